This is an optimization exercise on Yosys and OpenROAD, whose aim is small area and a short achievable clock period, not a production implementation.
The RTL was checked by simulation tests, not by an equivalence proof against the original design.
Runs are listed by start time; runs that overlapped did not see each other's results, and the first one shown may already differ from the original design.
The series may have gaps, and a smaller design here may also do less where the tests do not look.
Power figures rest on the tool's default switching activity, not on a simulated workload.

$ cat run.sh
#!/bin/bash
# synth_recipe.tcl (not shown) runs the flow's synth.tcl, then flattens the netlist and writes it again
# the make line also repeats each setting of config.mk as NAME=value (left out here)
make -C /OpenROAD-flow-scripts/flow DESIGN_CONFIG=/design/flow/config.mk WORK_HOME=/design/flow/orfs CLKGATE_MAP_FILE= SYNTH_SCRIPT=/design/flow/synth_recipe.tcl finish
$ cat config.mk
export PLATFORM = sky130hd
export DESIGN_NAME = CPU
export DESIGN_NICKNAME = CPU
export VERILOG_FILES = /design/flow/design.v
export SDC_FILE = /design/flow/constraint.sdc
export NUM_CORES = 4
export LEC_CHECK = 0
export CAP_MARGIN = 20
export CORE_MARGIN = 2
export CORE_UTILIZATION = 40
export PLACE_DENSITY = 0.6
export SETUP_SLACK_MARGIN = 0.5
export SLEW_MARGIN = 20
$ cat constraint.sdc
create_clock -name core_clock -period 12.0 [get_ports {sysclk}]
set_input_delay 2.4000 -clock core_clock [delete_from_list [all_inputs] [get_ports {sysclk}]]
set_output_delay 2.4000 -clock core_clock [all_outputs]
set_load 0.01 [all_outputs]
$ cat design.v
module CPU(
	input sysclk,
	input cpu_resetn,
	output [31:0] imem_addr,
	input  [31:0] imem_rdata,
	output [31:0] dmem_addr,
	output [31:0] dmem_wdata,
	output [3:0]  dmem_wen_n,
	input  [31:0] dmem_rdata,
	output uart_tx
);
	wire [31:0] pc, ins, rreg1, rreg2, imm, ex_result, rmem, nextpc, hc_data;
	wire [6:0] opcode;
	wire [2:0] funct3;
	wire [4:0] srcregnum1, srcregnum2, dstregnum;
	wire rd_enablen, uart_write_enablen;
	wire [3:0] mem_enablen;
	wire [7:0] uart_data;
	assign imem_addr = pc;
	assign ins = imem_rdata;
	decode decode0(
		.ins(ins),
		.opcode(opcode),
		.funct3(funct3),
		.rs1(srcregnum1),
		.rs2(srcregnum2),
		.rd(dstregnum),
		.imm(imm)
	);
	reg_file reg_file0(
		.clk(sysclk),
		.resetn(cpu_resetn),
		.rs1(srcregnum1),
		.rs2(srcregnum2),
		.rd(dstregnum),
		.rd_enablen(rd_enablen),
		.wdata(
			(opcode != 7'b0000011)? ex_result : 
			(funct3 == 3'b000)? {{24{rmem[7]}}, rmem[7:0]} : 
			(funct3 == 3'b001)? {{16{rmem[15]}}, rmem[15:0]} : 
			(funct3 == 3'b010)? rmem : 
			(funct3 == 3'b100)? {24'b0, rmem[7:0]} : 
			(funct3 == 3'b101)? {16'b0, rmem[15:0]} : 
			ex_result
		),
		.rreg1(rreg1),
		.rreg2(rreg2)
	);
	execute execute0(
		.opcode(opcode),
		.funct3(funct3),
		.rs1(rreg1),
		.rs2(rreg2),
		.imm(imm),
		.pc(pc),
		.rd_enablen(rd_enablen),
		.mem_enablen(mem_enablen),
		.result(ex_result),
		.nextpc(nextpc)
	);
	assign dmem_addr = ex_result;
	assign dmem_wdata = rreg2;
	assign dmem_wen_n = mem_enablen;
	assign rmem = (ex_result == 32'hffffff00)? hc_data : dmem_rdata;
	assign uart_data = rreg2[7:0];
	assign uart_write_enablen = (ex_result == 32'hf6fff070)? mem_enablen[0] : 1'b1;
	program_counter program_counter0(
		.clk(sysclk),
		.resetn(cpu_resetn),
		.nextpc(nextpc),
		.pc(pc)
	);
	hardware_counter hardware_counter0(
		.clk(sysclk),
		.resetn(cpu_resetn),
		.counter(hc_data)
	);
	uart uart0(
		.clk(sysclk),
		.resetn(cpu_resetn),
		.uart_enablen(uart_write_enablen),
		.data(uart_data),
		.uart_busy(),
		.uart_tx(uart_tx)
	);
endmodule
module decode(
	input [31:0] ins,
	output [6:0] opcode,
	output [2:0] funct3,
	output [4:0] rs1, rs2, rd,
	output [31:0] imm
);
	wire [31:0] imm_i, imm_s, imm_b, imm_u, imm_j, funct7;
	assign opcode = ins[6:0];
	assign funct3 = ins[14:12];
	assign rs1 = ins[19:15];
	assign rs2 = ins[24:20];
	assign rd = ins[11:7];
	assign imm = select_imm(imm_i, imm_s, imm_b, imm_u, imm_j, funct7);
	assign imm_i = {{20{ins[31]}}, ins[31:20]};
    assign imm_s = {{20{ins[31]}}, ins[31:25], ins[11:7]};
    assign imm_b = {{20{ins[31]}}, ins[7], ins[30:25], ins[11:8], 1'b0};
    assign imm_u = {ins[31:12], 12'b0};
    assign imm_j = {{12{ins[31]}}, ins[19:12], ins[20], ins[30:21], 1'b0};
	assign funct7 = {{25{ins[31]}}, ins[31:25]};
	function [31:0] select_imm;
		input [31:0] imm_i, imm_s, imm_b, imm_u, imm_j, funct7;
		case (ins[6:0])
			7'b0110111:
				select_imm = imm_u;
			7'b0010111:
				select_imm = imm_u;
			7'b1101111:
				select_imm = imm_j;
			7'b1100111:
				select_imm = imm_j;
			7'b1100011:
				select_imm = imm_b;
			7'b0000011:
				select_imm = imm_i;
			7'b0100011:
				select_imm = imm_s;
			7'b0010011:
				select_imm = imm_i;
			7'b0110011:
				select_imm = funct7;
			default:
				select_imm = 32'b0;
		endcase
	endfunction
endmodule
module reg_file (
	input clk,
	input resetn,
	input [4:0] rs1, rs2, rd,
	input rd_enablen,
	input [31:0] wdata,
	output [31:0] rreg1, rreg2
);
	reg [31:0] regfile[1:31];
	reg [31:0] reg0;
	assign rreg1 = (rs1 == 5'd0)? reg0 : regfile[rs1];
	assign rreg2 = (rs2 == 5'd0)? reg0 : regfile[rs2];
	always @(negedge resetn or posedge clk) begin
		if(resetn == 0) reg0 <= 32'h00000000;
	end
	always @(posedge clk) begin
		if(|rd & ~rd_enablen) regfile[rd] <= wdata;
	end
endmodule
module execute (
	input [6:0] opcode,
	input [2:0] funct3,
	input [31:0] rs1, rs2,
	input [31:0] imm,
	input [31:0] pc,
	output rd_enablen,
	output [3:0] mem_enablen,
	output [31:0] result, nextpc
);
	wire [31:0] alu_result;
	wire branch_flag;
	assign result = calc_result(opcode, alu_result, pc + 32'd4);
	assign rd_enablen = calc_rd_enablen(opcode);
	assign mem_enablen = calc_mem_enablen(opcode, funct3);
	assign branch_flag = calc_branch_flag(opcode, |alu_result);
	assign nextpc = (branch_flag)? alu_result : pc + 32'd4;
	function [31:0] calc_result;
		input [6:0] opcode;
		input [31:0] alu_result, pc4;
		case (opcode)
			7'b1101111: calc_result = pc4;
			7'b1100111: calc_result = pc4;
			default: calc_result = alu_result;
		endcase
	endfunction
	function calc_rd_enablen;
		input [6:0] opcode;
		case (opcode)
			7'b1100011: calc_rd_enablen = 1'b1;
			7'b0100011: calc_rd_enablen = 1'b1;
			default: calc_rd_enablen = 1'b0;
		endcase
	endfunction
	function [3:0] calc_mem_enablen;
		input [6:0] opcode;
		input [2:0] funct3;
		if(opcode == 7'b0100011) begin
			case (funct3)
				3'b000: calc_mem_enablen = 4'b1110;
				3'b001: calc_mem_enablen = 4'b1100;
				3'b010: calc_mem_enablen = 4'b0000;
				default: calc_mem_enablen = 4'b1111;
			endcase
		end else begin
			calc_mem_enablen = 4'b1111;
		end
	endfunction
	function calc_branch_flag;
		input [6:0] opcode;
		input alu_result_or;
		case (opcode)
			7'b1101111: calc_branch_flag = 1'b1;
			7'b1100111: calc_branch_flag = 1'b1;
			7'b1100011: calc_branch_flag = alu_result_or;
			default: calc_branch_flag = 1'b0;
		endcase
	endfunction
	alu alu0(
		.opcode(opcode),
		.funct3(funct3),
		.rs1(rs1),
		.rs2(rs2),
		.imm(imm),
		.pc(pc),
		.alu_result(alu_result)
	);
endmodule
module alu (
	input [6:0] opcode,
	input [2:0] funct3,
	input [31:0] rs1,
	input [31:0] rs2,
	input [31:0] imm, 
	input [31:0] pc,
	output [31:0] alu_result
);
	assign alu_result = alu_calc(opcode, funct3, rs1, rs2, imm, pc);
	function [31:0] alu_calc;
		input [6:0] opcode;
		input [2:0] funct3;
		input [31:0] rs1, rs2, imm, pc;
		case (opcode)
			7'b0110111:
				alu_calc = imm;
			7'b0010111:
				alu_calc = pc + imm;
			7'b1101111:
				alu_calc = pc + imm;
			7'b1100111:
				alu_calc = rs1 + imm;
			7'b1100011:
				case (funct3)
					3'b000:	alu_calc = (rs1 == rs2)? pc + imm : 32'b0;
					3'b001:	alu_calc = (rs1 != rs2)? pc + imm : 32'b0;
					3'b100:	alu_calc = ($signed(rs1) < $signed(rs2))? pc + imm : 32'b0;
					3'b101:	alu_calc = ($signed(rs1) >= $signed(rs2))? pc + imm : 32'b0;
					3'b110:	alu_calc = (rs1 < rs2)? pc + imm : 32'b0;
					3'b111:	alu_calc = (rs1 >= rs2)? pc + imm : 32'b0;
					default: alu_calc = 32'b0;
				endcase
			7'b0000011:
				alu_calc = rs1 + imm;
			7'b0100011:
				alu_calc = rs1 + imm;
			7'b0010011:
				case (funct3)
					3'b000:	 
						alu_calc = rs1 + imm;
					3'b010:	 
						alu_calc = $signed(rs1) < $signed(imm);
					3'b011:	 
						alu_calc = rs1 < imm;
					3'b100:	 
						alu_calc = rs1 ^ imm;
					3'b110:	 
						alu_calc = rs1 | imm;
					3'b111:	 
						alu_calc = rs1 & imm;
					3'b001:	 
						alu_calc = rs1 << imm[4:0];
					3'b101:	 
						alu_calc = (imm[10])? $signed(rs1) >>> imm[4:0] : $signed(rs1) >> imm[4:0];
				endcase
			7'b0110011:
				case (funct3)
					3'b000:	 
						alu_calc = (imm[5])? $signed(rs1) - $signed(rs2) : rs1 + rs2;
					3'b010:	 
						alu_calc = $signed(rs1) < $signed(rs2);
					3'b011:	 
						alu_calc = rs1 < rs2;
					3'b100:	 
						alu_calc = rs1 ^ rs2;
					3'b110:	 
						alu_calc = rs1 | rs2;
					3'b111:	 
						alu_calc = rs1 & rs2;
					3'b001:	 
						alu_calc = rs1 << rs2[4:0];
					3'b101:	 
						alu_calc = (imm[5])? $signed(rs1) >>> rs2[4:0] : $signed(rs1) >> rs2[4:0];
				endcase
			default:
				alu_calc = 32'b0;
		endcase
	endfunction
endmodule
module program_counter (
	input clk, resetn,
	input [31:0] nextpc,
	output reg [31:0] pc
);
	always @(negedge resetn or posedge clk) begin
		if (resetn == 0) pc <= 32'h00008000;
		else pc <= nextpc;
	end
endmodule
module hardware_counter (
	input clk, resetn,
	output reg [31:0] counter
);
	always @(posedge clk or negedge resetn) begin
		if(resetn == 0) begin
			counter <= 32'd0;
		end else begin
			counter <= counter + 1;
		end
	end
endmodule
module uart (
	input clk,
	input resetn,
	input uart_enablen,
	input [7:0] data,
	output uart_busy,
	output reg uart_tx
);
	reg [3:0] bitcount;
	reg [8:0] shifter;
	wire sending = |bitcount;
	assign uart_busy = |bitcount[3:1];
	reg [28:0] d;
	wire [28:0] dInc = d[28] ? (115200) : (115200 - 30000000);
	wire [28:0] dNxt = d + dInc;
	always @(posedge clk or negedge resetn) begin
		if(!resetn) begin
			d <= 29'b0;
		end else begin
			d <= dNxt;
		end
	end
	wire ser_clk = ~d[28];
	always @(posedge clk or negedge resetn) begin
		if(!resetn) begin
			uart_tx <= 1;
			bitcount <= 0;
			shifter <= 0;
		end else begin
			if(~uart_enablen & ~uart_busy) begin
				shifter <= {data[7:0], 1'h0};
				bitcount <= (1 + 8 + 2);
			end
			if(sending & ser_clk) begin
				{shifter, uart_tx} <= {1'h1, shifter};
				bitcount <= bitcount - 1;
			end
		end
	end
endmodule
==> out/results.ini, run 1 <==
[setup_path]
crit_path_top_delay_cell=sky130_fd_sc_hd__a31oi_1
path_common_cell=sky130_fd_sc_hd__buf_4
timing.critical_path.to_type=primary output
critPathLaunchType=input pin
timing.critical_path.slowest_cell_delay_ns=1.12
required_ns=9.60
arrival_worst_endpoint_ns=9.18
critPathMaxFanout=13
cp_num_buf_inv=11
timing.critical_path.cells=buf_16 > buf_16 > buf_12 > or3b_4 > buf_4 > buf_4 > o22ai_1 > a2111oi_1 > buf_4 > nor3_4 > buf_4 > buf_4 > inv_2 > o21ai_0 > a21oi_1 > mux2i_1 > o211ai_1 > a31oi_1 > a31oi_2 > buf_4 > mux2i_1 > clkdlybuf4s50_1
critPathTopFamily=buffers and inverters
worst-setup-path-type=input pin to primary output

[routing]
first_pass_iters=6
antenna_left=0
remaining_drc_errors=0
drt_iter0_drc=10100
via_per_inst=6.95
route.detailed.wl_per_inst_microns=42.7
vias_after_detailed_routing=70400
wl_microns=433000

[clock_tree]
max-clock-path-buffers=3
cts_root_buffer=sky130_fd_sc_hd__clkbuf_16
cts_inserted_buffers=112
clock_latency_reported_for_the_late_side_of_the_worst_skew_pair_ns=0.84
tritoncts=done
clk_pin_slew_ns=0.10
cts_max_level=3
cts_num_sinks=1092
hold_buffers=0

[global_routing]
grtUsageMet2_pct=66.5
wire_length_of_the_first_global_routing_pass_microns=573000
gr-total-overflow=0
grt_antenna_before_repair=30
peak_usage_layer_in_the_global_routing_report=met2
track_usage_pct=43.5
gr-usage-met1_pct=54.9
first_global_vias=66500
maximum_number_of_pins_on_one_net_before_global_route_repair=106
grt.met3_usage_pct=9.82

[power]
p_int_mw=7.51
p_leak_nw=33.7
switching_power_of_the_nets_mw=4.21
combinational_group_share_of_total_power_pct=32.9
power.switching_fraction_pct=35.9
share_seq_of_total_power_pct=37.0
vdd.ir_drop.worst_v=0.000180
p_clk_share_pct=30.1
p_per_area_nw_per_um2=129

[yosys]
cell_type_with_the_highest_aggregate_area_in_the_netlist=sky130_fd_sc_hd__edfxtp_1
synth.distinct_cells=111
yosysTopAreaCellShare_pct=39.7
synth_cells=6855
postSynth.asyncResetShare_pct=9.16
synth.ff_latch_count=1092
postSynth.topFlopCell=sky130_fd_sc_hd__edfxtp_1
seq_area_frac_synth_pct=43.1
post_syn_area_per_cell_sq_um=10.9
synth_edf_count=992
synth_warnings=7
synth_common_cells=sky130_fd_sc_hd__edfxtp_1 (992), sky130_fd_sc_hd__a21oi_1 (507), sky130_fd_sc_hd__mux2i_1 (504), sky130_fd_sc_hd__nand2_1 (479), sky130_fd_sc_hd__nor2_1 (466)
mappedNetlistArea_sq_um=75000
synth_most_common_cell=sky130_fd_sc_hd__edfxtp_1
post_synth_main_area_contributors=sky130_fd_sc_hd__edfxtp_1 (40%), sky130_fd_sc_hd__mux4_2 (8.4%), sky130_fd_sc_hd__mux2i_1 (6.7%)

[die]
die-area_sq_um=191000
initial_utilization_pct=40.4
pin_count=167
design.core.area_sq_um=186000
placement_rows=158
die-height_microns=437
die_w_microns=437

[placed_design]
gpl.final_weighted_congestion=1.10
place_area_sq_um=85500
place.detailed.instances=9847
buffer_ports.inserted=166
detailedPlacementHpwl_microns=318000

[timing]
minimum_hold_slack_ns=0.480
fin_skew_ns=0.128
post-route-period-util_pct=96.5
timing.max_slew.rel_slack_pct=12.3
max_slew.worst_pin.slew_ns=1.31
setup_viol=0
final_hold_viol_count=0
clock_period_minus_worst_slack_ns=11.58
max_clock_freq_mhz=86.3
rsz_0062_raised_after_global_routing=true
timing_max_transition_violations_final=0

[worst_hold_path]
hold_path.class=register to register

[layout]
nFillCells=16800
final_cell_area_sq_um=90900
multi_input_area_sq_um=40700
area_growth_syn_to_layout_pct=21.3
register_area_sq_um=32300
post-route-util_pct=48.9
finalNetCount=7854
drive_gt1_share_pct=23.5
finalNonFillerCells=10100

[job]
cap_violations=0

[outcome]
result_of_the_run=finished clean

layer usage:
| layer | up-vias | part of all wire, % |
|---|---|---|
| met5 | - | 0.026 |
| met1 | 35800 | 38 |
| li1 | 28500 | - |
| met4 | 18 | 8.4 |
| met2 | 4935 | 44 |
| met3 | 1183 | 10 |
cells by family after synthesis:
group	share of synthesized area, %
AOI/OAI and AO/OA	18.8
xor gates and xnor gates	1.93
adders and majority gates	4.14
buffers and inverters	4.37
DFF	43.1
muxes	17.5
and+or+nand+nor	10.2
power groups by stage:
stage / sequential (mW) / clock, mW / combinational (mW)
after detailed placement: 4.42 / 0 / 3.59
after global routing: 4.34 / 3.71 / 3.91
after global placement: 4.42 / 0 / 3.61
after floorplan: 4.37 / 0 / 1.71
after CTS: 4.34 / 3.56 / 3.63
final: 4.34 / 3.53 / 3.86
cell type report:
class,count,share of cell area (%)
clock inverters,64,0.828
flip-flops and latches,1092,35.5
multi-input cells,5040,44.7
inverters,188,0.783
repair buffers,1109,11.5
clock buffers,141,3.20
diodes,18,0.0495
well taps,2480,3.41
metrics by stage:
step                total power [mW]  setup WS (ns)  TNS [ns]
detailed placement              8.01         -0.517   -205.01
CTS                             11.5          0.432         0
finish                          11.7          0.415         0
floorplan                       6.08         -0.130    -16.07
global placement                8.03          -1.22   -366.34
global route                    12.0          0.403         0
state kept, by name, indices dropped and copies added (netlist names):
name / count
reg_file0.regfile: 992
hardware_counter0.counter: 32
program_counter0.pc: 32
uart0.d: 22
uart0.shifter: 9
uart0.bitcount: 4
uart0.uart_tx: 1
final timing paths:
| path | start | endpoint | slack [ns] | cells past startpoint |
|---|---|---|---|---|
| hold / removal | uart0.shifter[5]$_DFFE_PN0P_ | uart0.shifter[4]$_DFFE_PN0P_ | 0.48 | 2 |
| setup reg to reg | reg_file0.regfile[31][9]$_DFFE_PP_ | reg_file0.regfile[27][26]$_DFFE_PP_ | 3.04 | 32 |
| max in group asynchronous | cpu_resetn | hardware_counter0.counter[4]$_DFF_PN0_ | 9.02 | 2 |
| min in group asynchronous | cpu_resetn | uart0.shifter[4]$_DFFE_PN0P_ | 1.52 | 1 |
| setup / recovery | imem_rdata[15] | dmem_addr[27] | 0.42 | 22 |
| hold reg to reg | uart0.shifter[5]$_DFFE_PN0P_ | uart0.shifter[4]$_DFFE_PN0P_ | 0.48 | 2 |
repair_timing:
| item | in CTS | in global routing |
|---|---|---|
| gates resized for setup | 68 | 102 |
| cloned | 1 | 12 |
| buffers inserted | 5 | 43 |
| endpoints found under the setup margin | 277 | 25 |
| pin swaps | 5 | 27 |
worst reg2reg max path: cells and delay by family (launching register included):
kind | cells | cell delay [ns]
AO/OA/AOI/OAI | 11 | 3.11
AND/OR/NAND/NOR | 9 | 2.26
buffers and inverters | 9 | 1.61
multiplexers | 2 | 0.88
adder cells (fa/ha/maj) | 1 | 0.40
flip-flops | 1 | 0.39
layout by cell type, fill, tap and decap left out, types with 142 or more instances in the layout:
cell type / count
sky130_fd_sc_hd__nor2_1: 426
sky130_fd_sc_hd__mux2i_1: 503
sky130_fd_sc_hd__nand3_1: 142
sky130_fd_sc_hd__o22ai_1: 150
sky130_fd_sc_hd__buf_4: 817
sky130_fd_sc_hd__inv_1: 169
sky130_fd_sc_hd__nand2_1: 474
sky130_fd_sc_hd__clkdlybuf4s50_1: 150
sky130_fd_sc_hd__mux2_2: 142
sky130_fd_sc_hd__ha_1: 235
sky130_fd_sc_hd__o21ai_0: 360
sky130_fd_sc_hd__edfxtp_1: 992
sky130_fd_sc_hd__mux4_2: 279
sky130_fd_sc_hd__a21oi_1: 500
==> run 2, diff against run 1 <==
==> design.v (replaced) <==
module CPU(
	input sysclk,
	input cpu_resetn,
	output [31:0] imem_addr,
	input  [31:0] imem_rdata,
	output [31:0] dmem_addr,
	output [31:0] dmem_wdata,
	output [3:0]  dmem_wen_n,
	input  [31:0] dmem_rdata,
	output uart_tx
);
	wire [31:0] ins = imem_rdata;
	wire [6:0] op = ins[6:0];
	wire [2:0] f3 = ins[14:12];
	wire [4:0] ra = ins[19:15];
	wire [4:0] rb = ins[24:20];
	wire [4:0] rd = ins[11:7];
	wire alt = ins[30];
	wire is_lui    = (op == 7'b0110111);
	wire is_auipc  = (op == 7'b0010111);
	wire is_jal    = (op == 7'b1101111);
	wire is_jalr   = (op == 7'b1100111);
	wire is_branch = (op == 7'b1100011);
	wire is_load   = (op == 7'b0000011);
	wire is_store  = (op == 7'b0100011);
	wire is_opimm  = (op == 7'b0010011);
	wire is_op     = (op == 7'b0110011);
	wire [31:0] imm_i = {{20{ins[31]}}, ins[31:20]};
	wire [31:0] imm_s = {{20{ins[31]}}, ins[31:25], ins[11:7]};
	wire [31:0] imm_b = {{20{ins[31]}}, ins[7], ins[30:25], ins[11:8], 1'b0};
	wire [31:0] imm_u = {ins[31:12], 12'b0};
	wire [31:0] imm_j = {{12{ins[31]}}, ins[19:12], ins[20], ins[30:21], 1'b0};
	reg  [31:0] pc;
	wire [31:0] a, b, wd;
	wire we = ~(is_branch | is_store);
	reg_file reg_file0(
		.clk(sysclk),
		.ra(ra), .rb(rb), .rd(rd),
		.we(we), .wd(wd),
		.a(a), .b(b)
	);
	wire [31:0] addr = a + (is_store ? imm_s : imm_i);
	assign dmem_addr = addr;
	assign dmem_wdata = b;
	assign dmem_wen_n = ~({4{is_store}} & ((f3 == 3'b000) ? 4'b0001 :
	                                       (f3 == 3'b001) ? 4'b0011 :
	                                       (f3 == 3'b010) ? 4'b1111 : 4'b0000));
	wire use_b = is_op | is_branch;
	wire [31:0] bsel = use_b ? b : (is_jalr ? imm_j : imm_i);
	wire slt_op = (f3 == 3'b010) | (f3 == 3'b011);
	wire sub = is_branch | ((is_op | is_opimm) & slt_op) | (is_op & (f3 == 3'b000) & alt);
	wire [32:0] sum = {1'b0, a} + {1'b0, bsel ^ {32{sub}}} + {32'b0, sub};
	wire ltu = ~sum[32];
	wire lt = (a[31] ^ bsel[31]) ? a[31] : ltu;
	wire eq = (a == bsel);
	wire shl = ~f3[2];
	wire [4:0] shamt = is_op ? b[4:0] : rb;
	reg  [31:0] a_rev, sr_rev;
	integer k;
	always @(*) for (k = 0; k < 32; k = k + 1) a_rev[k] = a[31-k];
	wire [31:0] sin = shl ? a_rev : a;
	wire fill = ~shl & alt & a[31];
	wire [63:0] sr64 = {{32{fill}}, sin} >> shamt;
	wire [31:0] sr = sr64[31:0];
	always @(*) for (k = 0; k < 32; k = k + 1) sr_rev[k] = sr[31-k];
	wire [31:0] shres = shl ? sr_rev : sr;
	reg [31:0] alu;
	always @(*) begin
		case (f3)
			3'b000: alu = sum[31:0];
			3'b010: alu = {31'b0, lt};
			3'b011: alu = {31'b0, ltu};
			3'b100: alu = a ^ bsel;
			3'b110: alu = a | bsel;
			3'b111: alu = a & bsel;
			default: alu = shres;
		endcase
	end
	reg [31:0] hc;
	wire [31:0] rmem = (addr == 32'hffffff00) ? hc : dmem_rdata;
	wire ld_mem = (f3 == 3'b000) | (f3 == 3'b001) | (f3 == 3'b010) | (f3 == 3'b100) | (f3 == 3'b101);
	wire [31:0] ldv = (f3[1:0] == 2'b00) ? {{24{rmem[7] & ~f3[2]}}, rmem[7:0]} :
	                  (f3[1:0] == 2'b01) ? {{16{rmem[15] & ~f3[2]}}, rmem[15:0]} : rmem;
	wire [31:0] pc4 = pc + 32'd4;
	wire [31:0] pcimm = pc + (is_branch ? imm_b : is_jal ? imm_j : imm_u);
	assign wd = (is_lui) ? imm_u :
	            (is_auipc) ? pcimm :
	            (is_jal | is_jalr) ? pc4 :
	            (is_load) ? (ld_mem ? ldv : addr) :
	            (is_op | is_opimm) ? alu : 32'b0;
	reg cond;
	always @(*) begin
		case (f3)
			3'b000: cond = eq;
			3'b001: cond = ~eq;
			3'b100: cond = lt;
			3'b101: cond = ~lt;
			3'b110: cond = ltu;
			3'b111: cond = ~ltu;
			default: cond = 1'b0;
		endcase
	end
	wire taken = is_branch & cond & (pcimm != 32'b0);
	wire [31:0] nextpc = (is_jal | taken) ? pcimm : is_jalr ? sum[31:0] : pc4;
	always @(posedge sysclk or negedge cpu_resetn) begin
		if (!cpu_resetn) pc <= 32'h00008000;
		else pc <= nextpc;
	end
	assign imem_addr = pc;
	always @(posedge sysclk or negedge cpu_resetn) begin
		if (!cpu_resetn) hc <= 32'd0;
		else hc <= hc + 32'd1;
	end
	wire uart_we = is_store & (f3 == 3'b000 | f3 == 3'b001 | f3 == 3'b010) & (addr == 32'hf6fff070);
	uart uart0(
		.clk(sysclk),
		.resetn(cpu_resetn),
		.we(uart_we),
		.data(b[7:0]),
		.uart_tx(uart_tx)
	);
endmodule
module reg_file (
	input clk,
	input [4:0] ra, rb, rd,
	input we,
	input [31:0] wd,
	output reg [31:0] a, b
);
	reg [31:0] regs [1:31];
	integer i;
	always @(*) begin
		a = 32'b0;
		b = 32'b0;
		for (i = 1; i < 32; i = i + 1) begin
			a = a | ({32{ra == i}} & regs[i]);
			b = b | ({32{rb == i}} & regs[i]);
		end
	end
	genvar g;
	generate for (g = 1; g < 32; g = g + 1) begin : w
		always @(posedge clk)
			if (we & (rd == g)) regs[g] <= wd;
	end endgenerate
endmodule
module uart (
	input clk,
	input resetn,
	input we,
	input [7:0] data,
	output reg uart_tx
);
	reg [3:0] bitcount;
	reg [8:0] shifter;
	wire sending = |bitcount;
	wire busy = |bitcount[3:1];
	reg [12:0] d;
	wire ser_clk = ~d[12];
	always @(posedge clk or negedge resetn) begin
		if (!resetn) d <= 13'd0;
		else d <= d + (ser_clk ? -13'd3113 : 13'd12);
	end
	always @(posedge clk or negedge resetn) begin
		if (!resetn) begin
			uart_tx <= 1'b1;
			bitcount <= 4'd0;
		end else begin
			if (sending & ser_clk) begin
				uart_tx <= shifter[0];
				bitcount <= bitcount - 4'd1;
			end else if (we & ~busy) begin
				bitcount <= 4'd11;
			end
		end
	end
	always @(posedge clk) begin
		if (sending & ser_clk) shifter <= {1'b1, shifter[8:1]};
		else if (we & ~busy) shifter <= {data, 1'b0};
	end
endmodule
==> out/results.ini, run 2 <==
[outcome]
result_of_the_run=finished clean  ; unchanged

[yosys]
cell_type_with_the_highest_aggregate_area_in_the_netlist=sky130_fd_sc_hd__edfxtp_1  ; unchanged
post_synth_main_area_contributors=sky130_fd_sc_hd__edfxtp_1 (48%), sky130_fd_sc_hd__a22oi_1 (5.0%), sky130_fd_sc_hd__and3_1 (3.5%)  ; was sky130_fd_sc_hd__edfxtp_1 (40%), sky130_fd_sc_hd__mux4_2 (8.4%), sky130_fd_sc_hd__mux2i_1 (6.7%)
synth_common_cells=sky130_fd_sc_hd__edfxtp_1 (1,000), sky130_fd_sc_hd__a22oi_1 (420), sky130_fd_sc_hd__and3_1 (354), sky130_fd_sc_hd__nand2_1 (331), sky130_fd_sc_hd__nor2_1 (326)  ; was sky130_fd_sc_hd__edfxtp_1 (992), sky130_fd_sc_hd__a21oi_1 (507), sky130_fd_sc_hd__mux2i_1 (504), sky130_fd_sc_hd__nand2_1 (479), sky130_fd_sc_hd__nor2_1 (466)
synth_warnings=4  ; was 7
synth_most_common_cell=sky130_fd_sc_hd__edfxtp_1  ; unchanged
mappedNetlistArea_sq_um=63200  ; was 75,000 sq um
synth.ff_latch_count=1083  ; was 1,092
postSynth.topFlopCell=sky130_fd_sc_hd__edfxtp_1  ; unchanged
synth_cells=5716  ; was 6,855
yosysTopAreaCellShare_pct=47.5  ; was 39.7%
synth_edf_count=1000  ; was 992
seq_area_frac_synth_pct=50.8  ; was 43.1%
post_syn_area_per_cell_sq_um=11.1  ; was 10.9 sq um
synth.distinct_cells=128  ; was 111
postSynth.asyncResetShare_pct=7.57  ; was 9.16%

[clock_tree]
max-clock-path-buffers=3  ; unchanged
cts_num_sinks=1083  ; was 1,092
clk_pin_slew_ns=0.06  ; was 0.10 ns
tritoncts=done  ; unchanged
clock_latency_reported_for_the_late_side_of_the_worst_skew_pair_ns=0.83  ; was 0.84 ns
quantity_of_gates_resized_following_cts=0  ; was 68
post_cts_buffers=0  ; was 5
cts_root_buffer=sky130_fd_sc_hd__clkbuf_16  ; unchanged
cts_max_level=3  ; unchanged
cts_inserted_buffers=115  ; was 112
hold_buffers=0  ; unchanged

[power]
switching_power_of_the_nets_mw=3.77  ; was 4.21 mW
p_leak_nw=26.7  ; was 33.7 nW
final_power_mw=11.1  ; was 11.7 mW
p_clk_share_pct=34.1  ; was 30.1%
share_seq_of_total_power_pct=39.0  ; was 37.0%
power.switching_fraction_pct=34.0  ; was 35.9%
vdd.ir_drop.worst_v=0.000140  ; was 0.000180 V
p_int_mw=7.33  ; was 7.51 mW
combinational_group_share_of_total_power_pct=26.9  ; was 32.9%
p_per_area_nw_per_um2=153  ; was 129 nW/um^2

[worst_hold_path]
hold_path.class=register to register  ; unchanged
hold_path.startpoint=uart0.d[0]$_DFF_PN0_  ; was uart0.shifter[5]$_DFFE_PN0P_

[timing]
fin_skew_ns=0.119  ; was 0.128 ns
timing_max_transition_violations_final=0  ; unchanged
fin_tns_setup_ns=0  ; unchanged
max_clock_freq_mhz=86.9  ; was 86.3 MHz
post-route-period-util_pct=95.9  ; was 96.5%
timing.max_slew.rel_slack_pct=9.98  ; was 12.3%
final_hold_viol_count=0  ; unchanged
minimum_hold_slack_ns=0.484  ; was 0.480 ns
clock_period_minus_worst_slack_ns=11.50  ; was 11.58 ns
setup_viol=0  ; unchanged
max_slew.worst_pin.slew_ns=1.35  ; was 1.31 ns
rsz_0062_raised_after_global_routing=false  ; was true

[setup_path]
arrival_worst_endpoint_ns=9.10  ; was 9.18 ns
regToRegStartpoint=reg_file0.regs[3][3]$_DFFE_PP_  ; was reg_file0.regfile[31][9]$_DFFE_PP_
critPathMaxFanout=43  ; was 13
worst-setup-path-type=input pin to primary output  ; unchanged
timing.critical_path.to_type=primary output  ; unchanged
crit_start=imem_rdata[19]  ; was imem_rdata[15]
required_ns=9.60  ; about the same
critPathLaunchType=input pin  ; unchanged

[layout]
nFillCells=14300  ; was 16,800
multi_input_area_sq_um=29400  ; was 40,700 sq um
finalNonFillerCells=8082  ; was 10,100
mostFrequentLayoutCells=sky130_fd_sc_hd__edfxtp_1 (1,000), sky130_fd_sc_hd__a22oi_1 (420), sky130_fd_sc_hd__and3_1 (353)  ; was sky130_fd_sc_hd__edfxtp_1 (992), sky130_fd_sc_hd__buf_4 (817), sky130_fd_sc_hd__mux2i_1 (503)
drive_gt1_share_pct=13.1  ; was 23.5%
largest_reg_flops=992  ; unchanged
register_with_the_highest_flop_count=reg_file0.regs  ; was reg_file0.regfile
register_area_sq_um=32100  ; was 32,300 sq um
mostFrequentLayoutCell=sky130_fd_sc_hd__edfxtp_1  ; unchanged
final_cell_area_sq_um=72800  ; was 90,900 sq um
largest_registers=reg_file0.regs x992, hc x32, pc x32  ; was reg_file0.regfile x992, hardware_counter0.counter x32, program_counter0.pc x32
area_growth_syn_to_layout_pct=15.1  ; was 21.3%
finalNetCount=6137  ; was 7,854

[routing]
wl_microns=363000  ; was 433,000 microns
first_pass_iters=10  ; was 6
via_per_inst=7.64  ; was 6.95
drt_iter0_drc=13300  ; was 10,100
remaining_drc_errors=0  ; unchanged
vias_after_detailed_routing=61700  ; was 70,400
route.detailed.wl_per_inst_microns=44.9  ; was 42.7 microns
antenna_left=0  ; unchanged

[die]
pin_count=167  ; unchanged
placement_rows=145  ; was 158
die-height_microns=401  ; was 437 microns
die_w_microns=401  ; was 437 microns
design.core.area_sq_um=157000  ; was 186,000 sq um
initial_utilization_pct=40.4  ; about the same
die-area_sq_um=161000  ; was 191,000 sq um

[placed_design]
gpl.final_weighted_congestion=1.07  ; was 1.10
place_area_sq_um=68700  ; was 85,500 sq um
detailedPlacementHpwl_microns=242000  ; was 318,000 microns
place.detailed.instances=7838  ; was 9,847
buffer_ports.inserted=166  ; unchanged

[job]
cap_violations=0  ; unchanged

[global_routing]
grt_antenna_before_repair=31  ; was 30
wire_length_of_the_first_global_routing_pass_microns=484000  ; was 573,000 microns
maximum_number_of_pins_on_one_net_before_global_route_repair=78  ; was 106
gr-total-overflow=0  ; unchanged
first_global_vias=57000  ; was 66,500
track_usage_pct=43.4  ; was 43.5%

[run 2: cell type report]
type | count | share of cell area [%]
diodes | 24 | 0.0825
clock buffers | 138 | 4.10
clock inverters | 80 | 1.35
inverters | 126 | 0.650
multi-input cells | 4083 | 40.4
flip-flops and latches | 1083 | 44.1
well taps | 2058 | 3.54
repair buffers | 490 | 5.80
[run 2: stage by stage]
step | utilization [%] | worst slack, ns
floorplan | - | 2.78
global placement | 43.9 | 0.764
finish | 46.5 | 0.496
CTS | 46.4 | 0.763
detailed placement | 43.9 | 0.778
global route | 46.4 | 0.530
[run 2: worst paths after layout]
check / to / slack (ns) / depth (start not counted)
max: dmem_addr[31] / 0.50 / 16
min: uart0.d[0]$_DFF_PN0_ / 0.48 / 1
max reg2reg: reg_file0.regs[18][17]$_DFFE_PP_ / 3.94 / 20
min reg2reg: uart0.d[0]$_DFF_PN0_ / 0.48 / 1
max in group asynchronous: pc[21]$_DFF_PN0_ / 9.20 / 2
min in group asynchronous: uart0.bitcount[2]$_DFFE_PN0P_ / 1.54 / 1
[run 2: power groups by stage]
stage	Sequential, mW	Clock [mW]	Combinational, mW
global placement	4.41	0	2.85
finish	4.33	3.78	2.98
CTS	4.33	3.78	2.86
detailed placement	4.41	0	2.85
floorplan	4.38	0	1.52
global route	4.34	3.92	3.07
[run 2: critical path: stages]
cell and delay, ns:
sky130_fd_sc_hd__buf_4 0.62, sky130_fd_sc_hd__and3b_2 0.51, sky130_fd_sc_hd__buf_4 0.40, sky130_fd_sc_hd__and3_1 0.25
sky130_fd_sc_hd__a2111oi_0 0.41, sky130_fd_sc_hd__and4_1 0.26, sky130_fd_sc_hd__nand4_1 0.82, sky130_fd_sc_hd__ha_1 0.79
sky130_fd_sc_hd__nand4_1 0.16, sky130_fd_sc_hd__a211oi_1 0.26, sky130_fd_sc_hd__o21ai_1 0.26, sky130_fd_sc_hd__a2111oi_0 0.56
sky130_fd_sc_hd__nor3_1 0.13, sky130_fd_sc_hd__o21ai_0 0.12, sky130_fd_sc_hd__nor2b_1 0.40, sky130_fd_sc_hd__clkdlybuf4s50_1 0.62
[run 2: cell families after synthesis]
family / Yosys count / synth area share, %
buf+inv: 550 / 3.96
fa+ha+maj: 172 / 3.45
simple gates: 1929 / 16.7
compound gates: 1678 / 20.1
flops: 1083 / 50.8
mux: 148 / 2.85
xor+xnor: 156 / 2.16
[run 2: routing by layer]
| layer | global-route usage (%) | wire length, microns |
|---|---|---|
| met5 | 0.387 | 487 |
| met4 | 35.6 | 39400 |
| met3 | 16.8 | 53500 |
| met2 | 63.0 | 149000 |
| met1 | 50.7 | 121000 |
==> run 3, diff against run 2 <==
--- a/design.v
+++ b/design.v
@@ -32,13 +32,35 @@
 	wire [31:0] imm_j = {{12{ins[31]}}, ins[19:12], ins[20], ins[30:21], 1'b0};
 	reg  [31:0] pc;
-	wire [31:0] a, b, wd;
+	wire [31:0] an, bn, wd;
+	wire [31:0] a = ~an;
+	wire [31:0] b = ~bn;
 	wire we = ~(is_branch | is_store);
-	reg_file reg_file0(
-		.clk(sysclk),
-		.ra(ra), .rb(rb), .rd(rd),
-		.we(we), .wd(wd),
-		.a(a), .b(b)
-	);
-	wire [31:0] addr = a + (is_store ? imm_s : imm_i);
+	wire [31:1] sa, sb, en;
+	wire [31:0] q [1:31];
+	genvar g, j;
+	generate for (g = 1; g < 32; g = g + 1) begin : x
+		assign sa[g] = (ra == g);
+		assign sb[g] = (rb == g);
+		assign en[g] = we & (rd == g);
+		wire [31:0] dn;
+		reg [31:0] r;
+		wsel ws(.en(en[g]), .en_n(~en[g]), .w(wd), .q(r), .d(dn));
+		always @(posedge sysclk) r <= dn;
+		assign q[g] = r;
+	end endgenerate
+	generate for (j = 0; j < 32; j = j + 1) begin : col
+		wire [31:1] c;
+		for (g = 1; g < 32; g = g + 1) begin : rw
+			assign c[g] = q[g][j];
+		end
+		rdbit pa(.s(sa), .d(c), .yn(an[j]));
+		rdbit pb(.s(sb), .d(c), .yn(bn[j]));
+	end endgenerate
+	wire [31:0] addr;
+	wire [11:0] imm12 = is_store ? {ins[31:25], ins[11:7]} : ins[31:20];
+	addr_add addr_add0(.an(an), .b({{20{imm12[11]}}, imm12}), .y(addr));
+	wire hc_hit, uart_hit;
+	hc_eq hc_eq0(.an(an), .imm(imm12), .hit(hc_hit));
+	assign uart_hit = (addr == 32'hf6fff070);
 	assign dmem_addr = addr;
 	assign dmem_wdata = b;
@@ -50,5 +72,6 @@
 	wire slt_op = (f3 == 3'b010) | (f3 == 3'b011);
 	wire sub = is_branch | ((is_op | is_opimm) & slt_op) | (is_op & (f3 == 3'b000) & alt);
-	wire [32:0] sum = {1'b0, a} + {1'b0, bsel ^ {32{sub}}} + {32'b0, sub};
+	wire [31:0] bx = bsel ^ {32{sub}};
+	wire [32:0] sum = {1'b0, a} + {1'b0, bx} + {32'b0, sub};
 	wire ltu = ~sum[32];
 	wire lt = (a[31] ^ bsel[31]) ? a[31] : ltu;
@@ -64,29 +87,32 @@
 	wire [31:0] sr = sr64[31:0];
 	always @(*) for (k = 0; k < 32; k = k + 1) sr_rev[k] = sr[31-k];
-	wire [31:0] shres = shl ? sr_rev : sr;
-	reg [31:0] alu;
-	always @(*) begin
-		case (f3)
-			3'b000: alu = sum[31:0];
-			3'b010: alu = {31'b0, lt};
-			3'b011: alu = {31'b0, ltu};
-			3'b100: alu = a ^ bsel;
-			3'b110: alu = a | bsel;
-			3'b111: alu = a & bsel;
-			default: alu = shres;
-		endcase
-	end
 	reg [31:0] hc;
-	wire [31:0] rmem = (addr == 32'hffffff00) ? hc : dmem_rdata;
 	wire ld_mem = (f3 == 3'b000) | (f3 == 3'b001) | (f3 == 3'b010) | (f3 == 3'b100) | (f3 == 3'b101);
-	wire [31:0] ldv = (f3[1:0] == 2'b00) ? {{24{rmem[7] & ~f3[2]}}, rmem[7:0]} :
-	                  (f3[1:0] == 2'b01) ? {{16{rmem[15] & ~f3[2]}}, rmem[15:0]} : rmem;
+	wire [31:0] ldv_mem = (f3[1:0] == 2'b00) ? {{24{dmem_rdata[7] & ~f3[2]}}, dmem_rdata[7:0]} :
+	                      (f3[1:0] == 2'b01) ? {{16{dmem_rdata[15] & ~f3[2]}}, dmem_rdata[15:0]} : dmem_rdata;
+	wire [31:0] ldv_hc = (f3[1:0] == 2'b00) ? {{24{hc[7] & ~f3[2]}}, hc[7:0]} :
+	                     (f3[1:0] == 2'b01) ? {{16{hc[15] & ~f3[2]}}, hc[15:0]} : hc;
+	wire [31:0] ldv = hc_hit ? ldv_hc : ldv_mem;
 	wire [31:0] pc4 = pc + 32'd4;
 	wire [31:0] pcimm = pc + (is_branch ? imm_b : is_jal ? imm_j : imm_u);
-	assign wd = (is_lui) ? imm_u :
-	            (is_auipc) ? pcimm :
-	            (is_jal | is_jalr) ? pc4 :
-	            (is_load) ? (ld_mem ? ldv : addr) :
-	            (is_op | is_opimm) ? alu : 32'b0;
+	wire alu_op = is_op | is_opimm;
+	wire s_lui  = is_lui;
+	wire s_pci  = is_auipc;
+	wire s_link = is_jal | is_jalr;
+	wire s_ldm  = is_load & ld_mem;
+	wire s_addr = (is_load & ~ld_mem) | (is_opimm & (f3 == 3'b000));
+	wire s_add  = is_op & (f3 == 3'b000);
+	wire s_slt  = alu_op & (f3 == 3'b010);
+	wire s_sltu = alu_op & (f3 == 3'b011);
+	wire s_xor  = alu_op & (f3 == 3'b100);
+	wire s_or   = alu_op & (f3 == 3'b110);
+	wire s_and  = alu_op & (f3 == 3'b111);
+	wire s_srl  = alu_op & (f3 == 3'b101);
+	wire s_sll  = alu_op & (f3 == 3'b001);
+	assign wd = ({32{s_lui}} & imm_u) | ({32{s_pci}} & pcimm) | ({32{s_link}} & pc4) |
+	            ({32{s_ldm}} & ldv) | ({32{s_addr}} & addr) | ({32{s_add}} & sum[31:0]) |
+	            {31'b0, (s_slt & lt) | (s_sltu & ltu)} |
+	            ({32{s_xor}} & (a ^ bx)) | ({32{s_or}} & (a | bx)) | ({32{s_and}} & (a & bx)) |
+	            ({32{s_srl}} & sr) | ({32{s_sll}} & sr_rev);
 	reg cond;
 	always @(*) begin
@@ -112,5 +138,5 @@
 		else hc <= hc + 32'd1;
 	end
-	wire uart_we = is_store & (f3 == 3'b000 | f3 == 3'b001 | f3 == 3'b010) & (addr == 32'hf6fff070);
+	wire uart_we = is_store & (f3 == 3'b000 | f3 == 3'b001 | f3 == 3'b010) & uart_hit;
 	uart uart0(
 		.clk(sysclk),
@@ -121,26 +147,165 @@
 	);
 endmodule
-module reg_file (
-	input clk,
-	input [4:0] ra, rb, rd,
-	input we,
-	input [31:0] wd,
-	output reg [31:0] a, b
-);
-	reg [31:0] regs [1:31];
-	integer i;
+module rd3 (
+	input [2:0] s,
+	input [2:0] d,
+	output yn
+);
+	assign yn = ~|(s & d);
+endmodule
+module rd1 (
+	input s,
+	input d,
+	output yn
+);
+	assign yn = ~(s & d);
+endmodule
+module nand4m (
+	input [3:0] n,
+	output y
+);
+	assign y = ~&n;
+endmodule
+module nand3m (
+	input [2:0] n,
+	output y
+);
+	assign y = ~&n;
+endmodule
+module nor3m (
+	input [2:0] m,
+	output yn
+);
+	assign yn = ~|m;
+endmodule
+module rdbit (
+	input [31:1] s,
+	input [31:1] d,
+	output yn
+);
+	wire [10:0] n;
+	wire [2:0] m;
+	genvar g;
+	generate for (g = 0; g < 10; g = g + 1) begin : t
+		rd3 u(.s(s[3*g+3:3*g+1]), .d(d[3*g+3:3*g+1]), .yn(n[g]));
+	end endgenerate
+	rd1 u31(.s(s[31]), .d(d[31]), .yn(n[10]));
+	nand4m m0(.n(n[3:0]), .y(m[0]));
+	nand4m m1(.n(n[7:4]), .y(m[1]));
+	nand3m m2(.n(n[10:8]), .y(m[2]));
+	nor3m f(.m(m), .yn(yn));
+endmodule
+module wsel (
+	input en,
+	input en_n,
+	input [31:0] w,
+	input [31:0] q,
+	output [31:0] d
+);
+	assign d = (w & {32{en}}) | (q & {32{en_n}});
+endmodule
+module ks_add32n (
+	input [31:0] an,
+	input [31:0] b,
+	output [31:0] y
+);
+	wire [31:0] a = ~an;
+	reg [31:0] G, P, Gn, Pn;
+	integer i, l;
 	always @(*) begin
-		a = 32'b0;
-		b = 32'b0;
-		for (i = 1; i < 32; i = i + 1) begin
-			a = a | ({32{ra == i}} & regs[i]);
-			b = b | ({32{rb == i}} & regs[i]);
-		end
-	end
-	genvar g;
-	generate for (g = 1; g < 32; g = g + 1) begin : w
-		always @(posedge clk)
-			if (we & (rd == g)) regs[g] <= wd;
-	end endgenerate
+		G = a & b;
+		P = a ^ b;
+		for (l = 1; l < 32; l = l * 2) begin
+			Gn = G;
+			Pn = P;
+			for (i = l; i < 32; i = i + 1) begin
+				Gn[i] = G[i] | (P[i] & G[i-l]);
+				Pn[i] = P[i] & P[i-l];
+			end
+			G = Gn;
+			P = Pn;
+		end
+	end
+	assign y = (a ^ b) ^ {G[30:0], 1'b0};
+endmodule
+module g_inv (input a, output y); assign y = ~a; endmodule
+module g_nand2 (input a, input b, output y); assign y = ~(a & b); endmodule
+module g_nor2 (input a, input b, output y); assign y = ~(a | b); endmodule
+module g_a21oi (input a1, input a2, input b1, output y); assign y = ~((a1 & a2) | b1); endmodule
+module g_o21ai (input a1, input a2, input b1, output y); assign y = ~((a1 | a2) & b1); endmodule
+module g_xnor2 (input a, input b, output y); assign y = ~(a ^ b); endmodule
+module g_nor2b (input a, input bn, output y); assign y = ~(a | ~bn); endmodule
+module addr_add (
+	input [31:0] an,
+	input [31:0] b,
+	output [31:0] y
+);
+	wire [31:0] p0, g0;
+	wire [31:0] g1, g2, g3, g4, g5, p1, p2, p3, p4;
+	genvar i;
+	generate for (i = 0; i < 32; i = i + 1) begin : l0
+		g_nor2b ug(.a(an[i]), .bn(b[i]), .y(g0[i]));
+		g_xnor2 up(.a(an[i]), .b(b[i]), .y(p0[i]));
+	end endgenerate
+	generate for (i = 0; i < 32; i = i + 1) begin : l1
+		if (i < 1) begin : pass
+			g_inv ug(.a(g0[i]), .y(g1[i]));
+		end else begin : bc
+			g_a21oi ug(.a1(p0[i]), .a2(g0[i-1]), .b1(g0[i]), .y(g1[i]));
+			g_nand2 up(.a(p0[i]), .b(p0[i-1]), .y(p1[i]));
+		end
+	end endgenerate
+	generate for (i = 0; i < 32; i = i + 1) begin : l2
+		if (i < 2) begin : pass
+			g_inv ug(.a(g1[i]), .y(g2[i]));
+		end else begin : bc
+			g_o21ai ug(.a1(p1[i]), .a2(g1[i-2]), .b1(g1[i]), .y(g2[i]));
+			if (i >= 4) begin : pp
+				g_nor2 up(.a(p1[i]), .b(p1[i-2]), .y(p2[i]));
+			end
+		end
+	end endgenerate
+	generate for (i = 0; i < 32; i = i + 1) begin : l3
+		if (i < 4) begin : pass
+			g_inv ug(.a(g2[i]), .y(g3[i]));
+		end else begin : bc
+			g_a21oi ug(.a1(p2[i]), .a2(g2[i-4]), .b1(g2[i]), .y(g3[i]));
+			if (i >= 8) begin : pp
+				g_nand2 up(.a(p2[i]), .b(p2[i-4]), .y(p3[i]));
+			end
+		end
+	end endgenerate
+	generate for (i = 0; i < 32; i = i + 1) begin : l4
+		if (i < 8) begin : pass
+			g_inv ug(.a(g3[i]), .y(g4[i]));
+		end else begin : bc
+			g_o21ai ug(.a1(p3[i]), .a2(g3[i-8]), .b1(g3[i]), .y(g4[i]));
+			if (i >= 16) begin : pp
+				g_nor2 up(.a(p3[i]), .b(p3[i-8]), .y(p4[i]));
+			end
+		end
+	end endgenerate
+	generate for (i = 0; i < 32; i = i + 1) begin : l5
+		if (i < 16) begin : pass
+			g_inv ug(.a(g4[i]), .y(g5[i]));
+		end else begin : bc
+			g_a21oi ug(.a1(p4[i]), .a2(g4[i-16]), .b1(g4[i]), .y(g5[i]));
+		end
+	end endgenerate
+	assign y[0] = p0[0];
+	generate for (i = 1; i < 32; i = i + 1) begin : s
+		g_xnor2 u(.a(p0[i]), .b(g5[i-1]), .y(y[i]));
+	end endgenerate
+endmodule
+module hc_eq (
+	input [31:0] an,
+	input [11:0] imm,
+	output hit
+);
+	localparam [31:0] K = 32'hffffff00;
+	wire [31:0] a = ~an;
+	wire [31:0] b = {{20{imm[11]}}, imm};
+	wire [31:0] r = {(K[30:0] & a[30:0] & b[30:0]) | (~K[30:0] & (a[30:0] | b[30:0])), 1'b0};
+	assign hit = ~|(a ^ b ^ K ^ r);
 endmodule
 module uart (
==> flow/run.sh (new file) <==
#!/bin/bash
# Layout: the standard ORFS flow (standard.sh) with two sizing changes:
# cells may be resized across footprints, and ports get sky130 buf_4
# buffers instead of the delay buffers buffer_ports picks by default.
# Each step's full output is in orfs/logs; make's own output is in layout.log.
set -o pipefail
bash standard.sh synth > synth.log 2>&1 || exit 1
bash standard.sh MATCH_CELL_FOOTPRINT=0 \
	"BUFFER_PORTS_ARGS=-buffer_cell sky130_fd_sc_hd__buf_4" \
	finish > layout.log 2>&1
==> standard.sh (new file) <==
#!/bin/bash
# synth_recipe.tcl (not shown) runs the flow's synth.tcl, then flattens the netlist and writes it again
# the make line also repeats each setting of config.mk as NAME=value (left out here)
make -C /OpenROAD-flow-scripts/flow DESIGN_CONFIG=/design/flow/config.mk WORK_HOME=/design/flow/orfs CLKGATE_MAP_FILE= SYNTH_SCRIPT=/design/flow/synth_recipe.tcl "${@:-finish}"
--- a/config.mk
+++ b/config.mk
@@ -10,4 +10,6 @@
 export CORE_UTILIZATION = 40
 export PLACE_DENSITY = 0.6
-export SETUP_SLACK_MARGIN = 0.5
+export SETUP_SLACK_MARGIN = 5
 export SLEW_MARGIN = 20
+export SYNTH_HIERARCHICAL = 1
+export TNS_END_PERCENT = 5
removed: run.sh
==> out/results.ini, run 3 <==
[yosys]
post_synth_main_area_contributors=sky130_fd_sc_hd__dfxtp_1 (34%), sky130_fd_sc_hd__a22o_1 (14%), sky130_fd_sc_hd__a222oi_1 (11%)  ; was sky130_fd_sc_hd__edfxtp_1 (48%), sky130_fd_sc_hd__a22oi_1 (5.0%), sky130_fd_sc_hd__and3_1 (3.5%)
synth.distinct_cells=99  ; was 128
mappedNetlistArea_sq_um=59300  ; was 63,200 sq um
synth_cells=5941  ; was 5,716
post_syn_area_per_cell_sq_um=9.98  ; was 11.1 sq um
seq_area_frac_synth_pct=37.4  ; was 50.8%
synth_edf_count=8  ; was 1,000
synth_common_cells=sky130_fd_sc_hd__dfxtp_1 (993), sky130_fd_sc_hd__a22o_1 (945), sky130_fd_sc_hd__a222oi_1 (647), sky130_fd_sc_hd__nand2_1 (341), sky130_fd_sc_hd__nor2_1 (237)  ; was sky130_fd_sc_hd__edfxtp_1 (1,000), sky130_fd_sc_hd__a22oi_1 (420), sky130_fd_sc_hd__and3_1 (354), sky130_fd_sc_hd__nand2_1 (331), sky130_fd_sc_hd__nor2_1 (326)
synth_warnings=8  ; was 4
synth.ff_latch_count=1083  ; unchanged
cell_type_with_the_highest_aggregate_area_in_the_netlist=sky130_fd_sc_hd__dfxtp_1  ; was sky130_fd_sc_hd__edfxtp_1
postSynth.topFlopCell=sky130_fd_sc_hd__dfxtp_1  ; was sky130_fd_sc_hd__edfxtp_1
yosysTopAreaCellShare_pct=33.5  ; was 47.5%
postSynth.asyncResetShare_pct=7.57  ; unchanged
synth_most_common_cell=sky130_fd_sc_hd__dfxtp_1  ; was sky130_fd_sc_hd__edfxtp_1

[global_routing]
gr-total-overflow=0  ; unchanged
track_usage_pct=40.5  ; was 43.4%
grt_antenna_before_repair=15  ; was 31
first_global_vias=56900  ; was 57,000
wire_length_of_the_first_global_routing_pass_microns=447000  ; was 484,000 microns
maximum_number_of_pins_on_one_net_before_global_route_repair=54  ; was 78

[routing]
drt_iter0_drc=14000  ; was 13,300
wl_microns=329000  ; was 363,000 microns
remaining_drc_errors=0  ; unchanged
via_per_inst=7.48  ; was 7.64
antenna_left=0  ; unchanged
vias_after_detailed_routing=63700  ; was 61,700
route.detailed.wl_per_inst_microns=38.5  ; was 44.9 microns
first_pass_iters=14  ; was 10

[layout]
register_area_sq_um=22200  ; was 32,100 sq um
multi_input_area_sq_um=37400  ; was 29,400 sq um
area_growth_syn_to_layout_pct=25.0  ; was 15.1%
largest_registers=x.r x992, hc x32, pc x32  ; was reg_file0.regs x992, hc x32, pc x32
mostFrequentLayoutCells=sky130_fd_sc_hd__dfxtp_1 (993), sky130_fd_sc_hd__a22o_1 (945), sky130_fd_sc_hd__a222oi_1 (647)  ; was sky130_fd_sc_hd__edfxtp_1 (1,000), sky130_fd_sc_hd__a22oi_1 (420), sky130_fd_sc_hd__and3_1 (353)
nFillCells=13400  ; was 14,300
register_with_the_highest_flop_count=x.r  ; was reg_file0.regs
drive_gt1_share_pct=25.6  ; was 13.1%
post-route-util_pct=50.2  ; was 46.5%
largest_reg_flops=992  ; unchanged
finalNetCount=6695  ; was 6,137
mostFrequentLayoutCell=sky130_fd_sc_hd__dfxtp_1  ; was sky130_fd_sc_hd__edfxtp_1
final_cell_area_sq_um=74100  ; was 72,800 sq um

[timing]
final_hold_viol_count=0  ; unchanged
timing.max_slew.rel_slack_pct=-2.48  ; was 9.98%
setup_viol=0  ; unchanged
clock_period_minus_worst_slack_ns=8.94  ; was 11.50 ns
timing_max_transition_violations_final=14  ; was 0
fin_skew_ns=0.0686  ; was 0.119 ns
setup_slack_ns=3.06  ; was 0.496 ns
post-route-period-util_pct=74.5  ; was 95.9%
rsz_0062_raised_after_global_routing=true  ; was false
max_clock_freq_mhz=112  ; was 86.9 MHz
max_slew.worst_pin.slew_ns=1.53  ; was 1.35 ns
fin_tns_setup_ns=0  ; unchanged

[setup_path]
timing.critical_path.cells=buf_16 > buf_4 > nand3_2 > nor2_2 > nand2_1 > nand3_1 > nor3_4 > buf_12 > xnor2_2 > nand2_2 > nor2_4 > nand2_1 > nor2_2 > a21oi_4 > xnor2_4 > buf_6  ; was buf_4 > and3b_2 > buf_4 > and3_1 > a2111oi_0 > and4_1 > nand4_1 > ha_1 > nand4_1 > a211oi_1 > o21ai_1 > a2111oi_0 > nor3_1 > o21ai_0 > nor2b_1 > clkdlybuf4s50_1
required_ns=9.60  ; about the same
worst-setup-path-type=input pin to primary output  ; unchanged
timing.critical_path.to_type=primary output  ; unchanged
arrival_worst_endpoint_ns=6.54  ; was 9.10 ns
critPathLaunchType=input pin  ; unchanged
critPathTopFamily=simple AND/OR/NAND/NOR gates  ; unchanged
crit_path_top_delay_cell=sky130_fd_sc_hd__nor2_2  ; was sky130_fd_sc_hd__nand4_1
timing.critical_path.slowest_cell_delay_ns=1.04  ; was 0.82 ns
cp_num_buf_inv=4  ; was 3
critPathMaxFanout=10  ; was 43

[clock_tree]
hold_buffers=0  ; unchanged
tritoncts=done  ; unchanged
max-clock-path-buffers=3  ; unchanged
cts_max_level=3  ; unchanged
cts_inserted_buffers=117  ; was 115
clock_latency_reported_for_the_late_side_of_the_worst_skew_pair_ns=0.81  ; was 0.83 ns
clk_pin_slew_ns=0.06  ; about the same
cts_num_sinks=1083  ; unchanged
cts_root_buffer=sky130_fd_sc_hd__clkbuf_16  ; unchanged

[die]
initial_utilization_pct=40.2  ; was 40.4%
design.core.area_sq_um=147000  ; was 157,000 sq um
pin_count=167  ; unchanged
die-area_sq_um=151000  ; was 161,000 sq um
placement_rows=141  ; was 145
die-height_microns=389  ; was 401 microns
die_w_microns=389  ; was 401 microns

[power]
p_leak_nw=29.5  ; was 26.7 nW
vdd.ir_drop.worst_v=0.000143  ; was 0.000140 V
p_per_area_nw_per_um2=135  ; was 153 nW/um^2

[placed_design]
place_ws_ns=1.52  ; was 0.778 ns
gpl.final_weighted_congestion=1.03  ; was 1.07
detailedPlacementHpwl_microns=213000  ; was 242,000 microns
buffer_ports.inserted=166  ; unchanged
place_area_sq_um=63600  ; was 68,700 sq um

[worst_hold_path]
hold_path.class=register to register  ; unchanged

[outcome]
violations=max-capacitance violations, max-slew violations
result_of_the_run=failed layout checks  ; was finished clean

[job]
cap_violations=1  ; was 0

## run 3: cell types whose count changed in the layout (fill, tap and decap cells not counted), moves of 274 or more
cell	delta
sky130_fd_sc_hd__dfxtp_1	+992
sky130_fd_sc_hd__a222oi_1	+602
sky130_fd_sc_hd__edfxtp_1	-992
sky130_fd_sc_hd__buf_4	+274
sky130_fd_sc_hd__and3_1	-316
sky130_fd_sc_hd__a22oi_1	-397
sky130_fd_sc_hd__a22o_1	+845
## run 3: what timing repair did
item / 4_1_cts / 5_1_grt
buffers inserted: 231 / 95
setup endpoints to repair: 1100 / 1100
pin swaps: 248 / 159
resized for setup: 425 / 183
gates cloned: 23 / 14
## run 3: per-layer routing
| metal | track usage [%] | vias up | wire, microns |
|---|---|---|---|
| met5 | 0 | - | 679 |
| met4 | 23.4 | 28 | 25600 |
| met3 | 17.8 | 1274 | 54000 |
| met2 | 55.3 | 5644 | 127000 |
| met1 | 52.5 | 31200 | 122000 |
| li1 | - | 25600 | - |
## run 3: path summary, 6_finish.rpt
path                                                      from                         to  slack [ns]  cells past startpoint
worst max-delay path                            imem_rdata[19]              dmem_addr[26]        3.06                     16
worst min-delay path            uart0.shifter[0]$_SDFFCE_PN0P_  uart0.uart_tx$_DFFE_PN1P_        0.48                      1
worst max register to register              x[1].r[14]$_DFF_P_        x[20].r[25]$_DFF_P_        5.49                     23
worst min register to register  uart0.shifter[0]$_SDFFCE_PN0P_  uart0.uart_tx$_DFFE_PN1P_        0.48                      1
max in group asynchronous                           cpu_resetn       uart0.d[7]$_DFF_PN0_        9.24                      2
min in group asynchronous                           cpu_resetn           pc[23]$_DFF_PN0_        1.60                      1
## run 3: stage by stage
stage	std cells	hold slack [ns]	power, mW
final	8527	0.479	9.97
after global routing	8518	0.502	10.2
after CTS	8406	0.482	9.77
after detailed placement	7935	0.468	5.81
after global placement	7933	0.465	5.80
after floorplan	5941	0.443	5.06
## run 3: kinds of logic (layout without fill, tap and decap cells)
logic type               count (synthesis)  in the layout  synth area share [%]
multiplexers                           129            129                  2.61
XOR/XNOR                               273            273                  4.04
other                                    0             10                     0
adder cells (fa/ha/maj)                140            140                  2.99
AND/OR/NAND/NOR                       1230           1245                  11.1
AO/OA/AOI/OAI                         2506           2511                  35.7
buffers and inverters                  580           1206                  6.23
flip-flops                            1083           1083                  37.4
## run 3: Yosys stat by module, one instance, submodules excluded, excerpt
module,times used,cells inside
g_nor2,42,1
nand3m,64,1
g_nand2,52,1
hc_eq,1,105
nand4m,128,1
rd3,640,1
g_o21ai,52,1
uart,1,117
rd1,64,1
g_xnor2,63,1
nor3m,64,1
## run 3: worst reg2reg max path: cells and delay by family, from the launching register on
kind	cells	cell delay [ns]
and+or+nand+nor	9	2.43
AOI/OAI and AO/OA	6	2.32
buffers and inverters	6	0.90
DFF	1	0.32
adders and majority gates	1	0.29
xor gates and xnor gates	1	0.13
## run 3: power by group
| part | leakage [nW] | total (mW) | switching, mW | internal (mW) |
|---|---|---|---|---|
| sequential | 9.10 | 3.97 | 0.205 | 3.77 |
| combinational | 18.4 | 2.15 | 1.37 | 0.773 |
| clock | 1.98 | 3.85 | 1.67 | 2.18 |
| total | 29.5 | 9.97 | 3.25 | 6.72 |
## run 3: final cells by class
class                           instances  area share, %
Antenna cell                           10         0.0338
Clock buffer                          165           4.50
Clock inverter                         52           1.00
Inverter                              235           1.20
Multi-Input combinational cell       4298           50.5
Sequential cell                      1083           29.9
Tap cell                             1930           3.26
Timing Repair Buffer                  754           9.59
==> run 4, diff against run 3 <==
--- a/design.v
+++ b/design.v
@@ -43,8 +43,6 @@
 		assign sb[g] = (rb == g);
 		assign en[g] = we & (rd == g);
-		wire [31:0] dn;
 		reg [31:0] r;
-		wsel ws(.en(en[g]), .en_n(~en[g]), .w(wd), .q(r), .d(dn));
-		always @(posedge sysclk) r <= dn;
+		always @(posedge sysclk) if (en[g]) r <= wd;
 		assign q[g] = r;
 	end endgenerate
@@ -59,5 +57,5 @@
 	wire [31:0] addr;
 	wire [11:0] imm12 = is_store ? {ins[31:25], ins[11:7]} : ins[31:20];
-	addr_add addr_add0(.an(an), .b({{20{imm12[11]}}, imm12}), .y(addr));
+	ks32 #(.CIN(0)) addr_add0(.an(an), .b({{20{imm12[11]}}, imm12}), .cin(1'b0), .y(addr), .coutn());
 	wire hc_hit, uart_hit;
 	hc_eq hc_eq0(.an(an), .imm(imm12), .hit(hc_hit));
@@ -72,7 +70,9 @@
 	wire slt_op = (f3 == 3'b010) | (f3 == 3'b011);
 	wire sub = is_branch | ((is_op | is_opimm) & slt_op) | (is_op & (f3 == 3'b000) & alt);
-	wire [31:0] bx = bsel ^ {32{sub}};
-	wire [32:0] sum = {1'b0, a} + {1'b0, bx} + {32'b0, sub};
-	wire ltu = ~sum[32];
+	wire [31:0] immx = is_jalr ? imm_j : imm_i;
+	wire [31:0] bx = use_b ? (b ^ {32{sub}}) : (immx ^ {32{sub}});
+	wire [31:0] sum;
+	wire ltu;
+	ks32 #(.CIN(1)) alu_add0(.an(an), .b(bx), .cin(sub), .y(sum), .coutn(ltu));
 	wire lt = (a[31] ^ bsel[31]) ? a[31] : ltu;
 	wire eq = (a == bsel);
@@ -111,5 +111,5 @@
 	wire s_sll  = alu_op & (f3 == 3'b001);
 	assign wd = ({32{s_lui}} & imm_u) | ({32{s_pci}} & pcimm) | ({32{s_link}} & pc4) |
-	            ({32{s_ldm}} & ldv) | ({32{s_addr}} & addr) | ({32{s_add}} & sum[31:0]) |
+	            ({32{s_ldm}} & ldv) | ({32{s_addr}} & addr) | ({32{s_add}} & sum) |
 	            {31'b0, (s_slt & lt) | (s_sltu & ltu)} |
 	            ({32{s_xor}} & (a ^ bx)) | ({32{s_or}} & (a | bx)) | ({32{s_and}} & (a & bx)) |
@@ -128,5 +128,10 @@
 	end
 	wire taken = is_branch & cond & (pcimm != 32'b0);
-	wire [31:0] nextpc = (is_jal | taken) ? pcimm : is_jalr ? sum[31:0] : pc4;
+	wire [31:0] np_other = is_jal ? pcimm : is_jalr ? sum : pc4;
+	wire [31:0] nextpc;
+	genvar m;
+	generate for (m = 0; m < 32; m = m + 1) begin : npm
+		g_mux2 u(.a0(np_other[m]), .a1(pcimm[m]), .s(taken), .y(nextpc[m]));
+	end endgenerate
 	always @(posedge sysclk or negedge cpu_resetn) begin
 		if (!cpu_resetn) pc <= 32'h00008000;
@@ -196,37 +201,4 @@
 	nor3m f(.m(m), .yn(yn));
 endmodule
-module wsel (
-	input en,
-	input en_n,
-	input [31:0] w,
-	input [31:0] q,
-	output [31:0] d
-);
-	assign d = (w & {32{en}}) | (q & {32{en_n}});
-endmodule
-module ks_add32n (
-	input [31:0] an,
-	input [31:0] b,
-	output [31:0] y
-);
-	wire [31:0] a = ~an;
-	reg [31:0] G, P, Gn, Pn;
-	integer i, l;
-	always @(*) begin
-		G = a & b;
-		P = a ^ b;
-		for (l = 1; l < 32; l = l * 2) begin
-			Gn = G;
-			Pn = P;
-			for (i = l; i < 32; i = i + 1) begin
-				Gn[i] = G[i] | (P[i] & G[i-l]);
-				Pn[i] = P[i] & P[i-l];
-			end
-			G = Gn;
-			P = Pn;
-		end
-	end
-	assign y = (a ^ b) ^ {G[30:0], 1'b0};
-endmodule
 module g_inv (input a, output y); assign y = ~a; endmodule
 module g_nand2 (input a, input b, output y); assign y = ~(a & b); endmodule
@@ -236,8 +208,12 @@
 module g_xnor2 (input a, input b, output y); assign y = ~(a ^ b); endmodule
 module g_nor2b (input a, input bn, output y); assign y = ~(a | ~bn); endmodule
-module addr_add (
+module g_maj3n (input an, input b, input c, output y); assign y = (~an & b) | (~an & c) | (b & c); endmodule
+module g_mux2 (input a0, input a1, input s, output y); assign y = s ? a1 : a0; endmodule
+module ks32 #(parameter CIN = 0) (
 	input [31:0] an,
 	input [31:0] b,
-	output [31:0] y
+	input cin,
+	output [31:0] y,
+	output coutn
 );
 	wire [31:0] p0, g0;
@@ -245,5 +221,9 @@
 	genvar i;
 	generate for (i = 0; i < 32; i = i + 1) begin : l0
-		g_nor2b ug(.a(an[i]), .bn(b[i]), .y(g0[i]));
+		if (i == 0 && CIN) begin : c
+			g_maj3n ug(.an(an[i]), .b(b[i]), .c(cin), .y(g0[i]));
+		end else begin : n
+			g_nor2b ug(.a(an[i]), .bn(b[i]), .y(g0[i]));
+		end
 		g_xnor2 up(.a(an[i]), .b(b[i]), .y(p0[i]));
 	end endgenerate
@@ -293,8 +273,13 @@
 		end
 	end endgenerate
-	assign y[0] = p0[0];
+	generate if (CIN) begin : s0c
+		g_xnor2 u(.a(p0[0]), .b(~cin), .y(y[0]));
+	end else begin : s0n
+		assign y[0] = p0[0];
+	end endgenerate
 	generate for (i = 1; i < 32; i = i + 1) begin : s
 		g_xnor2 u(.a(p0[i]), .b(g5[i-1]), .y(y[i]));
 	end endgenerate
+	assign coutn = g5[31];
 endmodule
 module hc_eq (
==> out/results.ini, run 4 <==
[outcome]
result_of_the_run=finished clean  ; was failed layout checks

[timing]
minimum_hold_slack_ns=0.469  ; was 0.479 ns
post-route-period-util_pct=73.6  ; was 74.5%
fin_tns_setup_ns=0  ; unchanged
final_hold_viol_count=0  ; unchanged
timing.max_slew.rel_slack_pct=22.2  ; was -2.48%
timing_max_transition_violations_final=0  ; was 14
rsz_0062_raised_after_global_routing=true  ; unchanged
setup_viol=0  ; unchanged
max_clock_freq_mhz=113  ; was 112 MHz
fin_skew_ns=0.0853  ; was 0.0686 ns
max_slew.worst_pin.slew_ns=1.16  ; was 1.53 ns
clock_period_minus_worst_slack_ns=8.83  ; was 8.94 ns

[routing]
wl_microns=286000  ; was 329,000 microns
route.detailed.wl_per_inst_microns=37.7  ; was 38.5 microns
remaining_drc_errors=0  ; unchanged
first_pass_iters=11  ; was 14
drt_iter0_drc=11700  ; was 14,000
antenna_left=0  ; unchanged
vias_after_detailed_routing=54000  ; was 63,700
via_per_inst=7.13  ; was 7.48

[layout]
finalNonFillerCells=7574  ; was 8,527
mostFrequentLayoutCell=sky130_fd_sc_hd__edfxtp_1  ; was sky130_fd_sc_hd__dfxtp_1
mostFrequentLayoutCells=sky130_fd_sc_hd__edfxtp_1 (1,000), sky130_fd_sc_hd__a222oi_1 (644), sky130_fd_sc_hd__buf_4 (501)  ; was sky130_fd_sc_hd__dfxtp_1 (993), sky130_fd_sc_hd__a22o_1 (945), sky130_fd_sc_hd__a222oi_1 (647)
register_with_the_highest_flop_count=x.r  ; unchanged
finalNetCount=5744  ; was 6,695
nFillCells=12900  ; was 13,400
largest_reg_flops=992  ; unchanged
drive_gt1_share_pct=27.0  ; was 25.6%
final_cell_area_sq_um=74500  ; was 74,100 sq um
area_growth_syn_to_layout_pct=24.3  ; was 25.0%
largest_registers=x.r x992, hc x32, pc x32  ; unchanged
post-route-util_pct=49.9  ; was 50.2%

[placed_design]
gpl.final_weighted_congestion=1.05  ; was 1.03
buffer_ports.inserted=166  ; unchanged
place.detailed.instances=7115  ; was 7,935
detailedPlacementHpwl_microns=187000  ; was 213,000 microns
place_area_sq_um=66500  ; was 63,600 sq um

[yosys]
mappedNetlistArea_sq_um=59900  ; was 59,300 sq um
synth_cells=4953  ; was 5,941
post_syn_area_per_cell_sq_um=12.1  ; was 9.98 sq um
synth_warnings=8  ; unchanged

[clock_tree]
cts_inserted_buffers=114  ; was 117
clock_latency_reported_for_the_late_side_of_the_worst_skew_pair_ns=0.81  ; about the same
cts_root_buffer=sky130_fd_sc_hd__clkbuf_16  ; unchanged
tritoncts=done  ; unchanged
cts_max_level=3  ; unchanged
max-clock-path-buffers=3  ; unchanged
cts_num_sinks=1083  ; unchanged
clk_pin_slew_ns=0.06  ; about the same

[setup_path]
timing.critical_path.cells=buf_6 > nand2_2 > nor3_4 > buf_4 > a222oi_1 > nand4_1 > nor3_4 > nand4_1 > o21ai_0 > xor2_1 > buf_4 > xnor2_2 > nand2_1 > o21ai_1 > a21oi_2 > inv_1 > inv_1 > xnor2_1 > a221oi_1 > o21ai_0 > a21oi_1 > nand3_1 > buf_6  ; was buf_16 > buf_4 > nand3_2 > nor2_2 > nand2_1 > nand3_1 > nor3_4 > buf_12 > xnor2_2 > nand2_2 > nor2_4 > nand2_1 > nor2_2 > a21oi_4 > xnor2_4 > buf_6
arrival_worst_endpoint_ns=9.30  ; was 6.54 ns
worst-setup-path-type=input pin to register  ; was input pin to primary output
timing.critical_path.to_type=register  ; was primary output
crit_path_top_delay_cell=sky130_fd_sc_hd__a221oi_1  ; was sky130_fd_sc_hd__nor2_2
critPathTopFamily=compound AO/OA/AOI/OAI gates  ; was simple AND/OR/NAND/NOR gates
critPathMaxFanout=32  ; was 10
critical_path_cell_count=23  ; was 16
worst-r2r-cell-count=19  ; was 23
cp_num_buf_inv=6  ; was 4
critPathLaunchType=input pin  ; unchanged
required_ns=12.47  ; was 9.60 ns
timing.critical_path.slowest_cell_delay_ns=0.75  ; was 1.04 ns
r2r_setup_slack_ns=5.52  ; was 5.49 ns

[power]
p_leak_nw=26.5  ; was 29.5 nW
vdd.ir_drop.worst_v=0.000130  ; was 0.000143 V
p_per_area_nw_per_um2=154  ; was 135 nW/um^2

[die]
die-area_sq_um=153000  ; was 151,000 sq um
pin_count=167  ; unchanged
die-height_microns=391  ; was 389 microns
placement_rows=142  ; was 141
design.core.area_sq_um=149000  ; was 147,000 sq um
initial_utilization_pct=40.2  ; about the same
die_w_microns=391  ; was 389 microns

[global_routing]
grt_antenna_before_repair=7  ; was 15
track_usage_pct=36.4  ; was 40.5%
gr-total-overflow=0  ; unchanged
first_global_vias=50700  ; was 56,900
maximum_number_of_pins_on_one_net_before_global_route_repair=65  ; was 54
wire_length_of_the_first_global_routing_pass_microns=392000  ; was 447,000 microns

[job]
cap_violations=0  ; was 1

[worst_hold_path]
whs_path_depth=1  ; unchanged
hold_path.class=register to register  ; unchanged

==> run 4: cell types whose count changed in the layout (fill, tap and decap cells not counted), sizes merged, moves of 32 or more <==
cell,previous run,this run
dfxtp,993,1
edfxtp,8,1000
buf,737,612
nand2,341,382
nor2,251,330
clkbuf,182,140
o21ai,216,252
nor2b,51,84
a221o,15,47
xnor2,187,258
a22o,1007,5
a21oi,249,282
==> run 4: per-stage QoR <==
stage / worst slack, ns / power, mW
2_1_floorplan: 4.38 / 6.19
3_3_place_gp: 1.65 / 7.48
3_5_place_dp: 1.50 / 7.49
4_1_cts: 3.53 / 11.3
5_1_grt: 3.22 / 11.8
6_report: 3.17 / 11.5
==> run 4: layout make-up <==
cell class / instances / area [sq um] / area share, %
Timing Repair Buffer: 617 / 5700 / 7.65
Sequential cell: 1083 / 32100 / 43.1
Multi-Input combinational cell: 3486 / 29700 / 39.8
Antenna cell: 3 / 7.51 / 0.0101
Clock buffer: 135 / 2930 / 3.93
Inverter: 237 / 911 / 1.22
Tap cell: 1944 / 2430 / 3.26
Clock inverter: 69 / 779 / 1.05
==> run 4: what timing repair did <==
item,CTS,global route
pin swaps,188,40
cloned,19,0
endpoints found under the setup margin,1101,1101
gates resized for setup,335,31
endpoints found under the hold margin,0,0
setup buffers,209,21
hold buffers,0,0
==> run 4: worst paths after layout <==
path                                               startpoint                             to
worst max-delay path                           imem_rdata[22]           x[13].r[7]$_DFFE_PP_
worst min-delay path            uart0.bitcount[0]$_DFFE_PN0P_  uart0.bitcount[0]$_DFFE_PN0P_
worst max register to register           x[13].r[6]$_DFFE_PP_           x[13].r[7]$_DFFE_PP_
worst min register to register  uart0.bitcount[0]$_DFFE_PN0P_  uart0.bitcount[0]$_DFFE_PN0P_
max in group asynchronous                          cpu_resetn                hc[4]$_DFF_PN0_
min in group asynchronous                          cpu_resetn          uart0.d[11]$_DFF_PN0_
==> run 4: layer usage <==
metal / vias up / GRT usage (%) / wire length [microns]
met5: - / 0.223 / 21
met1: 26400 / 44.2 / 96600
met3: 1076 / 11.6 / 40800
met4: 4 / 29.0 / 28400
li1: 21800 / - / -
met2: 4655 / 53.2 / 120000
==> run 4: report_power, final <==
group          switching, mW  internal [mW]
clock                   1.57           1.99
sequential             0.140           4.20
combinational           2.29           1.29
==> run 5, diff against run 4 <==
--- a/design.v
+++ b/design.v
@@ -37,9 +37,9 @@
 	wire we = ~(is_branch | is_store);
 	wire [31:1] sa, sb, en;
+	dec5 deca(.r(ra), .s(sa));
+	dec5 decb(.r(rb), .s(sb));
 	wire [31:0] q [1:31];
 	genvar g, j;
 	generate for (g = 1; g < 32; g = g + 1) begin : x
-		assign sa[g] = (ra == g);
-		assign sb[g] = (rb == g);
 		assign en[g] = we & (rd == g);
 		reg [31:0] r;
@@ -110,6 +110,11 @@
 	wire s_srl  = alu_op & (f3 == 3'b101);
 	wire s_sll  = alu_op & (f3 == 3'b001);
-	assign wd = ({32{s_lui}} & imm_u) | ({32{s_pci}} & pcimm) | ({32{s_link}} & pc4) |
-	            ({32{s_ldm}} & ldv) | ({32{s_addr}} & addr) | ({32{s_add}} & sum) |
+	wire [31:0] wd_rest;
+	genvar w;
+	generate for (w = 0; w < 32; w = w + 1) begin : wdm
+		g_a21o u(.a1(s_add), .a2(sum[w]), .b1(wd_rest[w]), .y(wd[w]));
+	end endgenerate
+	assign wd_rest = ({32{s_lui}} & imm_u) | ({32{s_pci}} & pcimm) | ({32{s_link}} & pc4) |
+	            ({32{s_ldm}} & ldv) | ({32{s_addr}} & addr) |
 	            {31'b0, (s_slt & lt) | (s_sltu & ltu)} |
 	            ({32{s_xor}} & (a ^ bx)) | ({32{s_or}} & (a | bx)) | ({32{s_and}} & (a & bx)) |
@@ -209,4 +214,6 @@
 module g_nor2b (input a, input bn, output y); assign y = ~(a | ~bn); endmodule
 module g_maj3n (input an, input b, input c, output y); assign y = (~an & b) | (~an & c) | (b & c); endmodule
+module g_nand3 (input a, input b, input c, output y); assign y = ~(a & b & c); endmodule
+module g_a21o (input a1, input a2, input b1, output y); assign y = (a1 & a2) | b1; endmodule
 module g_mux2 (input a0, input a1, input s, output y); assign y = s ? a1 : a0; endmodule
 module ks32 #(parameter CIN = 0) (
@@ -294,4 +301,25 @@
 	assign hit = ~|(a ^ b ^ K ^ r);
 endmodule
+module dec5 (
+	input [4:0] r,
+	output [31:1] s
+);
+	wire [4:0] rn;
+	wire [3:0] lo_n;
+	wire [7:0] hi_n;
+	genvar i;
+	generate for (i = 0; i < 5; i = i + 1) begin : iv
+		g_inv u(.a(r[i]), .y(rn[i]));
+	end endgenerate
+	generate for (i = 0; i < 4; i = i + 1) begin : lo
+		g_nand2 u(.a(i[0] ? r[0] : rn[0]), .b(i[1] ? r[1] : rn[1]), .y(lo_n[i]));
+	end endgenerate
+	generate for (i = 0; i < 8; i = i + 1) begin : hi
+		g_nand3 u(.a(i[0] ? r[2] : rn[2]), .b(i[1] ? r[3] : rn[3]), .c(i[2] ? r[4] : rn[4]), .y(hi_n[i]));
+	end endgenerate
+	generate for (i = 1; i < 32; i = i + 1) begin : o
+		g_nor2 u(.a(hi_n[i >> 2]), .b(lo_n[i & 3]), .y(s[i]));
+	end endgenerate
+endmodule
 module uart (
 	input clk,
==> flow/run.sh (replaced) <==
#!/bin/bash
# Layout: the standard ORFS flow (standard.sh) with two sizing changes:
# cells may be resized across footprints, and ports get sky130 buf_4
# buffers instead of the delay buffers buffer_ports picks by default; the
# floorplan step removes synthesis buffers instead of sizing without wires.
# Each step's full output is in orfs/logs; make's own output is in layout.log.
set -o pipefail
bash standard.sh synth > synth.log 2>&1 || exit 1
bash standard.sh MATCH_CELL_FOOTPRINT=0 \
	"BUFFER_PORTS_ARGS=-buffer_cell sky130_fd_sc_hd__buf_4" REMOVE_ABC_BUFFERS=1 \
	finish > layout.log 2>&1
--- a/config.mk
+++ b/config.mk
@@ -10,5 +10,5 @@
 export CORE_UTILIZATION = 40
 export PLACE_DENSITY = 0.6
-export SETUP_SLACK_MARGIN = 5
+export SETUP_SLACK_MARGIN = 3.4
 export SLEW_MARGIN = 20
 export SYNTH_HIERARCHICAL = 1
==> out/results.ini, run 5 <==
[layout]
largest_reg_flops=992  ; unchanged
drive_gt1_share_pct=25.7  ; was 27.0%
finalNonFillerCells=7439  ; was 7,574
register_with_the_highest_flop_count=x.r  ; unchanged
mostFrequentLayoutCell=sky130_fd_sc_hd__edfxtp_1  ; unchanged
finalNetCount=5621  ; was 5,744
largest_registers=x.r x992, hc x32, pc x32  ; unchanged
area_growth_syn_to_layout_pct=21.9  ; was 24.3%
mostFrequentLayoutCells=sky130_fd_sc_hd__edfxtp_1 (1,000), sky130_fd_sc_hd__a222oi_1 (651), sky130_fd_sc_hd__buf_4 (528)  ; was sky130_fd_sc_hd__edfxtp_1 (1,000), sky130_fd_sc_hd__a222oi_1 (644), sky130_fd_sc_hd__buf_4 (501)
final_cell_area_sq_um=72300  ; was 74,500 sq um

[timing]
setup_slack_ns=3.05  ; was 3.17 ns
final_hold_viol_count=0  ; unchanged
minimum_hold_slack_ns=0.478  ; was 0.469 ns
clock_period_minus_worst_slack_ns=8.95  ; was 8.83 ns
rsz_0062_raised_after_global_routing=true  ; unchanged
max_clock_freq_mhz=112  ; was 113 MHz
fin_tns_setup_ns=0  ; unchanged
timing_max_transition_violations_final=0  ; unchanged
fin_skew_ns=0.0893  ; was 0.0853 ns
timing.max_slew.rel_slack_pct=21.3  ; was 22.2%
post-route-period-util_pct=74.6  ; was 73.6%
max_slew.worst_pin.slew_ns=1.18  ; was 1.16 ns
setup_viol=0  ; unchanged

[routing]
vias_after_detailed_routing=53400  ; was 54,000
route.detailed.wl_per_inst_microns=38.8  ; was 37.7 microns
remaining_drc_errors=0  ; unchanged
drt_iter0_drc=12500  ; was 11,700
first_pass_iters=14  ; was 11
via_per_inst=7.18  ; was 7.13
antenna_left=0  ; unchanged
wl_microns=289000  ; was 286,000 microns

[setup_path]
required_ns=9.60  ; was 12.47 ns
worst-r2r-cell-count=21  ; was 19
critPathMaxFanout=15  ; was 32
worst-setup-path-type=input pin to primary output  ; was input pin to register
timing.critical_path.to_type=primary output  ; was register
critPathLaunchType=input pin  ; unchanged
arrival_worst_endpoint_ns=6.55  ; was 9.30 ns
regToRegStartpoint=x[7].r[18]$_DFFE_PP_  ; was x[13].r[6]$_DFFE_PP_
r2r_setup_slack_ns=5.19  ; was 5.52 ns
reg2reg_to=x[17].r[12]$_DFFE_PP_  ; was x[13].r[7]$_DFFE_PP_

[die]
pin_count=167  ; unchanged
initial_utilization_pct=40.2  ; about the same
placement_rows=141  ; was 142
die-area_sq_um=151000  ; was 153,000 sq um
design.core.area_sq_um=147000  ; was 149,000 sq um
die-height_microns=389  ; was 391 microns
die_w_microns=389  ; was 391 microns

[yosys]
post_syn_area_per_cell_sq_um=12.3  ; was 12.1 sq um
mappedNetlistArea_sq_um=59300  ; was 59,900 sq um
synth_warnings=8  ; unchanged
synth_cells=4844  ; was 4,953

[clock_tree]
clock_latency_reported_for_the_late_side_of_the_worst_skew_pair_ns=0.79  ; was 0.81 ns
cts_max_level=3  ; unchanged
clk_pin_slew_ns=0.06  ; about the same
cts_root_buffer=sky130_fd_sc_hd__clkbuf_16  ; unchanged
cts_num_sinks=1083  ; unchanged
tritoncts=done  ; unchanged
max-clock-path-buffers=3  ; unchanged
hold_buffers=0  ; unchanged
cts_inserted_buffers=112  ; was 114

[global_routing]
maximum_number_of_pins_on_one_net_before_global_route_repair=61  ; was 65
wire_length_of_the_first_global_routing_pass_microns=395000  ; was 392,000 microns
grt_antenna_before_repair=11  ; was 7
track_usage_pct=36.9  ; was 36.4%
first_global_vias=49600  ; was 50,700
gr-total-overflow=0  ; unchanged

[job]
cap_violations=0  ; unchanged

[power]
p_per_area_nw_per_um2=158  ; was 154 nW/um^2
vdd.ir_drop.worst_v=0.000131  ; was 0.000130 V
p_leak_nw=25.9  ; was 26.5 nW

[worst_hold_path]
hold_path.startpoint=uart0.bitcount[0]$_DFFE_PN0P_  ; unchanged
worst_hold_path.endpoint=uart0.bitcount[0]$_DFFE_PN0P_  ; unchanged
hold_path.class=register to register  ; unchanged
whs_path_depth=1  ; unchanged

[placed_design]
place_area_sq_um=65000  ; was 66,500 sq um
place.detailed.instances=7044  ; was 7,115
buffer_ports.inserted=166  ; unchanged
gpl.final_weighted_congestion=1.05  ; about the same
place_ws_ns=1.16  ; was 1.50 ns
detailedPlacementHpwl_microns=199000  ; was 187,000 microns

[outcome]
result_of_the_run=finished clean  ; unchanged

run 5: changes by cell type in the layout (fill, tap and decap cells not counted), moves of 15 or more:
cell                       before  now
sky130_fd_sc_hd__buf_12        56   22
sky130_fd_sc_hd__a21o_1        35   64
sky130_fd_sc_hd__nand2_1      347  318
sky130_fd_sc_hd__buf_4        501  528
sky130_fd_sc_hd__o21ai_0      106   83
sky130_fd_sc_hd__xnor2_1      185  164
sky130_fd_sc_hd__xnor2_2       30   51
sky130_fd_sc_hd__buf_6         42   22
sky130_fd_sc_hd__xnor2_4       43   23
sky130_fd_sc_hd__nor3_4        65   46
sky130_fd_sc_hd__a221o_1       47   30
sky130_fd_sc_hd__a31oi_1       24    9
sky130_fd_sc_hd__o221ai_1      13   28
run 5: what timing repair did:
| action | CTS | global route |
|---|---|---|
| pin swaps | 111 | 71 |
| gates resized for setup | 259 | 97 |
| gates cloned | 9 | 2 |
| hold endpoints to repair | 0 | 0 |
| buffers inserted | 132 | 45 |
| endpoints found under the setup margin | 1033 | 912 |
run 5: through the flow:
step	util (%)	power, mW
2_1_floorplan	-	6.05
3_3_place_gp	44.0	7.45
3_5_place_dp	44.1	7.44
4_1_cts	48.4	11.2
5_1_grt	49.0	11.7
6_report	49.0	11.4
run 5: power breakdown:
part	switching (mW)	leakage [nW]	internal, mW	total [mW]
combinational	2.30	13.7	1.23	3.53
clock	1.55	1.78	2.00	3.55
sequential	0.129	10.3	4.20	4.33
run 5: how the worst max path moves through the flow:
stage / start / endpoint / slack, ns / cells past startpoint
CTS: imem_rdata[19] / dmem_addr[30] / 3.32 / 20
finish: imem_rdata[19] / dmem_addr[30] / 3.05 / 19
global placement: imem_rdata[16] / x[19].r[19]$_DFFE_PP_ / 1.27 / 24
detailed placement: imem_rdata[15] / x[18].r[22]$_DFFE_PP_ / 1.16 / 23
global route: imem_rdata[19] / dmem_addr[19] / 3.07 / 19
floorplan: imem_rdata[2] / pc[0]$_DFF_PN0_ / 1.64 / 18
run 5: critical path, cell delays in order:
cell and delay (ns):
sky130_fd_sc_hd__buf_16 0.13, sky130_fd_sc_hd__clkinvlp_4 0.18, sky130_fd_sc_hd__buf_4 0.19, sky130_fd_sc_hd__nand3_4 0.12
sky130_fd_sc_hd__nor2_4 0.13, sky130_fd_sc_hd__buf_6 0.20, sky130_fd_sc_hd__a222oi_1 0.40, sky130_fd_sc_hd__nand4_1 0.74
sky130_fd_sc_hd__nor3_4 0.39, sky130_fd_sc_hd__buf_6 0.19, sky130_fd_sc_hd__xnor2_4 0.20, sky130_fd_sc_hd__nand2_2 0.18
sky130_fd_sc_hd__nor2_4 0.17, sky130_fd_sc_hd__nand2_1 0.11, sky130_fd_sc_hd__nor2_1 0.21, sky130_fd_sc_hd__a21oi_4 0.11
sky130_fd_sc_hd__xnor2_2 0.18, sky130_fd_sc_hd__buf_4 0.18, sky130_fd_sc_hd__buf_6 0.10
run 5: area by class of cell:
class                   instances  area (sq um)
repair buffers                578          4790
fillers                     13100         75200
well taps                    1930          2410
clock inverters                64           761
clock buffers                 138          2920
flip-flops and latches       1083         32100
inverters                     241           935
diodes                          5          12.5
multi-input cells            3400         28400
run 5: metal layers:
layer	wire, microns	vias to the layer above	global-route usage, %
li1	-	21400	-
met3	41400	980	10.8
met2	120000	4780	54.1
met5	35	-	0
met1	102000	26200	47.3
met4	24900	6	24.3
==> run 6, diff against run 5 <==
--- a/config.mk
+++ b/config.mk
@@ -9,4 +9,5 @@
 export CORE_MARGIN = 2
 export CORE_UTILIZATION = 40
+export CTS_BUF_LIST = sky130_fd_sc_hd__clkbuf_8
 export PLACE_DENSITY = 0.6
 export SETUP_SLACK_MARGIN = 3.4
==> out/results.ini, run 6 <==
[layout]
register_with_the_highest_flop_count=x.r  ; unchanged
mostFrequentLayoutCell=sky130_fd_sc_hd__edfxtp_1  ; unchanged
largest_registers=x.r x992, hc x32, pc x32  ; unchanged
mostFrequentLayoutCells=sky130_fd_sc_hd__edfxtp_1 (1,000), sky130_fd_sc_hd__a222oi_1 (651), sky130_fd_sc_hd__buf_4 (518)  ; was sky130_fd_sc_hd__edfxtp_1 (1,000), sky130_fd_sc_hd__a222oi_1 (651), sky130_fd_sc_hd__buf_4 (528)
largest_reg_flops=992  ; unchanged
finalNetCount=5720  ; was 5,621
drive_gt1_share_pct=26.9  ; was 25.7%
area_growth_syn_to_layout_pct=22.1  ; was 21.9%
multi_input_area_sq_um=28500  ; was 28,400 sq um
finalNonFillerCells=7587  ; was 7,439
register_area_sq_um=32100  ; unchanged
nFillCells=13100  ; about the same

[routing]
remaining_drc_errors=0  ; unchanged
antenna_left=0  ; unchanged
via_per_inst=7.15  ; was 7.18
drt_iter0_drc=12100  ; was 12,500
wl_microns=292000  ; was 289,000 microns
route.detailed.wl_per_inst_microns=38.5  ; was 38.8 microns
first_pass_iters=15  ; was 14
vias_after_detailed_routing=54200  ; was 53,400

[die]
initial_utilization_pct=40.2  ; unchanged
design.core.area_sq_um=147000  ; unchanged
die-area_sq_um=151000  ; unchanged
die-height_microns=389  ; unchanged
pin_count=167  ; unchanged
placement_rows=141  ; unchanged
die_w_microns=389  ; unchanged

[setup_path]
reg2reg_to=x[17].r[19]$_DFFE_PP_  ; was x[17].r[12]$_DFFE_PP_
timing.critical_path.to_type=primary output  ; unchanged
regToRegStartpoint=x[13].r[23]$_DFFE_PP_  ; was x[7].r[18]$_DFFE_PP_
worst-setup-path-type=input pin to primary output  ; unchanged
critPathMaxFanout=14  ; was 15
r2r_setup_slack_ns=5.23  ; was 5.19 ns
arrival_worst_endpoint_ns=6.60  ; was 6.55 ns
required_ns=9.60  ; about the same
worst-r2r-cell-count=21  ; unchanged
critPathLaunchType=input pin  ; unchanged

[power]
final_power_mw=11.0  ; was 11.4 mW
share_seq_of_total_power_pct=39.5  ; was 38.0%
switching_power_of_the_nets_mw=4.01  ; was 3.98 mW
power.switching_fraction_pct=36.6  ; was 34.9%
p_leak_nw=26.2  ; was 25.9 nW
p_int_mw=6.94  ; was 7.43 mW
vdd.ir_drop.worst_v=0.000104  ; was 0.000131 V
combinational_group_share_of_total_power_pct=32.7  ; was 31.0%
p_per_area_nw_per_um2=151  ; was 158 nW/um^2
p_clk_share_pct=27.8  ; was 31.1%

[timing]
setup_viol=0  ; unchanged
timing_max_transition_violations_final=0  ; unchanged
fin_tns_setup_ns=0  ; unchanged
timing.max_slew.rel_slack_pct=20.3  ; was 21.3%
final_hold_viol_count=0  ; unchanged
post-route-period-util_pct=75.0  ; was 74.6%
max_slew.worst_pin.slew_ns=1.17  ; was 1.18 ns
clock_period_minus_worst_slack_ns=9.00  ; was 8.95 ns
rsz_0062_raised_after_global_routing=true  ; unchanged
minimum_hold_slack_ns=0.483  ; was 0.478 ns
max_clock_freq_mhz=111  ; was 112 MHz
fin_skew_ns=0.0990  ; was 0.0893 ns

[yosys]
mappedNetlistArea_sq_um=59300  ; unchanged
synth_warnings=8  ; unchanged
post_syn_area_per_cell_sq_um=12.3  ; unchanged
synth_cells=4844  ; unchanged

[global_routing]
maximum_number_of_pins_on_one_net_before_global_route_repair=61  ; unchanged
grt_antenna_before_repair=15  ; was 11
gr-total-overflow=0  ; unchanged
first_global_vias=50300  ; was 49,600
wire_length_of_the_first_global_routing_pass_microns=397000  ; was 395,000 microns
track_usage_pct=37.1  ; was 36.9%

[clock_tree]
clock_latency_reported_for_the_late_side_of_the_worst_skew_pair_ns=0.94  ; was 0.79 ns
cts_root_buffer=sky130_fd_sc_hd__clkbuf_8  ; was sky130_fd_sc_hd__clkbuf_16
clk_pin_slew_ns=0.06  ; about the same
cts_inserted_buffers=180  ; was 112
cts_num_sinks=1083  ; unchanged
max-clock-path-buffers=3  ; unchanged
hold_buffers=0  ; unchanged
cts_max_level=4  ; was 3
tritoncts=done  ; unchanged

[job]
cap_violations=0  ; unchanged

[placed_design]
gpl.final_weighted_congestion=1.05  ; unchanged
place.detailed.instances=7044  ; unchanged
detailedPlacementHpwl_microns=199000  ; unchanged
buffer_ports.inserted=166  ; unchanged

[outcome]
result_of_the_run=finished clean  ; unchanged

[worst_hold_path]
worst_hold_path.endpoint=uart0.bitcount[0]$_DFFE_PN0P_  ; unchanged
whs_path_depth=1  ; unchanged
hold_path.startpoint=uart0.bitcount[0]$_DFFE_PN0P_  ; unchanged
hold_path.class=register to register  ; unchanged

[run 6: through the flow]
step / cell area [sq um] / utilization (%) / setup slack [ns]
after floorplan: 58800 / - / 1.64
after global placement: 65000 / 44.0 / 1.27
after detailed placement: 65000 / 44.1 / 1.16
after CTS: 71000 / 48.1 / 3.32
after global routing: 72400 / 49.1 / 3.01
final: 72400 / 49.1 / 3.00
[run 6: per-layer routing]
metal / up-vias / global-route usage, % / wire (microns)
met2: 4931 / 54.1 / 122000
met3: 1040 / 10.8 / 42300
met5: - / 0 / 104
met1: 26600 / 47.5 / 102000
met4: 16 / 25.7 / 25300
li1: 21700 / - / -
[run 6: worst max-delay path by stage]
stage	start	end	slack, ns	cells after the start
after floorplan	imem_rdata[2]	pc[0]$_DFF_PN0_	1.64	18
after global placement	imem_rdata[16]	x[19].r[19]$_DFFE_PP_	1.27	24
after detailed placement	imem_rdata[15]	x[18].r[22]$_DFFE_PP_	1.16	23
after CTS	imem_rdata[19]	dmem_addr[30]	3.32	20
after global routing	imem_rdata[16]	dmem_addr[24]	3.01	21
final	imem_rdata[18]	dmem_addr[15]	3.00	19
[run 6: area by class of cell]
class,count,share of cell area [%]
diodes,6,0.0207
clock buffers,184,3.50
clock inverters,134,1.00
inverters,241,1.28
multi-input cells,3401,39.3
flip-flops and latches,1083,44.3
well taps,1930,3.33
repair buffers,608,7.26
[run 6: power groups by stage]
stage                     sequential (mW)  combinational [mW]  clock [mW]
after floorplan                      4.38                1.67           0
after global placement               4.40                3.04           0
after detailed placement             4.40                3.04           0
after CTS                            4.33                3.34        3.07
after global routing                 4.34                3.67        3.23
final                                4.33                3.58        3.04
[run 6: worst max-delay path: stages]
cell and delay (ns):
sky130_fd_sc_hd__buf_12 0.15, sky130_fd_sc_hd__clkinvlp_4 0.19, sky130_fd_sc_hd__buf_6 0.16, sky130_fd_sc_hd__nand3_4 0.13
sky130_fd_sc_hd__buf_4 0.14, sky130_fd_sc_hd__nor2_4 0.08, sky130_fd_sc_hd__buf_12 0.17, sky130_fd_sc_hd__a222oi_1 0.37
sky130_fd_sc_hd__nand4_1 0.78, sky130_fd_sc_hd__nor3_4 0.41, sky130_fd_sc_hd__buf_6 0.18, sky130_fd_sc_hd__xnor2_4 0.18
sky130_fd_sc_hd__nand2_2 0.15, sky130_fd_sc_hd__nor2_2 0.21, sky130_fd_sc_hd__a21oi_2 0.10, sky130_fd_sc_hd__o21ai_2 0.19
sky130_fd_sc_hd__inv_1 0.10, sky130_fd_sc_hd__xnor2_2 0.30, sky130_fd_sc_hd__buf_4 0.19
[run 6: repair_timing]
action,CTS,global route
setup buffers,138,68
pin swaps,115,92
gates resized for setup,282,154
setup endpoints to repair,924,931
cloned,10,3
==> run 7, diff against run 6 <==
--- a/design.v
+++ b/design.v
@@ -59,5 +59,5 @@
 	ks32 #(.CIN(0)) addr_add0(.an(an), .b({{20{imm12[11]}}, imm12}), .cin(1'b0), .y(addr), .coutn());
 	wire hc_hit, uart_hit;
-	hc_eq hc_eq0(.an(an), .imm(imm12), .hit(hc_hit));
+	assign hc_hit = (addr == 32'hffffff00);
 	assign uart_hit = (addr == 32'hf6fff070);
 	assign dmem_addr = addr;
@@ -290,15 +290,4 @@
 	assign coutn = g5[31];
 endmodule
-module hc_eq (
-	input [31:0] an,
-	input [11:0] imm,
-	output hit
-);
-	localparam [31:0] K = 32'hffffff00;
-	wire [31:0] a = ~an;
-	wire [31:0] b = {{20{imm[11]}}, imm};
-	wire [31:0] r = {(K[30:0] & a[30:0] & b[30:0]) | (~K[30:0] & (a[30:0] | b[30:0])), 1'b0};
-	assign hit = ~|(a ^ b ^ K ^ r);
-endmodule
 module dec5 (
 	input [4:0] r,
==> out/results.ini, run 7 <==
[timing]
setup_slack_ns=2.99  ; was 3.00 ns
max_clock_freq_mhz=111  ; about the same
rsz_0062_raised_after_global_routing=true  ; unchanged
timing.max_slew.rel_slack_pct=5.64  ; was 20.3%
setup_viol=0  ; unchanged
clock_period_minus_worst_slack_ns=9.01  ; was 9.00 ns
fin_skew_ns=0.0856  ; was 0.0990 ns
max_slew.worst_pin.slew_ns=1.42  ; was 1.17 ns
minimum_hold_slack_ns=0.479  ; was 0.483 ns
timing_max_transition_violations_final=0  ; unchanged
post-route-period-util_pct=75.1  ; was 75.0%
fin_tns_setup_ns=0  ; unchanged
final_hold_viol_count=0  ; unchanged

[die]
design.core.area_sq_um=146000  ; was 147,000 sq um
placement_rows=140  ; was 141
die-height_microns=388  ; was 389 microns
initial_utilization_pct=40.4  ; was 40.2%
die-area_sq_um=151000  ; about the same
pin_count=167  ; unchanged
die_w_microns=388  ; was 389 microns

[routing]
route.detailed.wl_per_inst_microns=39.5  ; was 38.5 microns
antenna_left=0  ; unchanged
first_pass_iters=19  ; was 15
via_per_inst=7.23  ; was 7.15
vias_after_detailed_routing=54800  ; was 54,200
drt_iter0_drc=13700  ; was 12,100
wl_microns=299000  ; was 292,000 microns
remaining_drc_errors=0  ; unchanged

[setup_path]
cp_num_buf_inv=8  ; unchanged
critPathTopFamily=buffers and inverters  ; was simple AND/OR/NAND/NOR gates
required_ns=9.60  ; about the same
crit_start=imem_rdata[19]  ; was imem_rdata[18]
path_common_cell=sky130_fd_sc_hd__buf_4
critPathLaunchType=input pin  ; unchanged
timing.critical_path.to_type=primary output  ; unchanged
worst-setup-path-type=input pin to primary output  ; unchanged
crit_path_top_delay_cell=sky130_fd_sc_hd__nand4_1  ; unchanged
timing.critical_path.slowest_cell_delay_ns=0.53  ; was 0.78 ns
critPathMaxFanout=16  ; was 14
regToRegStartpoint=x[4].r[9]$_DFFE_PP_  ; was x[13].r[23]$_DFFE_PP_
timing.critical_path.cells=buf_16 > clkinvlp_4 > buf_6 > nand3_4 > buf_4 > nor2_4 > buf_12 > a222oi_1 > nand4_1 > nor3_4 > buf_6 > nor2b_4 > a21oi_2 > o21ai_4 > a21oi_2 > o21ai_2 > a21oi_4 > xnor2_1 > buf_4 > buf_4  ; was buf_12 > clkinvlp_4 > buf_6 > nand3_4 > buf_4 > nor2_4 > buf_12 > a222oi_1 > nand4_1 > nor3_4 > buf_6 > xnor2_4 > nand2_2 > nor2_2 > a21oi_2 > o21ai_2 > inv_1 > xnor2_2 > buf_4
arrival_worst_endpoint_ns=6.61  ; was 6.60 ns

[clock_tree]
cts_root_buffer=sky130_fd_sc_hd__clkbuf_8  ; unchanged
clk_pin_slew_ns=0.06  ; about the same
hold_buffers=0  ; unchanged
max-clock-path-buffers=3  ; unchanged
cts_num_sinks=1083  ; unchanged
cts_inserted_buffers=178  ; was 180
cts_max_level=4  ; unchanged
tritoncts=done  ; unchanged
clock_latency_reported_for_the_late_side_of_the_worst_skew_pair_ns=0.96  ; was 0.94 ns

[placed_design]
detailedPlacementHpwl_microns=206000  ; was 199,000 microns
place_ws_ns=0.662  ; was 1.16 ns
place_area_sq_um=65100  ; was 65,000 sq um
buffer_ports.inserted=166  ; unchanged
gpl.final_weighted_congestion=1.07  ; was 1.05
place.detailed.instances=7041  ; was 7,044

[yosys]
mappedNetlistArea_sq_um=59000  ; was 59,300 sq um
synth_cells=4818  ; was 4,844
post_syn_area_per_cell_sq_um=12.3  ; about the same
synth_warnings=8  ; unchanged

[global_routing]
maximum_number_of_pins_on_one_net_before_global_route_repair=71  ; was 61
gr-total-overflow=0  ; unchanged
first_global_vias=50900  ; was 50,300
track_usage_pct=38.3  ; was 37.1%
wire_length_of_the_first_global_routing_pass_microns=407000  ; was 397,000 microns
grt_antenna_before_repair=14  ; was 15

[layout]
register_area_sq_um=32100  ; unchanged
finalNonFillerCells=7575  ; was 7,587
register_with_the_highest_flop_count=x.r  ; unchanged
mostFrequentLayoutCell=sky130_fd_sc_hd__edfxtp_1  ; unchanged
drive_gt1_share_pct=27.8  ; was 26.9%
finalNetCount=5687  ; was 5,720
final_cell_area_sq_um=72500  ; was 72,400 sq um
largest_reg_flops=992  ; unchanged
mostFrequentLayoutCells=sky130_fd_sc_hd__edfxtp_1 (1,000), sky130_fd_sc_hd__a222oi_1 (655), sky130_fd_sc_hd__buf_4 (560)  ; was sky130_fd_sc_hd__edfxtp_1 (1,000), sky130_fd_sc_hd__a222oi_1 (651), sky130_fd_sc_hd__buf_4 (518)
nFillCells=12900  ; was 13,100
multi_input_area_sq_um=28300  ; was 28,500 sq um
largest_registers=x.r x992, hc x32, pc x32  ; unchanged
post-route-util_pct=49.7  ; was 49.1%
area_growth_syn_to_layout_pct=22.9  ; was 22.1%

[power]
final_power_mw=10.9  ; was 11.0 mW
vdd.ir_drop.worst_v=0.000121  ; was 0.000104 V
p_leak_nw=26.5  ; was 26.2 nW
p_per_area_nw_per_um2=150  ; was 151 nW/um^2

[outcome]
result_of_the_run=finished clean  ; unchanged

[job]
cap_violations=0  ; unchanged

[worst_hold_path]
hold_path.startpoint=uart0.bitcount[0]$_DFFE_PN0P_  ; unchanged
hold_path.class=register to register  ; unchanged

## run 7: path summary, 6_finish.rpt
| path | to | slack, ns | depth (start not counted) |
|---|---|---|---|
| worst max-delay path | dmem_addr[21] | 2.99 | 20 |
| worst min-delay path | uart0.bitcount[0]$_DFFE_PN0P_ | 0.48 | 1 |
| worst max register to register | x[20].r[23]$_DFFE_PP_ | 5.11 | 28 |
| worst min register to register | uart0.bitcount[0]$_DFFE_PN0P_ | 0.48 | 1 |
| max in group asynchronous | pc[16]$_DFF_PN0_ | 9.44 | 2 |
| min in group asynchronous | hc[4]$_DFF_PN0_ | 1.38 | 1 |
## run 7: timing repair
action                                  4_1_cts  5_1_grt
setup buffers                               125       69
gates cloned                                 14        1
resized for setup                           228      179
hold endpoints to repair                      0        0
pin swaps                                   120       99
endpoints found under the setup margin     1056     1054
## run 7: power breakdown
| part | leakage, nW | switching [mW] | total [mW] | internal, mW |
|---|---|---|---|---|
| Clock | 1.91 | 1.57 | 3.14 | 1.57 |
| Sequential | 10.5 | 0.127 | 4.32 | 4.20 |
| Combinational | 14.1 | 2.26 | 3.42 | 1.16 |
## run 7: per-layer routing
| layer | wire [microns] | vias up | share of wire (%) | global-route usage (%) |
|---|---|---|---|---|
| met1 | 107000 | 26600 | 36 | 49.7 |
| met5 | 940 | - | 0.31 | 1.91 |
| li1 | - | 21700 | - | - |
| met4 | 23700 | 32 | 7.9 | 24.0 |
| met3 | 48700 | 1154 | 16 | 15.4 |
| met2 | 119000 | 5348 | 40 | 52.8 |
## run 7: layout make-up
cell class,instances,area share [%]
Multi-Input combinational cell,3410,39.0
Antenna cell,9,0.0310
Timing Repair Buffer,648,7.78
Tap cell,1917,3.31
Clock inverter,131,1.12
Sequential cell,1083,44.3
Clock buffer,185,3.51
Inverter,192,1.02
==> run 8, diff against run 7 <==
--- a/design.v
+++ b/design.v
@@ -93,5 +93,4 @@
 	wire [31:0] ldv_hc = (f3[1:0] == 2'b00) ? {{24{hc[7] & ~f3[2]}}, hc[7:0]} :
 	                     (f3[1:0] == 2'b01) ? {{16{hc[15] & ~f3[2]}}, hc[15:0]} : hc;
-	wire [31:0] ldv = hc_hit ? ldv_hc : ldv_mem;
 	wire [31:0] pc4 = pc + 32'd4;
 	wire [31:0] pcimm = pc + (is_branch ? imm_b : is_jal ? imm_j : imm_u);
@@ -110,14 +109,17 @@
 	wire s_srl  = alu_op & (f3 == 3'b101);
 	wire s_sll  = alu_op & (f3 == 3'b001);
-	wire [31:0] wd_rest;
+	wire s_ldhc = s_ldm & hc_hit;
+	wire s_ldmem = s_ldm & ~hc_hit;
+	wire [31:0] wd_rest_n = ~(({32{s_lui}} & imm_u) | ({32{s_pci}} & pcimm) | ({32{s_link}} & pc4) |
+	            {31'b0, (s_slt & lt) | (s_sltu & ltu)} |
+	            ({32{s_xor}} & (a ^ bx)) | ({32{s_or}} & (a | bx)) | ({32{s_and}} & (a & bx)));
 	genvar w;
 	generate for (w = 0; w < 32; w = w + 1) begin : wdm
-		g_a21o u(.a1(s_add), .a2(sum[w]), .b1(wd_rest[w]), .y(wd[w]));
+		wire t1, t2, t3;
+		g_a22oi u1(.a1(s_add), .a2(sum[w]), .b1(s_addr), .b2(addr[w]), .y(t1));
+		g_a22oi u2(.a1(s_ldhc), .a2(ldv_hc[w]), .b1(s_ldmem), .b2(ldv_mem[w]), .y(t2));
+		g_a22oi u3(.a1(s_srl), .a2(sr[w]), .b1(s_sll), .b2(sr_rev[w]), .y(t3));
+		g_nand4 u4(.a(t1), .b(t2), .c(t3), .d(wd_rest_n[w]), .y(wd[w]));
 	end endgenerate
-	assign wd_rest = ({32{s_lui}} & imm_u) | ({32{s_pci}} & pcimm) | ({32{s_link}} & pc4) |
-	            ({32{s_ldm}} & ldv) | ({32{s_addr}} & addr) |
-	            {31'b0, (s_slt & lt) | (s_sltu & ltu)} |
-	            ({32{s_xor}} & (a ^ bx)) | ({32{s_or}} & (a | bx)) | ({32{s_and}} & (a & bx)) |
-	            ({32{s_srl}} & sr) | ({32{s_sll}} & sr_rev);
 	reg cond;
 	always @(*) begin
@@ -216,4 +218,6 @@
 module g_nand3 (input a, input b, input c, output y); assign y = ~(a & b & c); endmodule
 module g_a21o (input a1, input a2, input b1, output y); assign y = (a1 & a2) | b1; endmodule
+module g_a22oi (input a1, input a2, input b1, input b2, output y); assign y = ~((a1 & a2) | (b1 & b2)); endmodule
+module g_nand4 (input a, input b, input c, input d, output y); assign y = ~(a & b & c & d); endmodule
 module g_mux2 (input a0, input a1, input s, output y); assign y = s ? a1 : a0; endmodule
 module ks32 #(parameter CIN = 0) (
==> out/results.ini, run 8 <==
[power]
p_per_area_nw_per_um2=155  ; was 150 nW/um^2
vdd.ir_drop.worst_v=0.0000985  ; was 0.000121 V
final_power_mw=10.9  ; about the same
p_leak_nw=25.1  ; was 26.5 nW

[layout]
mostFrequentLayoutCell=sky130_fd_sc_hd__edfxtp_1  ; unchanged
largest_reg_flops=992  ; unchanged
area_growth_syn_to_layout_pct=19.8  ; was 22.9%
finalNonFillerCells=7401  ; was 7,575
mostFrequentLayoutCells=sky130_fd_sc_hd__edfxtp_1 (1,000), sky130_fd_sc_hd__a222oi_1 (645), sky130_fd_sc_hd__buf_4 (459)  ; was sky130_fd_sc_hd__edfxtp_1 (1,000), sky130_fd_sc_hd__a222oi_1 (655), sky130_fd_sc_hd__buf_4 (560)
drive_gt1_share_pct=26.8  ; was 27.8%
largest_registers=x.r x992, hc x32, pc x32  ; unchanged
register_with_the_highest_flop_count=x.r  ; unchanged
finalNetCount=5491  ; was 5,687

[yosys]
synth_cells=4724  ; was 4,818
synth_warnings=8  ; unchanged
post_syn_area_per_cell_sq_um=12.4  ; was 12.3 sq um
mappedNetlistArea_sq_um=58800  ; was 59,000 sq um

[clock_tree]
clock_latency_reported_for_the_late_side_of_the_worst_skew_pair_ns=0.95  ; was 0.96 ns
clk_pin_slew_ns=0.05  ; was 0.06 ns
tritoncts=done  ; unchanged
cts_root_buffer=sky130_fd_sc_hd__clkbuf_8  ; unchanged
cts_max_level=4  ; unchanged
cts_inserted_buffers=179  ; was 178
max-clock-path-buffers=3  ; unchanged
cts_num_sinks=1083  ; unchanged

[routing]
first_pass_iters=22  ; was 19
vias_after_detailed_routing=54300  ; was 54,800
drt_iter0_drc=12200  ; was 13,700
antenna_left=0  ; unchanged
route.detailed.wl_per_inst_microns=40.8  ; was 39.5 microns
wl_microns=302000  ; was 299,000 microns
remaining_drc_errors=0  ; unchanged
via_per_inst=7.33  ; was 7.23

[placed_design]
gpl.final_weighted_congestion=1.09  ; was 1.07
place.detailed.instances=6940  ; was 7,041
buffer_ports.inserted=166  ; unchanged
detailedPlacementHpwl_microns=197000  ; was 206,000 microns
place_ws_ns=1.56  ; was 0.662 ns

[die]
placement_rows=140  ; unchanged
initial_utilization_pct=40.3  ; was 40.4%
die-area_sq_um=150000  ; was 151,000 sq um
die-height_microns=387  ; was 388 microns
pin_count=167  ; unchanged
design.core.area_sq_um=146000  ; about the same
die_w_microns=387  ; was 388 microns

[outcome]
result_of_the_run=finished clean  ; unchanged

[setup_path]
critPathMaxFanout=10  ; was 16
r2r_setup_slack_ns=5.06  ; was 5.11 ns
arrival_worst_endpoint_ns=6.51  ; was 6.61 ns
critPathLaunchType=input pin  ; unchanged
required_ns=9.60  ; about the same
worst-setup-path-type=input pin to primary output  ; unchanged
timing.critical_path.to_type=primary output  ; unchanged

[worst_hold_path]
hold_path.class=register to register  ; unchanged

[global_routing]
track_usage_pct=38.8  ; was 38.3%
first_global_vias=50700  ; was 50,900
gr-usage-met1_pct=45.1  ; was 49.7%
wire_length_of_the_first_global_routing_pass_microns=407000  ; about the same
grt_antenna_before_repair=24  ; was 14
maximum_number_of_pins_on_one_net_before_global_route_repair=58  ; was 71
peak_usage_layer_in_the_global_routing_report=met2  ; unchanged
grt.met3_usage_pct=19.5  ; was 15.4%
grtUsageMet2_pct=54.0  ; was 52.8%
gr-total-overflow=0  ; unchanged

[timing]
timing_max_transition_violations_final=0  ; unchanged
fin_skew_ns=0.0649  ; was 0.0856 ns
final_hold_viol_count=0  ; unchanged
setup_slack_ns=3.09  ; was 2.99 ns
max_clock_freq_mhz=112  ; was 111 MHz
post-route-period-util_pct=74.3  ; was 75.1%
setup_viol=0  ; unchanged
rsz_0062_raised_after_global_routing=true  ; unchanged
timing.max_slew.rel_slack_pct=17.2  ; was 5.64%
clock_period_minus_worst_slack_ns=8.91  ; was 9.01 ns
fin_tns_setup_ns=0  ; unchanged
max_slew.worst_pin.slew_ns=1.24  ; was 1.42 ns

[job]
cap_violations=0  ; unchanged

-- run 8: final cells by class --
type	instances	area, sq um
flip-flops and latches	1083	32100
clock inverters	149	1110
clock buffers	183	2520
repair buffers	518	4230
inverters	227	863
well taps	1917	2400
multi-input cells	3308	27200
diodes	16	40.0
fillers	13000	75300
-- run 8: report_power, final --
group	switching [mW]	internal, mW
combinational	2.11	1.12
clock	1.63	1.73
sequential	0.113	4.20
total	3.85	7.04
-- run 8: path summary, 6_finish.rpt --
| check | from | endpoint | cells after the start |
|---|---|---|---|
| min reg2reg | uart0.shifter[0]$_SDFFCE_PN0P_ | uart0.uart_tx$_DFFE_PN1P_ | 1 |
| max in group asynchronous | cpu_resetn | hc[0]$_DFF_PN0_ | 2 |
| max | imem_rdata[15] | dmem_addr[20] | 19 |
| max reg2reg | x[13].r[10]$_DFFE_PP_ | x[1].r[28]$_DFFE_PP_ | 23 |
| min in group asynchronous | cpu_resetn | pc[4]$_DFF_PN0_ | 1 |
| min | uart0.shifter[0]$_SDFFCE_PN0P_ | uart0.uart_tx$_DFFE_PN1P_ | 1 |
-- run 8: critical path, stage by stage --
cell and delay (ns):
sky130_fd_sc_hd__buf_4 0.19, sky130_fd_sc_hd__inv_1 0.14, sky130_fd_sc_hd__nand2_4 0.23, sky130_fd_sc_hd__nor2_4 0.09, sky130_fd_sc_hd__buf_4 0.22, sky130_fd_sc_hd__buf_4 0.20, sky130_fd_sc_hd__a222oi_1 0.39, sky130_fd_sc_hd__nand4_1 0.24
sky130_fd_sc_hd__nor3_2 0.28, sky130_fd_sc_hd__buf_6 0.23, sky130_fd_sc_hd__xnor2_2 0.19, sky130_fd_sc_hd__a21oi_2 0.33, sky130_fd_sc_hd__o21ai_1 0.20, sky130_fd_sc_hd__a21oi_2 0.21, sky130_fd_sc_hd__o21ai_1 0.10, sky130_fd_sc_hd__a21oi_2 0.25
sky130_fd_sc_hd__xnor2_1 0.17, sky130_fd_sc_hd__buf_4 0.25, sky130_fd_sc_hd__buf_4 0.16
-- run 8: timing repair --
item                                   4_1_cts  5_1_grt
setup endpoints to repair                 1043     1062
resized for setup                           91      154
cloned                                       1        0
pin swaps                                   33       31
hold buffers                                 0        0
endpoints found under the hold margin        0        0
buffers inserted                            53       56
-- run 8: routing by layer --
layer,wire (microns),vias to the layer above
li1,-,21200
met1,98800,26200
met2,120000,5369
met3,52600,1448
met4,29700,32
met5,509,-
-- run 8: metrics by stage --
stage                     hold WS, ns  utilization, %  instance area (sq um)
after detailed placement        0.464            44.3                  64500
after floorplan                 0.442               -                  58300
final                           0.475            48.3                  70400
after CTS                       0.478            47.5                  69200
after global routing            0.499            48.3                  70400
after global placement          0.460            44.3                  64500
==> run 9, diff against run 8 <==
--- a/config.mk
+++ b/config.mk
@@ -9,5 +9,7 @@
 export CORE_MARGIN = 2
 export CORE_UTILIZATION = 40
-export CTS_BUF_LIST = sky130_fd_sc_hd__clkbuf_8
+export CTS_BUF_LIST = sky130_fd_sc_hd__clkbuf_16
+export CTS_CLUSTER_DIAMETER = 70
+export CTS_CLUSTER_SIZE = 20
 export PLACE_DENSITY = 0.6
 export SETUP_SLACK_MARGIN = 3.4
==> out/results.ini, run 9 <==
[clock_tree]
clock_latency_reported_for_the_late_side_of_the_worst_skew_pair_ns=0.78  ; was 0.95 ns
cts_root_buffer=sky130_fd_sc_hd__clkbuf_16  ; was sky130_fd_sc_hd__clkbuf_8
clk_pin_slew_ns=0.07  ; was 0.05 ns
hold_buffers=0  ; unchanged
cts_max_level=3  ; was 4
tritoncts=done  ; unchanged
max-clock-path-buffers=3  ; unchanged
cts_num_sinks=1083  ; unchanged
cts_inserted_buffers=86  ; was 179

[setup_path]
timing.critical_path.cells=buf_6 > clkinvlp_4 > nand3_4 > buf_4 > nor2_4 > buf_4 > a222oi_1 > nand4_1 > nor3_4 > buf_8 > xnor2_2 > nand2_1 > o21ai_1 > a21oi_2 > inv_1 > inv_1 > xnor2_1 > buf_4  ; was buf_4 > inv_1 > nand2_4 > nor2_4 > buf_4 > buf_4 > a222oi_1 > nand4_1 > nor3_2 > buf_6 > xnor2_2 > a21oi_2 > o21ai_1 > a21oi_2 > o21ai_1 > a21oi_2 > xnor2_1 > buf_4 > buf_4
timing.critical_path.slowest_cell_delay_ns=0.61  ; was 0.39 ns
path_common_cell=sky130_fd_sc_hd__buf_4  ; unchanged
worst-r2r-cell-count=22  ; was 23
required_ns=9.60  ; about the same
timing.critical_path.to_type=primary output  ; unchanged
crit_path_top_delay_cell=sky130_fd_sc_hd__xnor2_1  ; was sky130_fd_sc_hd__a222oi_1
critPathTopFamily=buffers and inverters  ; was compound AO/OA/AOI/OAI gates
critPathLaunchType=input pin  ; unchanged
cp_num_buf_inv=8  ; was 7
critPathMaxFanout=18  ; was 10
arrival_worst_endpoint_ns=6.45  ; was 6.51 ns
critical_path_cell_count=18  ; was 19
worst-setup-path-type=input pin to primary output  ; unchanged

[yosys]
mappedNetlistArea_sq_um=58800  ; unchanged
synth_cells=4724  ; unchanged
synth_warnings=8  ; unchanged
post_syn_area_per_cell_sq_um=12.4  ; unchanged

[layout]
mostFrequentLayoutCell=sky130_fd_sc_hd__edfxtp_1  ; unchanged
drive_gt1_share_pct=25.6  ; was 26.8%
post-route-util_pct=47.8  ; was 48.3%
nFillCells=13000  ; about the same
largest_reg_flops=992  ; unchanged
largest_registers=x.r x992, hc x32, pc x32  ; unchanged
area_growth_syn_to_layout_pct=18.5  ; was 19.8%
register_area_sq_um=32100  ; unchanged
finalNetCount=5387  ; was 5,491
multi_input_area_sq_um=27100  ; was 27,200 sq um
finalNonFillerCells=7218  ; was 7,401
mostFrequentLayoutCells=sky130_fd_sc_hd__edfxtp_1 (1,000), sky130_fd_sc_hd__a222oi_1 (645), sky130_fd_sc_hd__buf_4 (449)  ; was sky130_fd_sc_hd__edfxtp_1 (1,000), sky130_fd_sc_hd__a222oi_1 (645), sky130_fd_sc_hd__buf_4 (459)
register_with_the_highest_flop_count=x.r  ; unchanged

[global_routing]
maximum_number_of_pins_on_one_net_before_global_route_repair=58  ; unchanged
gr-usage-met1_pct=45.5  ; was 45.1%
grt_antenna_before_repair=27  ; was 24
wire_length_of_the_first_global_routing_pass_microns=408000  ; was 407,000 microns
first_global_vias=49900  ; was 50,700
peak_usage_layer_in_the_global_routing_report=met2  ; unchanged
grtUsageMet2_pct=54.1  ; was 54.0%
grt.met3_usage_pct=19.4  ; was 19.5%
gr-total-overflow=0  ; unchanged
track_usage_pct=39.0  ; was 38.8%

[job]
cap_violations=0  ; unchanged

[routing]
drt_iter0_drc=12400  ; was 12,200
via_per_inst=7.47  ; was 7.33
remaining_drc_errors=0  ; unchanged
antenna_left=0  ; unchanged
route.detailed.wl_per_inst_microns=41.9  ; was 40.8 microns
first_pass_iters=15  ; was 22
wl_microns=302000  ; about the same
vias_after_detailed_routing=53900  ; was 54,300

[timing]
rsz_0062_raised_after_global_routing=true  ; unchanged
fin_skew_ns=0.0659  ; was 0.0649 ns
final_hold_viol_count=0  ; unchanged
setup_viol=0  ; unchanged
minimum_hold_slack_ns=0.476  ; was 0.475 ns
post-route-period-util_pct=73.8  ; was 74.3%
clock_period_minus_worst_slack_ns=8.85  ; was 8.91 ns
max_slew.worst_pin.slew_ns=1.52  ; was 1.24 ns
timing.max_slew.rel_slack_pct=-1.25  ; was 17.2%
fin_tns_setup_ns=0  ; unchanged
max_clock_freq_mhz=113  ; was 112 MHz
timing_max_transition_violations_final=1  ; was 0

[worst_hold_path]
whs_path_depth=1  ; unchanged
hold_path.class=register to register  ; unchanged

[die]
design.core.area_sq_um=146000  ; unchanged
initial_utilization_pct=40.3  ; unchanged
die_w_microns=387  ; unchanged
placement_rows=140  ; unchanged
die-area_sq_um=150000  ; unchanged
die-height_microns=387  ; unchanged
pin_count=167  ; unchanged

[outcome]
violations=max-slew violations
result_of_the_run=failed layout checks  ; was finished clean

[placed_design]
gpl.final_weighted_congestion=1.09  ; unchanged
place.detailed.instances=6940  ; unchanged
detailedPlacementHpwl_microns=197000  ; unchanged
buffer_ports.inserted=166  ; unchanged

[power]
vdd.ir_drop.worst_v=0.000137  ; was 0.0000985 V
p_leak_nw=24.5  ; was 25.1 nW
final_power_mw=10.6  ; was 10.9 mW
p_per_area_nw_per_um2=152  ; was 155 nW/um^2

run 9: layout make-up:
type                            instances  share of cell area, %
Sequential cell                      1083                   46.1
Tap cell                             1917                   3.44
Inverter                              227                   1.24
Clock buffer                           87                   3.13
Clock inverter                         63                   1.07
Antenna cell                           26                 0.0934
Multi-Input combinational cell       3308                   38.9
Timing Repair Buffer                  507                   6.02
run 9: worst reg2reg max path: cells and delay by family, from the launching register on:
family                    cells  cell delay [ns]
and+or+nand+nor               9             2.44
xor gates and xnor gates      1             0.17
buffers and inverters         5             1.15
AOI/OAI and AO/OA             7             1.85
DFF                           1             0.60
run 9: final timing paths:
path,from,endpoint,slack [ns]
worst max-delay path,imem_rdata[19],dmem_addr[7],3.15
worst min-delay path,hc[31]$_DFF_PN0_,hc[31]$_DFF_PN0_,0.48
worst max register to register,x[15].r[10]$_DFFE_PP_,x[16].r[28]$_DFFE_PP_,5.47
worst min register to register,hc[31]$_DFF_PN0_,hc[31]$_DFF_PN0_,0.48
max in group asynchronous,cpu_resetn,hc[13]$_DFF_PN0_,9.25
min in group asynchronous,cpu_resetn,uart0.d[1]$_DFF_PN0_,1.55
run 9: stage by stage:
stage / instance area, sq um / setup WS, ns
6_report: 69700 / 3.15
5_1_grt: 69600 / 3.16
4_1_cts: 69000 / 3.36
3_3_place_gp: 64500 / 1.04
2_1_floorplan: 58300 / -2.98
3_5_place_dp: 64500 / 1.56
run 9: timing repair:
| item | 4_1_cts | 5_1_grt |
|---|---|---|
| endpoints found under the setup margin | 1067 | 1054 |
| resized for setup | 161 | 74 |
| setup buffers | 78 | 19 |
| cloned | 1 | 2 |
| pin swaps | 62 | 40 |
run 9: power breakdown:
part	leakage, nW	internal, mW	switching [mW]	total [mW]
logic	12.6	1.10	2.12	3.21
registers	10.4	4.19	0.114	4.30
clock network	1.42	1.49	1.55	3.05
total	24.5	6.78	3.78	10.6
run 9: metal layers:
metal  wire [microns]  share of wire (%)  vias to the layer above
met4            30300                 10                       40
met1            98100                 32                    26200
met5              988               0.33                        -
met2           121000                 40                     5408
li1                 -                  -                    20900
met3            52400                 17                     1402

static timing again, ports no longer ideal:
How much do the figures lean on ideal ports? The routed layouts below were timed once more, with nothing changed but the port constraints. Step 1: set_driving_cell puts a clkbuf_16 on sysclk and a buf_2 on each other input, an assumption about the parent block. Step 2, shift: input delay + t, output delay - t, t = (earliest + latest rising clock arrival at the registers) / 2. This alone moves slack from input paths to output paths. Slacks: ideal ports / drivers / drivers and shift; pairs: ideal ports / drivers.
run | t (ns) | slack for setup (ns) | hold WS [ns]
run 1 | 0.861 | 0.415 / 0.272 / 0.272 | 0.480 / 0.480 / 0.480
run 2 | 0.864 | 0.496 / 0.470 / 0.459 | 0.484 / 0.484 / 0.484
run 3 | 0.863 | 3.064 / 2.960 / 2.476 | 0.479 / 0.479 / 0.479
run 4 | 0.847 | 3.170 / 3.049 / 2.370 | 0.469 / 0.469 / 0.469
run 5 | 0.825 | 3.048 / 2.956 / 2.227 | 0.478 / 0.478 / 0.478
run 6 | 0.971 | 2.997 / 2.909 / 2.110 | 0.483 / 0.483 / 0.483
run 7 | 0.998 | 2.993 / 2.899 / 2.009 | 0.479 / 0.479 / 0.479
run 8 | 0.996 | 3.086 / 3.054 / 2.168 | 0.475 / 0.475 / 0.475
run 9 | 0.822 | 3.149 / 3.100 / 2.592 | 0.476 / 0.476 / 0.476
The setup slack of run 7, which loses most, moves by -0.094 ns with the drivers and by -0.984 ns with both steps.
